Context: an optimization exercise on an open-source flow, tuned for small area. The choices shown serve that exercise and are no tape-out recipe.
Function was checked by simulation only, so behaviour that the tests miss may differ from the original.
Runs are listed by start time; runs that overlapped did not see each other's results, and the first one shown may already differ from the original design.
Not every run is shown, and edits may drop behaviour that the tests do not exercise.

`flow/run.sh`:
```
#!/bin/bash
# synth_recipe.tcl (not shown) runs the flow's synth.tcl, then flattens the netlist and writes it again
# the make line also repeats each setting of config.mk as NAME=value (left out here)
make -C /OpenROAD-flow-scripts/flow DESIGN_CONFIG=/design/flow/config.mk WORK_HOME=/design/flow/orfs CLKGATE_MAP_FILE= SYNTH_SCRIPT=/design/flow/synth_recipe.tcl finish
```
`flow/config.mk`:
```
export PLATFORM = sky130hd
export DESIGN_NAME = top
export DESIGN_NICKNAME = top
export VERILOG_FILES = /design/flow/design.v
export SDC_FILE = /design/flow/constraint.sdc
export NUM_CORES = 4
export LEC_CHECK = 0
export CAP_MARGIN = 20
export CORE_MARGIN = 2
export CORE_UTILIZATION = 40
export SLEW_MARGIN = 20
```
`flow/constraint.sdc`:
```
create_clock -name core_clock -period 10.0 [get_ports {clk}]
set_input_delay 2.0000 -clock core_clock [delete_from_list [all_inputs] [get_ports {clk}]]
set_output_delay 2.0000 -clock core_clock [all_outputs]
set_load 0.01 [all_outputs]
```
`flow/design.v`:
```
module debouncer(
    input clk,
    input rst_n,
    input btn_in, 
    output reg btn_out 
);
    parameter [19:0] DEBOUNCE_LIMIT = 4999;
    reg [19:0] counter;
    reg btn_state; 
    always @(posedge clk or negedge rst_n) begin
        if (!rst_n) begin
            counter <= 0;
            btn_state <= 0;
            btn_out <= 0;
        end else begin
            if (btn_in == btn_state) begin
                counter <= 0;
            end else begin
                if (counter == DEBOUNCE_LIMIT) begin
                    btn_state <= btn_in;
                    btn_out <= btn_in;
                    counter <= 0;
                end else begin
                    counter <= counter + 1;
                end
            end
        end
    end
endmodule
module morse_buffer(
    input           clk,
    input           rst_n,
    input           new_dot,
    input           new_dash,
    input           clear,
    output reg [11:0] symbol_data,
    output reg [2:0]  symbol_count
);
    always @(posedge clk or negedge rst_n) begin
        if (!rst_n) begin
            symbol_data <= 0;
            symbol_count <= 0;
        end else if (clear) begin
            symbol_data <= 0;
            symbol_count <= 0;
        end else if (new_dot && symbol_count < 6) begin
            symbol_data <= {symbol_data[9:0], 2'b01};
            symbol_count <= symbol_count + 1;
        end else if (new_dash && symbol_count < 6) begin
            symbol_data <= {symbol_data[9:0], 2'b10};
            symbol_count <= symbol_count + 1;
        end
    end
endmodule
module morse_decoder(
    input [11:0] symbol_data, 
    input [2:0]  symbol_count, 
    output reg [7:0] ascii_out
);
    wire [14:0] lookup_key = {symbol_count, symbol_data};
    always @(*) begin
        case (lookup_key)
            {3'd2, 12'b000000000110}: ascii_out = "A";  
            {3'd4, 12'b000010010101}: ascii_out = "B";  
            {3'd4, 12'b000010011001}: ascii_out = "C";  
            {3'd3, 12'b000000100101}: ascii_out = "D";  
            {3'd1, 12'b000000000001}: ascii_out = "E";  
            {3'd4, 12'b000001011001}: ascii_out = "F";  
            {3'd3, 12'b000000101001}: ascii_out = "G";  
            {3'd4, 12'b000001010101}: ascii_out = "H";  
            {3'd2, 12'b000000000101}: ascii_out = "I";  
            {3'd4, 12'b000001101010}: ascii_out = "J";  
            {3'd3, 12'b000000100110}: ascii_out = "K";  
            {3'd4, 12'b000001100101}: ascii_out = "L";  
            {3'd2, 12'b000000001010}: ascii_out = "M";  
            {3'd2, 12'b000000001001}: ascii_out = "N";  
            {3'd3, 12'b000000101010}: ascii_out = "O";  
            {3'd4, 12'b000001101001}: ascii_out = "P";  
            {3'd4, 12'b000010100110}: ascii_out = "Q";  
            {3'd3, 12'b000000011001}: ascii_out = "R";  
            {3'd3, 12'b000000010101}: ascii_out = "S";  
            {3'd1, 12'b000000000010}: ascii_out = "T";  
            {3'd3, 12'b000000010110}: ascii_out = "U";  
            {3'd4, 12'b000001010110}: ascii_out = "V";  
            {3'd3, 12'b000000011010}: ascii_out = "W";  
            {3'd4, 12'b000010010110}: ascii_out = "X";  
            {3'd4, 12'b000010011010}: ascii_out = "Y";  
            {3'd4, 12'b000010100101}: ascii_out = "Z";  
            {3'd5, 12'b001010101010}: ascii_out = "0";  
            {3'd5, 12'b000110101010}: ascii_out = "1";  
            {3'd5, 12'b000101101010}: ascii_out = "2";  
            {3'd5, 12'b000101011010}: ascii_out = "3";  
            {3'd5, 12'b000101010110}: ascii_out = "4";  
            {3'd5, 12'b000101010101}: ascii_out = "5";  
            {3'd5, 12'b001001010101}: ascii_out = "6";  
            {3'd5, 12'b001010010101}: ascii_out = "7";  
            {3'd5, 12'b001010100101}: ascii_out = "8";  
            {3'd5, 12'b001010101001}: ascii_out = "9";  
            default: ascii_out = "?"; 
        endcase
    end
endmodule
module morse_logic(
    input           clk,
    input           rst_n,
    input           ms_tick,    
    input           key_state,    
    output  reg     new_dot,    
    output  reg     new_dash,  
    output  reg     gap_letter,   
    output  reg     gap_word,  
    output  reg     gap_line,    
    output  reg     long_press_clear 
);
    parameter MIN_PRESS = 50;
    parameter DOT_MAX = 200;
    parameter LETTER_GAP_MIN = 400;
    parameter WORD_GAP_MIN = 700;
    parameter LINE_GAP_MIN = 1200;
    parameter LONG_PRESS = 2000;   
    localparam S_IDLE = 2'b00;
    localparam S_PRESSED = 2'b01;
    localparam S_GAP = 2'b10;
    reg [1:0] state;
    reg [11:0] pulse_timer;  
    reg [11:0] gap_timer;  
    reg key_state_prev;
    wire key_pressed = key_state & ~key_state_prev;
    wire key_released = ~key_state & key_state_prev;
    always @(posedge clk or negedge rst_n) begin
        if (!rst_n) begin
            state <= S_IDLE;
            pulse_timer <= 0;
            gap_timer <= 0;
            key_state_prev <= 0;
            new_dot <= 0;
            new_dash <= 0;
            gap_letter <= 0;
            gap_word <= 0;
            gap_line <= 0;
            long_press_clear <= 0;  
        end else begin
            new_dot <= 0;
            new_dash <= 0;
            gap_letter <= 0;
            gap_word <= 0;
            gap_line <= 0;
            long_press_clear <= 0;  
            key_state_prev <= key_state;
            if (ms_tick) begin
                if (state == S_PRESSED) pulse_timer <= pulse_timer + 1;
                if (state == S_GAP)     gap_timer <= gap_timer + 1;
            end
            case (state)
                S_IDLE: begin
                    if (key_pressed) begin
                        state <= S_PRESSED;
                        pulse_timer <= 0;
                    end
                end
                S_PRESSED: begin
                    if (ms_tick && pulse_timer == LONG_PRESS) begin
                        long_press_clear <= 1;
                        state <= S_IDLE; 
                    end
                    else if (key_released) begin
                        state <= S_GAP;
                        gap_timer <= 0;
                        if (pulse_timer > MIN_PRESS) begin
                            if (pulse_timer < DOT_MAX) new_dot <= 1;
                            else new_dash <= 1;
                        end
                    end
                end
                S_GAP: begin
                    if (key_pressed) begin
                        state <= S_PRESSED;
                        pulse_timer <= 0;
                    end
                    if (ms_tick) begin
                        if (gap_timer == LINE_GAP_MIN) begin
                            gap_line <= 1;
                            state <= S_IDLE;
                        end
                        else if (gap_timer == WORD_GAP_MIN) begin
                            gap_word <= 1;
                        end
                        else if (gap_timer == LETTER_GAP_MIN) begin
                            gap_letter <= 1;
                        end
                    end
                end
            endcase
        end
    end
endmodule
module output_controller(
    input           clk,
    input           rst_n,
    input           trigger_letter,
    input           trigger_word,
    input           trigger_line,
    input           manual_space_press,
    input           manual_newline_press,
    input           manual_backspace_press,  
    input           long_press_clear,
    input [7:0]     decoded_char_in,
    input           uart_busy_in,
    output reg [7:0] char_to_send_out,
    output reg      send_trigger_out
);
    localparam S_IDLE = 4'b0000;
    localparam S_SEND_LF = 4'b0011;
    localparam S_WAIT = 4'b0100;
    localparam S_SEND_CLR1 = 4'b0101;  
    localparam S_SEND_CLR2 = 4'b0110;  
    localparam S_SEND_CLR3 = 4'b0111;  
    localparam S_SEND_CLR4 = 4'b1000;  
    localparam S_SEND_HOME1 = 4'b1001;  
    localparam S_SEND_HOME2 = 4'b1010;  
    localparam S_SEND_HOME3 = 4'b1011;  
    localparam S_SEND_BS1 = 4'b1100;  
    localparam S_SEND_BS2 = 4'b1101;  
    localparam S_SEND_BS3 = 4'b1110;  
    reg [3:0] state;
    reg [3:0] next_state;
    always @(posedge clk or negedge rst_n) begin
        if (!rst_n) begin
            state <= S_IDLE;
            next_state <= S_IDLE;
            send_trigger_out <= 0;
        end else begin
            send_trigger_out <= 0;  
            if (state != S_WAIT && state != S_IDLE && uart_busy_in) begin
                state <= state;  
            end
            else begin
                case (state)
                    S_IDLE: begin
                        if (manual_backspace_press && !uart_busy_in) begin
                            state <= S_SEND_BS1;  
                        end
                        else if (long_press_clear && !uart_busy_in) begin
                            state <= S_SEND_CLR1;  
                        end
                        else if (manual_space_press && !uart_busy_in) begin
                            char_to_send_out <= 8'h20;  
                            send_trigger_out <= 1;
                            state <= S_WAIT;
                            next_state <= S_IDLE;
                        end 
                        else if (manual_newline_press && !uart_busy_in) begin
                            char_to_send_out <= 8'h0D;  
                            send_trigger_out <= 1;
                            state <= S_WAIT;
                            next_state <= S_SEND_LF;
                        end
                        else if (trigger_letter && !uart_busy_in) begin
                            char_to_send_out <= decoded_char_in;
                            send_trigger_out <= 1;
                            state <= S_WAIT;
                            next_state <= S_IDLE;
                        end 
                        else if (trigger_word && !uart_busy_in) begin
                            char_to_send_out <= 8'h20;  
                            send_trigger_out <= 1;
                            state <= S_WAIT;
                            next_state <= S_IDLE;
                        end
                        else if (trigger_line && !uart_busy_in) begin
                            char_to_send_out <= 8'h0D;  
                            send_trigger_out <= 1;
                            state <= S_WAIT;
                            next_state <= S_SEND_LF;
                        end
                    end
                    S_SEND_LF: begin
                        char_to_send_out <= 8'h0A;  
                        send_trigger_out <= 1;
                        state <= S_WAIT;
                        next_state <= S_IDLE;
                    end
                    S_SEND_CLR1: begin
                        char_to_send_out <= 8'h1B;  
                        send_trigger_out <= 1;
                        state <= S_WAIT;
                        next_state <= S_SEND_CLR2;
                    end
                    S_SEND_CLR2: begin
                        char_to_send_out <= 8'h5B;  
                        send_trigger_out <= 1;
                        state <= S_WAIT;
                        next_state <= S_SEND_CLR3;
                    end
                    S_SEND_CLR3: begin
                        char_to_send_out <= 8'h32;  
                        send_trigger_out <= 1;
                        state <= S_WAIT;
                        next_state <= S_SEND_CLR4;
                    end
                    S_SEND_CLR4: begin
                        char_to_send_out <= 8'h4A;  
                        send_trigger_out <= 1;
                        state <= S_WAIT;
                        next_state <= S_SEND_HOME1;
                    end
                    S_SEND_HOME1: begin
                        char_to_send_out <= 8'h1B;  
                        send_trigger_out <= 1;
                        state <= S_WAIT;
                        next_state <= S_SEND_HOME2;
                    end
                    S_SEND_HOME2: begin
                        char_to_send_out <= 8'h5B;  
                        send_trigger_out <= 1;
                        state <= S_WAIT;
                        next_state <= S_SEND_HOME3;
                    end
                    S_SEND_HOME3: begin
                        char_to_send_out <= 8'h48;  
                        send_trigger_out <= 1;
                        state <= S_WAIT;
                        next_state <= S_IDLE;  
                    end
                    S_SEND_BS1: begin
                        char_to_send_out <= 8'h08;  
                        send_trigger_out <= 1;
                        state <= S_WAIT;
                        next_state <= S_SEND_BS2;
                    end
                    S_SEND_BS2: begin
                        char_to_send_out <= 8'h20;  
                        send_trigger_out <= 1;
                        state <= S_WAIT;
                        next_state <= S_SEND_BS3;
                    end
                    S_SEND_BS3: begin
                        char_to_send_out <= 8'h08;  
                        send_trigger_out <= 1;
                        state <= S_WAIT;
                        next_state <= S_IDLE;
                    end
                    S_WAIT: begin
                        if (!uart_busy_in) begin
                            state <= next_state;  
                        end
                    end
                endcase
            end
        end
    end
endmodule
module uart_tx(
    input           clk,       
    input           rst_n,      
    input [7:0]     data_in,    
    input           send,       
    output  reg     tx_pin,     
    output  reg     busy        
);
    parameter CLKS_PER_BIT = 26;
    localparam STATE_IDLE = 3'b001;
    localparam STATE_START = 3'b010;
    localparam STATE_DATA = 3'b011;
    localparam STATE_STOP = 3'b100;
    reg [2:0] state;
    reg [11:0] clk_counter;
    reg [3:0] bit_index;  
    reg [7:0] data_reg;   
    always @(posedge clk or negedge rst_n) begin
        if (!rst_n) begin
            state <= STATE_IDLE;
            tx_pin <= 1;  
            busy <= 0;
            clk_counter <= 0;
            bit_index <= 0;
        end else begin
            case (state)
                STATE_IDLE: begin
                    tx_pin <= 1;
                    busy <= 0;
                    clk_counter <= 0;
                    bit_index <= 0;
                    if (send) begin
                        data_reg <= data_in;
                        busy <= 1;
                        state <= STATE_START;
                    end
                end
                STATE_START: begin
                    tx_pin <= 0;  
                    if (clk_counter == CLKS_PER_BIT - 1) begin
                        clk_counter <= 0;
                        state <= STATE_DATA;
                    end else begin
                        clk_counter <= clk_counter + 1;
                    end
                end
                STATE_DATA: begin
                    tx_pin <= data_reg[bit_index];  
                    if (clk_counter == CLKS_PER_BIT - 1) begin
                        clk_counter <= 0;
                        if (bit_index == 7) begin
                            bit_index <= 0;
                            state <= STATE_STOP;
                        end else begin
                            bit_index <= bit_index + 1;
                        end
                    end else begin
                        clk_counter <= clk_counter + 1;
                    end
                end
                STATE_STOP: begin
                    tx_pin <= 1;  
                    if (clk_counter == CLKS_PER_BIT - 1) begin
                        clk_counter <= 0;
                        state <= STATE_IDLE;
                    end else begin
                        clk_counter <= clk_counter + 1;
                    end
                end
            endcase
        end
    end
endmodule
module top(
    input clk,       
    input morse_in,   
    input btn_space,  
    input btn_newline,
    input rst_n,
    output tx_pin    
);
    reg [14:0] ms_counter;
    wire ms_tick;
    assign ms_tick = (ms_counter == 249);
    always @(posedge clk or negedge rst_n) begin
        if (!rst_n) begin
            ms_counter <= 0;
        end else if (ms_tick) begin
            ms_counter <= 0;
        end else begin
            ms_counter <= ms_counter + 1;
        end
    end
    reg morse_sync_r1, morse_sync_r2;
    wire morse_in_sync;
    always @(posedge clk or negedge rst_n) begin
        if (!rst_n) begin
            morse_sync_r1 <= 0;
            morse_sync_r2 <= 0;
        end else begin
            morse_sync_r1 <= morse_in;
            morse_sync_r2 <= morse_sync_r1;
        end
    end
    assign morse_in_sync = morse_sync_r2;
    wire btn_space_clean;
    wire btn_newline_clean;
    debouncer space_debouncer (
        .clk(clk),
        .rst_n(rst_n),
        .btn_in(btn_space),
        .btn_out(btn_space_clean)
    );
    debouncer newline_debouncer (
        .clk(clk),
        .rst_n(rst_n),
        .btn_in(btn_newline),
        .btn_out(btn_newline_clean)
    );
    wire btn3_pressed = !btn_space_clean;
    wire btn4_pressed = !btn_newline_clean;
    reg btn3_prev;
    reg btn4_prev;
    wire btn3_just_pressed = btn3_pressed & !btn3_prev;
    wire btn4_just_pressed = btn4_pressed & !btn4_prev;
    always @(posedge clk) begin
        btn3_prev <= btn3_pressed;
        btn4_prev <= btn4_pressed;
    end
    wire manual_backspace_press;
    wire manual_space_press;
    wire manual_newline_press;
    assign manual_backspace_press = btn4_just_pressed & btn3_pressed;
    assign manual_space_press     = btn3_just_pressed & !btn4_pressed;
    assign manual_newline_press   = btn4_just_pressed & !btn3_pressed;
    wire        new_dot;
    wire        new_dash;
    wire        gap_letter;
    wire        gap_word;
    wire        gap_line;
    wire        long_press_clear;
    wire [11:0] symbol_data;
    wire [2:0]  symbol_count;
    wire [7:0]  decoded_char;
    wire [7:0]  char_to_send;
    wire        send_trigger;
    wire        uart_busy;
    morse_logic logic_fsm (
        .clk(clk),
        .rst_n(rst_n),
        .ms_tick(ms_tick),
        .key_state(morse_in_sync),
        .new_dot(new_dot),
        .new_dash(new_dash),
        .gap_letter(gap_letter),
        .gap_word(gap_word),
        .gap_line(gap_line),
        .long_press_clear(long_press_clear)
    );
    morse_buffer buffer (
        .clk(clk),
        .rst_n(rst_n),
        .new_dot(new_dot),
        .new_dash(new_dash),
        .clear(gap_letter | gap_word | gap_line | manual_backspace_press),  
        .symbol_data(symbol_data),
        .symbol_count(symbol_count)
    );
    morse_decoder decoder (
        .symbol_data(symbol_data),
        .symbol_count(symbol_count),
        .ascii_out(decoded_char)
    );
    output_controller out_ctrl (
        .clk(clk),
        .rst_n(rst_n),
        .trigger_letter(gap_letter),
        .trigger_word(gap_word),
        .trigger_line(gap_line),
        .manual_space_press(manual_space_press),
        .manual_newline_press(manual_newline_press),
        .manual_backspace_press(manual_backspace_press),  
        .long_press_clear(long_press_clear),
        .decoded_char_in(decoded_char),
        .uart_busy_in(uart_busy),
        .char_to_send_out(char_to_send),
        .send_trigger_out(send_trigger)
    );
    uart_tx my_uart (
        .clk(clk),
        .rst_n(rst_n),
        .data_in(char_to_send),
        .send(send_trigger),
        .tx_pin(tx_pin),
        .busy(uart_busy)
    );
endmodule
```
==> run_results.csv, run 1 <==
group,metric,value,unit
run_status,outcome,"timing/DRC/antenna clean",
finish,syn_to_final_growth,10.5,%
timing,skew,0.0108,ns
clocking,clkSinkCount,153,
clocking,hold_buffers,0,
clocking,cts_resized,0,
worst_setup_path,end_kind,"output pin",
yosys,syn_nets,961,
worst_setup_path,rr_worst_depth,10,
global_route,overflow,0,
global_route,track_usage,15.8,%
drt,vias,6387,
timing,setup_violations,0,
drt,dr.pass1.iters,5,
yosys,ys_warn_count,7,
timing,finalCritPeriodShare,34.9,%
min_path,min_from,"morse_sync_r1$_DFF_PN0_",
global_route,grt_pass1_wl,28800,um
finish,antennaDiodeCount,0,
place,globalplace.congestion,0.873,
finish,design_area,9250,um2
finish,nets,953,
timing,tightest_slew,0.943,ns
drt,routedWlPerCell,13.4,um
finish,largestRegisters,"newline_debouncer.counter: 20 flops, space_debouncer.counter: 20 flops, ms_counter: 15 flops",
worst_setup_path,cp_slowest_cell,"dfstp_2",
global_route,first_global_vias,6054,
min_path,hold_path_class,"reg -> reg",
global_route,grt_max_degree,78,
yosys,synth_area,8370,um2
finish,fin_cells,1211,
clocking,cts_setup_buffers,0,
drt,first_iter_violations,451,
yosys,synth_seq_cells,153,
run,cap_violations,0,
floorplan,io_pins,6,
yosys,synth_flop_cell,"dfrtp_1",
worst_setup_path,crit_type,"reg -> out",
yosys,synth-seq-area-share,46.5,%
yosys,async_flop_share,89.5,%
drt,routed_wl,16300,um
worst_setup_path,ff2ff_setup_slack,6.86,ns
place,placement.cell_area,8650,um2
finish,final_common_cell,"dfrtp_1",
timing,fin_crit,3.49,ns
worst_setup_path,rr_endpoint,"logic_fsm.pulse_timer[11]$_DFF_PN0_",
finish,drive_gt1_share,6.16,%
timing,slew_headroom,37.1,%
min_path,min_to,"morse_sync_r2$_DFF_PN0_",
clocking,clkTransAtPathRegs,0.06,ns
worst_setup_path,arrival,1.49,ns
clocking,cts_made_buffers,17,
yosys,avgSynthCellArea,8.94,um2
drt,drt.antenna.violating_nets,0,
timing,tns,0,ns
worst_setup_path,path_max_fanout,3,
timing,drv_slew,0,
floorplan,dieArea,22100,um2
worst_setup_path,worstPathCellList,"clkdlybuf4s50_1",
clocking,cts_tree,"built",
worst_setup_path,cp-start-kind,"register",
min_path,hold_depth,0,
timing,finalHoldViolations,0,
clocking,htree_num_levels,4,
finish,n_fill_cell,1964,
timing,rsz0062_at_grt,"false",
floorplan,rows,52,
clocking,clock_latency,0.43,ns
place,io_buffer_count,5,
floorplan,die_w,149,um
worst_setup_path,slowest_delay,0.54,ns
finish,final_core_util,45.4,%
floorplan,core_area,20400,um2
clocking,clockBufferDepth,2,
global_route,antenna_found_initial,0,
worst_setup_path,path_buf_inv,1,
yosys,synth_cells,936,
yosys,synth_edf_count,14,
drt,post-route-drc-count,0,
yosys,ys_types,71,
worst_setup_path,cpLargestDelayFamily,"flip-flops",
drt,viasPerCell,5.27,
place,dpl.hpwl,11400,um
floorplan,initial_core_util,41.1,%
worst_setup_path,r2r-start,"ms_counter[1]$_DFF_PN0_",
timing,fmax,286,MHz
clocking,cts_root_buffer,"clkbuf_16",
place,placed_cells,1179,
floorplan,dieHeight,149,um
worst_setup_path,required,8.00,ns
finish,final_cell_mix,"dfrtp_1 (135), nor2_1 (129), nand2_1 (119), nand3_1 (59), o21ai_0 (56)",
cells by family after synthesis:
family / after synthesis / share of synthesized area, %
DFF: 153 / 46.5
adders and majority gates: 20 / 2.99
xor gates and xnor gates: 79 / 8.27
buffers and inverters: 68 / 3.23
AOI/OAI and AO/OA: 146 / 10.4
muxes: 7 / 1.03
and+or+nand+nor: 463 / 27.6
through the flow:
stage          setup slack (ns)  hold WS, ns
2_1_floorplan              7.14        0.331
3_3_place_gp               6.39        0.347
3_5_place_dp               6.32        0.336
4_1_cts                    6.48        0.364
5_1_grt                    6.47        0.392
6_report                   6.51        0.364
Yosys cell counts (all sizes together), types with 15 or more instances:
master,number,area [um2]
xor2,46,403
clkbuf,24,90.1
nor2b,17,106
inv,34,128
a21oi,43,219
and3,19,119
nor3,22,110
ha,20,250
o21ai,56,280
dfrtp,135,3380
xnor2,33,289
nand2,120,453
nor2,129,484
nor4,15,109
nand3,59,295
area by class of cell:
class,instances,area [um2],area share [%]
timing repair buffer,7,66.3,0.717
clock buffer,20,457,4.94
inverter,34,128,1.38
sequential,153,3890,42.1
clock inverter,12,139,1.50
tap,270,338,3.65
multi-input combinational,715,4230,45.7
metal layers:
metal / up-vias / routed length (um) / part of all wire (%) / track usage (%)
li1: 3251 / - / - / -
met2: 101 / 7240 / 45 / 24.0
met5: - / 0 / 0 / 0
met4: 0 / 388 / 2.4 / 6.90
met3: 29 / 490 / 3.0 / 2.98
met1: 3006 / 8130 / 50 / 22.1
worst max-delay path by stage:
stage                                from                                     end  slack (ns)  cells after the start
2_1_floorplan                       rst_n  out_ctrl.char_to_send_out[0]$_DFFE_PP_        7.14                      2
5_1_grt        my_uart.tx_pin$_DFFE_PN1P_                                  tx_pin        6.47                      1
3_5_place_dp                        rst_n  out_ctrl.char_to_send_out[0]$_DFFE_PP_        6.32                      3
3_3_place_gp                        rst_n  out_ctrl.char_to_send_out[0]$_DFFE_PP_        6.39                      3
4_1_cts        my_uart.tx_pin$_DFFE_PN1P_                                  tx_pin        6.48                      1
6_report       my_uart.tx_pin$_DFFE_PN1P_                                  tx_pin        6.51                      1
Power of run 1 is not shown: the default activity estimate is doubtful for this run.
==> inputs of run 2 (changes only) <==
==> flow/design.v (replaced) <==
module top(
    input clk,
    input morse_in,
    input btn_space,
    input btn_newline,
    input rst_n,
    output tx_pin
);
    reg [7:0] ms_counter;
    wire ms_tick = (ms_counter == 8'd249);
    always @(posedge clk or negedge rst_n) begin
        if (!rst_n) ms_counter <= 8'd0;
        else if (ms_tick) ms_counter <= 8'd0;
        else ms_counter <= ms_counter + 8'd1;
    end
    reg morse_sync_r1, morse_sync_r2, key_prev;
    always @(posedge clk or negedge rst_n) begin
        if (!rst_n) begin
            morse_sync_r1 <= 1'b0;
            morse_sync_r2 <= 1'b0;
            key_prev <= 1'b0;
        end else begin
            morse_sync_r1 <= morse_in;
            morse_sync_r2 <= morse_sync_r1;
            key_prev <= morse_sync_r2;
        end
    end
    wire key_pressed  =  morse_sync_r2 & ~key_prev;
    wire key_released = ~morse_sync_r2 &  key_prev;
    reg [12:0] db3_cnt, db4_cnt;
    reg db3_state, db4_state;
    always @(posedge clk or negedge rst_n) begin
        if (!rst_n) begin
            db3_cnt <= 13'd0;
            db3_state <= 1'b0;
        end else if (btn_space == db3_state) begin
            db3_cnt <= 13'd0;
        end else if (db3_cnt == 13'd4999) begin
            db3_state <= btn_space;
            db3_cnt <= 13'd0;
        end else begin
            db3_cnt <= db3_cnt + 13'd1;
        end
    end
    always @(posedge clk or negedge rst_n) begin
        if (!rst_n) begin
            db4_cnt <= 13'd0;
            db4_state <= 1'b0;
        end else if (btn_newline == db4_state) begin
            db4_cnt <= 13'd0;
        end else if (db4_cnt == 13'd4999) begin
            db4_state <= btn_newline;
            db4_cnt <= 13'd0;
        end else begin
            db4_cnt <= db4_cnt + 13'd1;
        end
    end
    wire btn3_pressed = ~db3_state;
    wire btn4_pressed = ~db4_state;
    reg btn3_prev, btn4_prev;
    always @(posedge clk) begin
        btn3_prev <= btn3_pressed;
        btn4_prev <= btn4_pressed;
    end
    wire btn3_just_pressed = btn3_pressed & ~btn3_prev;
    wire btn4_just_pressed = btn4_pressed & ~btn4_prev;
    wire manual_backspace_press = btn4_just_pressed &  btn3_pressed;
    wire manual_space_press     = btn3_just_pressed & ~btn4_pressed;
    wire manual_newline_press   = btn4_just_pressed & ~btn3_pressed;
    localparam S_IDLE = 2'd0, S_PRESSED = 2'd1, S_GAP = 2'd2;
    reg [1:0] state;
    reg [10:0] timer;
    reg gap_letter, gap_word;
    wire t_inc_tick = ms_tick;
    wire [10:0] timer_inc = timer + 11'd1;
    wire is_idle    = (state == S_IDLE);
    wire is_pressed = (state == S_PRESSED);
    wire is_gap     = (state == S_GAP);
    wire long_press = is_pressed & ms_tick & (timer == 11'd2000);
    wire line_fire  = is_gap & ms_tick & (timer == 11'd1200);
    wire gap_line         = is_idle & timer[10] & ~timer[9];
    wire long_press_clear = is_idle & timer[9];
    wire sym_valid = timer > 11'd50;
    wire sym_dash  = timer >= 11'd200;
    wire new_sym   = is_pressed & ~long_press & key_released & sym_valid;
    always @(posedge clk or negedge rst_n) begin
        if (!rst_n) begin
            state <= S_IDLE;
            timer <= 11'd0;
            gap_letter <= 1'b0;
            gap_word <= 1'b0;
        end else begin
            gap_letter <= is_gap & ms_tick & (timer == 11'd400);
            gap_word   <= is_gap & ms_tick & (timer == 11'd700);
            case (state)
                S_IDLE: begin
                    timer <= 11'd0;
                    if (key_pressed) state <= S_PRESSED;
                end
                S_PRESSED: begin
                    if (long_press) begin
                        state <= S_IDLE;
                        timer <= timer_inc;
                    end else if (key_released) begin
                        state <= S_GAP;
                        timer <= 11'd0;
                    end else if (ms_tick) begin
                        timer <= timer_inc;
                    end
                end
                default: begin
                    if (line_fire) begin
                        state <= S_IDLE;
                        timer <= timer_inc;
                    end else if (key_pressed) begin
                        state <= S_PRESSED;
                        timer <= 11'd0;
                    end else if (ms_tick) begin
                        timer <= timer_inc;
                    end
                end
            endcase
        end
    end
    reg [6:0] symbols;
    wire buf_clear = gap_letter | gap_word | gap_line | manual_backspace_press;
    wire [6:0] sym_base = buf_clear ? 7'd1 : symbols;
    always @(posedge clk or negedge rst_n) begin
        if (!rst_n) symbols <= 7'd1;
        else if (new_sym & ~sym_base[6]) symbols <= {sym_base[5:0], sym_dash};
        else if (buf_clear) symbols <= 7'd1;
    end
    reg [7:0] dec;
    always @(*) begin
        case (symbols)
            7'd5: dec = 8'h41;  
            7'd24: dec = 8'h42;  
            7'd26: dec = 8'h43;  
            7'd12: dec = 8'h44;  
            7'd2: dec = 8'h45;  
            7'd18: dec = 8'h46;  
            7'd14: dec = 8'h47;  
            7'd16: dec = 8'h48;  
            7'd4: dec = 8'h49;  
            7'd23: dec = 8'h4A;  
            7'd13: dec = 8'h4B;  
            7'd20: dec = 8'h4C;  
            7'd7: dec = 8'h4D;  
            7'd6: dec = 8'h4E;  
            7'd15: dec = 8'h4F;  
            7'd22: dec = 8'h50;  
            7'd29: dec = 8'h51;  
            7'd10: dec = 8'h52;  
            7'd8: dec = 8'h53;  
            7'd3: dec = 8'h54;  
            7'd9: dec = 8'h55;  
            7'd17: dec = 8'h56;  
            7'd11: dec = 8'h57;  
            7'd25: dec = 8'h58;  
            7'd27: dec = 8'h59;  
            7'd28: dec = 8'h5A;  
            7'd63: dec = 8'h30;  
            7'd47: dec = 8'h31;  
            7'd39: dec = 8'h32;  
            7'd35: dec = 8'h33;  
            7'd33: dec = 8'h34;  
            7'd32: dec = 8'h35;  
            7'd48: dec = 8'h36;  
            7'd56: dec = 8'h37;  
            7'd60: dec = 8'h38;  
            7'd62: dec = 8'h39;  
            default: dec = 8'h3F;
        endcase
    end
    localparam Q_IDLE = 4'd0, Q_LF = 4'd1, Q_BS1 = 4'd2, Q_BS2 = 4'd3, Q_BS3 = 4'd4,
               Q_CLR1 = 4'd5, Q_CLR2 = 4'd6, Q_CLR3 = 4'd7, Q_CLR4 = 4'd8,
               Q_HOME1 = 4'd9, Q_HOME2 = 4'd10, Q_HOME3 = 4'd11;
    reg [3:0] q;
    reg [3:0] bitpos;
    reg [4:0] bitclk;
    reg [7:0] data;
    wire uart_free = (bitpos == 4'd1);
    reg [3:0] q_next;
    reg [7:0] seq_char;
    always @(*) begin
        case (q)
            Q_LF:    begin seq_char = 8'h0A; q_next = Q_IDLE;  end
            Q_BS1:   begin seq_char = 8'h08; q_next = Q_BS2;   end
            Q_BS2:   begin seq_char = 8'h20; q_next = Q_BS3;   end
            Q_BS3:   begin seq_char = 8'h08; q_next = Q_IDLE;  end
            Q_CLR1:  begin seq_char = 8'h1B; q_next = Q_CLR2;  end
            Q_CLR2:  begin seq_char = 8'h5B; q_next = Q_CLR3;  end
            Q_CLR3:  begin seq_char = 8'h32; q_next = Q_CLR4;  end
            Q_CLR4:  begin seq_char = 8'h4A; q_next = Q_HOME1; end
            Q_HOME1: begin seq_char = 8'h1B; q_next = Q_HOME2; end
            Q_HOME2: begin seq_char = 8'h5B; q_next = Q_HOME3; end
            Q_HOME3: begin seq_char = 8'h48; q_next = Q_IDLE;  end
            default: begin seq_char = 8'h0A; q_next = Q_IDLE;  end
        endcase
    end
    reg send;
    reg [7:0] send_char;
    reg [3:0] q_upd;
    always @(*) begin
        send = 1'b0;
        send_char = seq_char;
        q_upd = q;
        if (uart_free) begin
            if (q == Q_IDLE) begin
                if (manual_backspace_press) q_upd = Q_BS1;
                else if (long_press_clear) q_upd = Q_CLR1;
                else if (manual_space_press) begin
                    send = 1'b1; send_char = 8'h20;
                end else if (manual_newline_press) begin
                    send = 1'b1; send_char = 8'h0D; q_upd = Q_LF;
                end else if (gap_letter) begin
                    send = 1'b1; send_char = dec;
                end else if (gap_word) begin
                    send = 1'b1; send_char = 8'h20;
                end else if (gap_line) begin
                    send = 1'b1; send_char = 8'h0D; q_upd = Q_LF;
                end
            end else begin
                send = 1'b1;
                q_upd = q_next;
            end
        end
    end
    always @(posedge clk or negedge rst_n) begin
        if (!rst_n) q <= Q_IDLE;
        else q <= q_upd;
    end
    always @(posedge clk) begin
        if (send) data <= send_char;
    end
    always @(posedge clk or negedge rst_n) begin
        if (!rst_n) begin
            bitpos <= 4'd1;
            bitclk <= 5'd0;
        end else if (send) begin
            bitpos <= 4'd6;
            bitclk <= 5'd24;
        end else begin
            bitclk <= (bitclk == 5'd25) ? 5'd0 : bitclk + 5'd1;
            if (bitclk == 5'd25 && !uart_free) bitpos <= bitpos + 4'd1;
        end
    end
    assign tx_pin = bitpos[3] ? data[bitpos[2:0]] : (bitpos != 4'd7);
endmodule
==> run_results.csv, run 2 <==
group,metric,value,unit
timing,tightest_slew,0.935,ns
global_route,gr-usage-met3,3.68,%
timing,slew_headroom,37.7,%
min_path,hold_path_class,"reg -> reg",
yosys,syn_nets,561,
worst_setup_path,cp-start-kind,"register",
timing,drv_slew,0,
clocking,clkTransAtPathRegs,0.06,ns
finish,syn_to_final_growth,9.79,%
yosys,synth_flop_cell,"dfrtp_1",
clocking,cts_resized,0,
finish,largestRegisters,"db3_cnt: 13 flops, db4_cnt: 13 flops, timer: 11 flops",
global_route,grt_max_degree,75,
yosys,ys_warn_count,1,
yosys,synthTopCellsByCount,"dfrtp_1 (72), nor2_1 (64), nand2_1 (38)",
yosys,synth-seq-area-share,41.7,%
timing,finalCritPeriodShare,42.1,%
timing,final.setup.worst_slack,5.79,ns
yosys,yosys.area.top_type,"dfrtp_1",
floorplan,core_area,12500,um2
floorplan,rows,41,
clocking,htree_num_levels,3,
yosys,synth_cells,533,
timing,rsz0062_at_grt,"false",
place,io_buffer_count,5,
place,place_ws,6.14,ns
drt,vias,3838,
timing,finalHoldViolations,0,
worst_setup_path,path_buf_inv,1,
global_route,grt_busiest_layer,"met2",
timing,tns,0,ns
global_route,use_met2,24.7,%
run_status,outcome,"timing/DRC/antenna clean",
finish,final_core_util,44.4,%
clocking,cts_root_buffer,"clkbuf_16",
global_route,first_global_vias,3621,
worst_setup_path,slowest_delay,0.62,ns
global_route,antenna_found_initial,0,
worst_setup_path,crit_type,"reg -> out",
timing,fin_crit,4.21,ns
worst_setup_path,path_max_fanout,8,
yosys,ys_types,71,
worst_setup_path,crit_end,"tx_pin",
finish,antennaDiodeCount,0,
yosys,synth_area,5050,um2
drt,post-route-drc-count,0,
finish,nets,554,
timing,fmax,238,MHz
global_route,grt_pass1_wl,17000,um
finish,final_cell_mix,"dfrtp_1 (72), nor2_1 (64), nand2_1 (38), o21ai_0 (29), nand3_1 (26)",
finish,drive_gt1_share,6.78,%
worst_setup_path,r2r-start,"db3_state$_DFFE_PN0P_",
worst_setup_path,ff2ff_setup_slack,7.47,ns
floorplan,dieHeight,116,um
timing,skew,0.00638,ns
yosys,avgSynthCellArea,9.47,um2
worst_setup_path,rr_endpoint,"data[2]$_SDFFCE_PP0P_",
place,globalplace.congestion,0.880,
drt,viasPerCell,5.46,
drt,drt.antenna.violating_nets,0,
run,cap_violations,0,
yosys,synth_edf_count,7,
worst_setup_path,rr_worst_depth,4,
clocking,clkSinkCount,83,
worst_setup_path,cp_slowest_cell,"dfstp_2",
worst_setup_path,end_kind,"output pin",
yosys,async_flop_share,89.2,%
clocking,cts_setup_buffers,0,
clocking,clockBufferDepth,2,
drt,routedWlPerCell,14.2,um
worst_setup_path,cpLargestDelayFamily,"flip-flops",
clocking,cts_made_buffers,9,
worst_setup_path,cp.depth,4,
floorplan,initial_core_util,40.5,%
global_route,overflow,0,
floorplan,die_w,116,um
yosys,synthTopCellsByArea,"dfrtp_1 (36%), ha_1 (5.7%), nor2_1 (4.8%)",
drt,first_iter_violations,135,
worst_setup_path,required,8.00,ns
worst_setup_path,arrival,2.21,ns
floorplan,dieArea,13500,um2
timing,setup_violations,0,
yosys,synth_top_cell_area_share,35.7,%
clocking,hold_buffers,0,
place,dpl.hpwl,6990,um
global_route,track_usage,15.7,%
floorplan,io_pins,6,
yosys,synth_most_common_cell,"dfrtp_1",
drt,dr.pass1.iters,4,
clocking,clock_latency,0.34,ns
worst_setup_path,crit_start,"bitpos[0]$_DFFE_PN1P_",
yosys,synth_seq_cells,83,
drt,routed_wl,9950,um
clocking,cts_tree,"built",
finish,final_common_cell,"dfrtp_1",
global_route,grt_util_met1,21.0,%
worst_setup_path,worstPathCellList,"mux4_2 -> o21ai_0 -> a21oi_1 -> clkdlybuf4s50_1",
## run 2: cell count changes in the layout (fill, tap and decap cells not counted), sizes merged, moves of 26 or more
cell,before,now
dfrtp,135,72
o21ai,56,30
nor2,129,65
nand2,120,38
a21oi,43,17
nand3,59,26
## run 2: worst min path at each step
stage | startpoint | end | slack (ns) | depth (start not counted)
after detailed placement | morse_sync_r1$_DFF_PN0_ | morse_sync_r2$_DFF_PN0_ | 0.33 | 0
after global placement | morse_sync_r1$_DFF_PN0_ | morse_sync_r2$_DFF_PN0_ | 0.34 | 0
after CTS | morse_sync_r1$_DFF_PN0_ | morse_sync_r2$_DFF_PN0_ | 0.35 | 0
after global routing | morse_sync_r1$_DFF_PN0_ | morse_sync_r2$_DFF_PN0_ | 0.37 | 0
after floorplan | morse_sync_r1$_DFF_PN0_ | morse_sync_r2$_DFF_PN0_ | 0.33 | 0
final | morse_sync_r1$_DFF_PN0_ | morse_sync_r2$_DFF_PN0_ | 0.35 | 0
## run 2: cells by family (layout without fill, tap and decap cells)
group,Yosys count,after routing,synth area share (%)
simple gates,225,225,24.2
compound gates,100,100,13.4
flops,83,83,41.7
xor+xnor,42,42,7.29
buf+inv,41,39,3.30
fa+ha+maj,23,23,5.70
mux,19,19,4.34
## run 2: final cells by class
| cell class | count | area [um2] |
|---|---|---|
| flip-flops and latches | 83 | 2100 |
| repair buffers | 5 | 47.5 |
| fillers | 1154 | 6930 |
| clock buffers | 9 | 225 |
| multi-input cells | 409 | 2780 |
| well taps | 172 | 215 |
| inverters | 18 | 67.6 |
| clock inverters | 7 | 105 |
## run 2: worst register-to-register path: cells and delay by family, from the launching register on
kind	cells	cell delay, ns
simple gates	3	1.40
compound gates	1	0.26
flops	1	0.50
## run 2: metal layers
| metal | up-vias | share of wire (%) |
|---|---|---|
| li1 | 1907 | - |
| met1 | 1836 | 48 |
| met2 | 80 | 47 |
| met3 | 15 | 3.5 |
| met4 | 0 | 1.7 |
| met5 | - | 0 |
## run 2: stage by stage
stage                     cell area, um2  hold WS, ns  std cells
after floorplan                     5050        0.331        533
after global placement              5210        0.335        687
after CTS                           5540        0.350        703
after global routing                5540        0.370        703
final                               5540        0.347        703
after detailed placement            5210        0.335        687
Power of run 2 is not shown: the default activity estimate is doubtful for this run.
==> inputs of run 3 (changes only) <==
--- a/flow/design.v
+++ b/flow/design.v
@@ -8,9 +8,9 @@
 );
     reg [7:0] ms_counter;
-    wire ms_tick = (ms_counter == 8'd249);
+    wire ms_tick = (ms_counter == 8'd72);
     always @(posedge clk or negedge rst_n) begin
         if (!rst_n) ms_counter <= 8'd0;
         else if (ms_tick) ms_counter <= 8'd0;
-        else ms_counter <= ms_counter + 8'd1;
+        else ms_counter <= {ms_counter[6:0], ~(ms_counter[7] ^ ms_counter[6] ^ ms_counter[5])};
     end
     reg morse_sync_r1, morse_sync_r2, key_prev;
@@ -36,9 +36,9 @@
         end else if (btn_space == db3_state) begin
             db3_cnt <= 13'd0;
-        end else if (db3_cnt == 13'd4999) begin
+        end else if (db3_cnt == 13'd311) begin
             db3_state <= btn_space;
             db3_cnt <= 13'd0;
         end else begin
-            db3_cnt <= db3_cnt + 13'd1;
+            db3_cnt <= {db3_cnt[11:0], ~(db3_cnt[12] ^ db3_cnt[0])};
         end
     end
@@ -49,9 +49,9 @@
         end else if (btn_newline == db4_state) begin
             db4_cnt <= 13'd0;
-        end else if (db4_cnt == 13'd4999) begin
+        end else if (db4_cnt == 13'd311) begin
             db4_state <= btn_newline;
             db4_cnt <= 13'd0;
         end else begin
-            db4_cnt <= db4_cnt + 13'd1;
+            db4_cnt <= {db4_cnt[11:0], ~(db4_cnt[12] ^ db4_cnt[0])};
         end
     end
@@ -72,54 +72,47 @@
     reg [10:0] timer;
     reg gap_letter, gap_word;
-    wire t_inc_tick = ms_tick;
-    wire [10:0] timer_inc = timer + 11'd1;
+    reg over50, over199;    
+    wire [10:0] timer_inc = {timer[9:0], ~(timer[10] ^ timer[8])};
     wire is_idle    = (state == S_IDLE);
     wire is_pressed = (state == S_PRESSED);
     wire is_gap     = (state == S_GAP);
-    wire long_press = is_pressed & ms_tick & (timer == 11'd2000);
-    wire line_fire  = is_gap & ms_tick & (timer == 11'd1200);
-    wire gap_line         = is_idle & timer[10] & ~timer[9];
-    wire long_press_clear = is_idle & timer[9];
-    wire sym_valid = timer > 11'd50;
-    wire sym_dash  = timer >= 11'd200;
-    wire new_sym   = is_pressed & ~long_press & key_released & sym_valid;
+    wire long_press = is_pressed & ms_tick & (timer == 11'd935);
+    wire line_fire  = is_gap & ms_tick & (timer == 11'd158);
+    wire gap_line         = is_idle & timer[0];
+    wire long_press_clear = is_idle & timer[10];
+    wire new_sym   = is_pressed & ~long_press & key_released & over50;
+    wire sym_dash  = over199;
+    wire enter_pressed = key_pressed & ~is_pressed;
     always @(posedge clk or negedge rst_n) begin
         if (!rst_n) begin
             state <= S_IDLE;
-            timer <= 11'd0;
-            gap_letter <= 1'b0;
-            gap_word <= 1'b0;
-        end else begin
-            gap_letter <= is_gap & ms_tick & (timer == 11'd400);
-            gap_word   <= is_gap & ms_tick & (timer == 11'd700);
+        end else begin
             case (state)
-                S_IDLE: begin
-                    timer <= 11'd0;
-                    if (key_pressed) state <= S_PRESSED;
-                end
-                S_PRESSED: begin
-                    if (long_press) begin
-                        state <= S_IDLE;
-                        timer <= timer_inc;
-                    end else if (key_released) begin
-                        state <= S_GAP;
-                        timer <= 11'd0;
-                    end else if (ms_tick) begin
-                        timer <= timer_inc;
-                    end
-                end
-                default: begin
-                    if (line_fire) begin
-                        state <= S_IDLE;
-                        timer <= timer_inc;
-                    end else if (key_pressed) begin
-                        state <= S_PRESSED;
-                        timer <= 11'd0;
-                    end else if (ms_tick) begin
-                        timer <= timer_inc;
-                    end
-                end
+                S_IDLE:    if (key_pressed) state <= S_PRESSED;
+                S_PRESSED: if (long_press) state <= S_IDLE;
+                           else if (key_released) state <= S_GAP;
+                default:   if (line_fire) state <= S_IDLE;
+                           else if (key_pressed) state <= S_PRESSED;
             endcase
         end
+    end
+    always @(posedge clk) begin
+        gap_letter <= is_gap & ms_tick & (timer == 11'd442);
+        gap_word   <= is_gap & ms_tick & (timer == 11'd1912);
+        over50  <= ~enter_pressed & (over50  | (ms_tick & (timer == 11'd39)));
+        over199 <= ~enter_pressed & (over199 | (ms_tick & (timer == 11'd1251)));
+        case (state)
+            S_IDLE: timer <= 11'd0;
+            S_PRESSED: begin
+                if (long_press) timer <= timer_inc;
+                else if (key_released) timer <= 11'd0;
+                else if (ms_tick) timer <= timer_inc;
+            end
+            default: begin
+                if (line_fire) timer <= timer_inc;
+                else if (key_pressed) timer <= 11'd0;
+                else if (ms_tick) timer <= timer_inc;
+            end
+        endcase
     end
     reg [6:0] symbols;
@@ -179,5 +172,5 @@
     reg [3:0] bitpos;
     reg [4:0] bitclk;
-    reg [7:0] data;
+    reg [6:0] data;    
     wire uart_free = (bitpos == 4'd1);
     reg [3:0] q_next;
@@ -232,18 +225,15 @@
     end
     always @(posedge clk) begin
-        if (send) data <= send_char;
-    end
-    always @(posedge clk or negedge rst_n) begin
-        if (!rst_n) begin
-            bitpos <= 4'd1;
-            bitclk <= 5'd0;
-        end else if (send) begin
-            bitpos <= 4'd6;
-            bitclk <= 5'd24;
-        end else begin
-            bitclk <= (bitclk == 5'd25) ? 5'd0 : bitclk + 5'd1;
-            if (bitclk == 5'd25 && !uart_free) bitpos <= bitpos + 4'd1;
-        end
-    end
-    assign tx_pin = bitpos[3] ? data[bitpos[2:0]] : (bitpos != 4'd7);
+        if (send) data <= send_char[6:0];
+    end
+    always @(posedge clk or negedge rst_n) begin
+        if (!rst_n) bitpos <= 4'd1;
+        else if (send) bitpos <= 4'd6;
+        else if (bitclk == 5'd9 && !uart_free) bitpos <= bitpos + 4'd1;
+    end
+    always @(posedge clk) begin
+        if (send) bitclk <= 5'd20;
+        else bitclk <= (bitclk == 5'd9) ? 5'd0 : {bitclk[3:0], ~(bitclk[4] ^ bitclk[2])};
+    end
+    assign tx_pin = bitpos[3] ? (bitpos[2:0] != 3'd7 && data[bitpos[2:0]]) : (bitpos != 4'd7);
 endmodule
==> run_results.csv, run 3 <==
group,metric,value,unit
run_status,outcome,"timing/DRC/antenna clean",
timing,fin_crit,4.33,ns
timing,slew_headroom,40.3,%
yosys,synthTopCellsByArea,"dfrtp_1 (31%), dfxtp_1 (10%), edfxtp_1 (4.8%)",
worst_setup_path,path_max_fanout,8,
finish,n_fill_cell,1057,
finish,final_common_cell,"dfrtp_1",
drt,routedWlPerCell,14.6,um
timing,rsz0062_at_grt,"false",
clocking,cts_tree,"built",
yosys,async_flop_share,65.9,%
clocking,cts_setup_buffers,0,
timing,fmax,231,MHz
clocking,clkSinkCount,85,
finish,largestRegisters,"db3_cnt: 13 flops, db4_cnt: 13 flops, timer: 11 flops",
clocking,hold_buffers,0,
clocking,cts_resized,0,
yosys,synth_seq_cells,85,
worst_setup_path,cp-start-kind,"register",
place,io_buffer_count,5,
floorplan,initial_core_util,40.6,%
worst_setup_path,arrival,2.33,ns
worst_setup_path,required,8.00,ns
yosys,ys_types,74,
yosys,synth_area,4370,um2
clocking,htree_num_levels,3,
yosys,synth-seq-area-share,47.0,%
finish,final_cell_mix,"dfrtp_1 (54), nor2_1 (36), nand2_1 (34), and2_1 (27), dfxtp_1 (22)",
global_route,grt_pass1_wl,14700,um
run,cap_violations,0,
floorplan,dieArea,11800,um2
place,dpl.hpwl,5910,um
drt,first_iter_violations,159,
clocking,clock_latency,0.35,ns
timing,skew,0.00788,ns
yosys,synth_top_cell_area_share,30.9,%
clocking,clkTransAtPathRegs,0.08,ns
floorplan,rows,38,
drt,drt.antenna.violating_nets,0,
worst_setup_path,crit_type,"reg -> out",
finish,antennaDiodeCount,0,
floorplan,dieHeight,108,um
drt,vias,3169,
min_path,hold_path_class,"reg -> reg",
finish,drive_gt1_share,9.45,%
place,globalplace.congestion,0.817,
timing,tns,0,ns
floorplan,io_pins,6,
yosys,synthTopCellsByCount,"dfrtp_1 (54), nor2_1 (36), nand2_1 (34)",
yosys,yosys.area.top_type,"dfrtp_1",
global_route,overflow,0,
drt,dr.pass1.iters,4,
drt,post-route-drc-count,0,
yosys,synth_most_common_cell,"dfrtp_1",
timing,tightest_slew,0.895,ns
yosys,synth_flop_cell,"dfrtp_1",
worst_setup_path,end_kind,"output pin",
floorplan,core_area,10700,um2
yosys,syn_nets,453,
timing,setup_violations,0,
drt,routed_wl,8400,um
timing,drv_slew,0,
global_route,antenna_found_initial,0,
yosys,ys_warn_count,1,
finish,syn_to_final_growth,6.88,%
drt,viasPerCell,5.52,
worst_setup_path,ff2ff_setup_slack,7.44,ns
clocking,clockBufferDepth,2,
yosys,synth_edf_count,7,
global_route,grt_max_degree,57,
clocking,cts_made_buffers,9,
global_route,first_global_vias,3157,
global_route,track_usage,15.8,%
yosys,synth_cells,432,
finish,nets,450,
yosys,avgSynthCellArea,10.1,um2
timing,finalCritPeriodShare,43.3,%
clocking,cts_root_buffer,"clkbuf_8",
timing,finalHoldViolations,0,
floorplan,die_w,108,um
==> run 3: cell types whose count changed after synthesis, moves of 12 or more <==
cell     previous run  this run
dfrtp_1            72        54
and2_1              1        27
dfxtp_1             2        22
xor2_1             25         6
xnor2_1            17         5
o21ai_0            29        17
nand3_1            26         7
nor2_1             64        36
==> run 3: cells by family (layout without fill, tap and decap cells) <==
kind of cell / Yosys count / count (layout) / synth area share [%]
DFF: 85 / 85 / 47.0
AOI/OAI and AO/OA: 94 / 94 / 16.0
muxes: 16 / 16 / 4.27
and+or+nand+nor: 171 / 171 / 21.7
xor gates and xnor gates: 11 / 11 / 2.21
buffers and inverters: 39 / 41 / 4.18
adders and majority gates: 16 / 16 / 4.58
==> run 3: critical path: stages (launching register included) <==
cell and delay [ns]:
dfstp_2 0.63, mux4_2 0.51, o21ai_0 0.15, nor2_1 0.06, a21o_1 0.17, clkdlybuf4s50_1 0.46
==> run 3: final timing paths <==
check | start | end | cells after the start
hold reg to reg | morse_sync_r1$_DFF_PN0_ | morse_sync_r2$_DFF_PN0_ | 0
setup / recovery | bitpos[0]$_DFFE_PN1P_ | tx_pin | 5
min in group asynchronous | rst_n | bitpos[1]$_DFFE_PN0P_ | 2
max in group asynchronous | rst_n | db3_cnt[3]$_DFF_PN0_ | 2
setup reg to reg | bitpos[0]$_DFFE_PN1P_ | bitpos[0]$_DFFE_PN1P_ | 6
hold / removal | morse_sync_r1$_DFF_PN0_ | morse_sync_r2$_DFF_PN0_ | 0
==> run 3: per-layer routing <==
layer / share of wire (%) / vias up / track usage, %
met1: 49 / 1549 / 20.6
met3: 2.9 / 10 / 3.80
met2: 47 / 47 / 25.4
met5: 0 / - / 0
li1: - / 1563 / -
met4: 1.3 / 0 / 5.95
==> run 3: cell type report <==
cell class	instances	area, um2	area share (%)
clock buffers	11	131	2.82
clock inverters	5	52.6	1.13
inverters	19	71.3	1.53
multi-input cells	308	2130	45.6
flip-flops and latches	85	2050	44.0
well taps	140	175	3.75
repair buffers	6	52.6	1.13
==> run 3: per-stage QoR <==
step           setup slack [ns]  hold WS [ns]  cells  cell area [um2]  util (%)
6_report                   5.67         0.352    574             4670      43.4
5_1_grt                    5.55         0.363    574             4670      43.4
4_1_cts                    5.64         0.355    574             4670      43.4
3_5_place_dp               6.04         0.337    558             4480      41.7
3_3_place_gp               6.05         0.334    558             4480      41.7
2_1_floorplan              6.54         0.331    432             4370         -
Power of run 3 is not shown: the default activity estimate is doubtful for this run.
==> inputs of run 4 (changes only) <==
--- a/flow/config.mk
+++ b/flow/config.mk
@@ -8,4 +8,4 @@
 export CAP_MARGIN = 20
 export CORE_MARGIN = 2
-export CORE_UTILIZATION = 40
+export CORE_UTILIZATION = 70
 export SLEW_MARGIN = 20
==> run_results.csv, run 4 <==
group,metric,value,unit
global_route,grt_pass1_wl,14100,um
timing,tns,0,ns
place,globalplace.congestion,0.887,
drt,drt.antenna.violating_nets,0,
yosys,synthSimpleGateAreaFrac,21.7,%
finish,n_fill_cell,411,
worst_setup_path,slowest_delay,0.63,ns
timing,finalHoldViolations,0,
worst_setup_path,cpLargestDelayFamily,"flip-flops",
yosys,synth_top_cell_area_share,30.9,%
place,io_buffer_count,5,
timing,slew_headroom,42.8,%
run,cap_violations,0,
finish,final_common_cell,"dfrtp_1",
floorplan,dieHeight,83.0,um
drt,routed_wl,8080,um
global_route,overflow,0,
yosys,async_flop_share,65.9,%
timing,setup_violations,0,
finish,largestRegisters,"db3_cnt: 13 flops, db4_cnt: 13 flops, timer: 11 flops",
timing,tightest_slew,0.858,ns
finish,drive_gt1_share,9.68,%
timing,final.setup.worst_slack,5.65,ns
finish,antennaDiodeCount,0,
floorplan,dieArea,6890,um2
yosys,avgSynthCellArea,10.1,um2
clocking,clkSinkCount,85,
clocking,cts_setup_buffers,0,
timing,fmax,230,MHz
clocking,htree_num_levels,3,
drt,post-route-drc-count,0,
min_path,min_from,"morse_sync_r1$_DFF_PN0_",
yosys,yosys.area.top_type,"dfrtp_1",
yosys,synth-seq-area-share,47.0,%
min_path,hold_path_class,"reg -> reg",
floorplan,core_area,5990,um2
timing,fin_crit,4.35,ns
finish,nets,450,
worst_setup_path,required,8.00,ns
yosys,syn_nets,453,
clocking,cts_resized,0,
worst_setup_path,cp-start-kind,"register",
global_route,first_global_vias,3003,
run_status,outcome,"timing/DRC/antenna clean",
yosys,synth_seq_cells,85,
floorplan,die_w,83.0,um
worst_setup_path,worstPathCellList,"mux4_2 -> o21ai_0 -> nor2_1 -> a21o_1 -> clkdlybuf4s50_1",
place,dpl.hpwl,5620,um
global_route,antenna_found_initial,0,
global_route,grt_max_degree,57,
clocking,cts_root_buffer,"clkbuf_8",
clocking,clkTransAtPathRegs,0.07,ns
global_route,track_usage,25.3,%
drt,vias,3164,
timing,rsz0062_at_grt,"false",
yosys,synth_flop_cell,"dfrtp_1",
clocking,clockBufferDepth,2,
yosys,synthTopCellsByArea,"dfrtp_1 (31%), dfxtp_1 (10%), edfxtp_1 (4.8%)",
yosys,synth_xor_area_share,2.21,%
yosys,synthTopCellsByCount,"dfrtp_1 (54), nor2_1 (36), nand2_1 (34)",
clocking,cts_made_buffers,9,
timing,skew,0.0161,ns
worst_setup_path,cp_slowest_cell,"dfstp_2",
yosys,synth_mux_area_share,4.27,%
place,place_ws,6.01,ns
timing,finalCritPeriodShare,43.5,%
clocking,hold_buffers,0,
drt,routedWlPerCell,15.9,um
yosys,synth_area,4370,um2
yosys,synth_edf_count,7,
floorplan,rows,28,
yosys,synth_top_family_by_area,"simple AND/OR/NAND/NOR gates",
floorplan,io_pins,6,
yosys,synth_most_common_cell,"dfrtp_1",
timing,drv_slew,0,
drt,dr.pass1.iters,4,
worst_setup_path,r2r-start,"bitpos[0]$_DFFE_PN1P_",
yosys,synth_compound_area_share,16.0,%
finish,final_cell_mix,"dfrtp_1 (54), nor2_1 (36), nand2_1 (34), and2_1 (27), dfxtp_1 (22)",
floorplan,initial_core_util,72.9,%
worst_setup_path,ff2ff_setup_slack,7.42,ns
clocking,cts_tree,"built",
drt,first_iter_violations,180,
yosys,ys_types,74,
worst_setup_path,crit_type,"reg -> out",
yosys,ys_warn_count,1,
worst_setup_path,path_buf_inv,1,
drt,viasPerCell,6.22,
yosys,synth_cells,432,
worst_setup_path,arrival,2.35,ns
yosys,synth_fa_ha_area_share,4.58,%
worst_setup_path,path_max_fanout,8,
worst_setup_path,end_kind,"output pin",
worst_setup_path,crit_start,"bitpos[0]$_DFFE_PN1P_",
clocking,clock_latency,0.37,ns
finish,syn_to_final_growth,5.73,%
run 4: area by class of cell:
cell class / count / area [um2] / share of cell area, %
tap: 75 / 93.8 / 2.03
inverter: 19 / 71.3 / 1.54
clock inverter: 5 / 83.8 / 1.82
clock buffer: 11 / 131 / 2.85
timing repair buffer: 6 / 52.6 / 1.14
multi-input combinational: 308 / 2130 / 46.1
sequential: 85 / 2050 / 44.5
run 4: stage by stage:
stage / instances / hold WS, ns / area (um2) / util (%)
global placement: 493 / 0.341 / 4400 / 73.5
finish: 509 / 0.361 / 4620 / 77.1
detailed placement: 493 / 0.340 / 4400 / 73.5
CTS: 509 / 0.363 / 4620 / 77.1
floorplan: 432 / 0.331 / 4370 / -
global route: 509 / 0.380 / 4620 / 77.1
run 4: layer usage:
layer	wire, um	part of all wire (%)	track usage (%)	vias to the layer above
met3	274	3.4	5.57	17
li1	-	-	-	1563
met4	218	2.7	11.5	0
met2	3780	47	38.1	65
met5	0	0	0	-
met1	3810	47	35.2	1519
run 4: final timing paths:
path / endpoint / depth (start not counted)
worst min-delay path: morse_sync_r2$_DFF_PN0_ / 0
worst max-delay path: tx_pin / 5
worst min register to register: morse_sync_r2$_DFF_PN0_ / 0
min in group asynchronous: bitpos[3]$_DFFE_PN0P_ / 2
worst max register to register: bitpos[0]$_DFFE_PN1P_ / 6
max in group asynchronous: morse_sync_r1$_DFF_PN0_ / 2
run 4: logic make-up after synthesis:
group | count (synthesis)
AOI/OAI and AO/OA | 94
DFF | 85
and+or+nand+nor | 171
xor gates and xnor gates | 11
muxes | 16
buffers and inverters | 39
adders and majority gates | 16
Power of run 4 is not shown: the default activity estimate is doubtful for this run.
==> inputs of run 5 (changes only) <==
--- a/flow/design.v
+++ b/flow/design.v
@@ -29,30 +29,26 @@
     wire key_released = ~morse_sync_r2 &  key_prev;
     reg [12:0] db3_cnt, db4_cnt;
+    reg db3_run, db4_run;
     reg db3_state, db4_state;
+    wire db3_diff = btn_space ^ db3_state;
+    wire db4_diff = btn_newline ^ db4_state;
+    wire db3_flip = db3_diff & db3_run & (db3_cnt == 13'd311);
+    wire db4_flip = db4_diff & db4_run & (db4_cnt == 13'd311);
     always @(posedge clk or negedge rst_n) begin
         if (!rst_n) begin
-            db3_cnt <= 13'd0;
+            db3_run <= 1'b0;
             db3_state <= 1'b0;
-        end else if (btn_space == db3_state) begin
-            db3_cnt <= 13'd0;
-        end else if (db3_cnt == 13'd311) begin
-            db3_state <= btn_space;
-            db3_cnt <= 13'd0;
+            db4_run <= 1'b0;
+            db4_state <= 1'b0;
         end else begin
-            db3_cnt <= {db3_cnt[11:0], ~(db3_cnt[12] ^ db3_cnt[0])};
-        end
-    end
-    always @(posedge clk or negedge rst_n) begin
-        if (!rst_n) begin
-            db4_cnt <= 13'd0;
-            db4_state <= 1'b0;
-        end else if (btn_newline == db4_state) begin
-            db4_cnt <= 13'd0;
-        end else if (db4_cnt == 13'd311) begin
-            db4_state <= btn_newline;
-            db4_cnt <= 13'd0;
-        end else begin
-            db4_cnt <= {db4_cnt[11:0], ~(db4_cnt[12] ^ db4_cnt[0])};
-        end
+            db3_run <= db3_diff & ~db3_flip;
+            db3_state <= db3_state ^ db3_flip;
+            db4_run <= db4_diff & ~db4_flip;
+            db4_state <= db4_state ^ db4_flip;
+        end
+    end
+    always @(posedge clk) begin
+        db3_cnt <= db3_run ? {db3_cnt[11:0], ~(db3_cnt[12] ^ db3_cnt[0])} : 13'd1;
+        db4_cnt <= db4_run ? {db4_cnt[11:0], ~(db4_cnt[12] ^ db4_cnt[0])} : 13'd1;
     end
     wire btn3_pressed = ~db3_state;
--- a/flow/config.mk
+++ b/flow/config.mk
@@ -8,4 +8,4 @@
 export CAP_MARGIN = 20
 export CORE_MARGIN = 2
-export CORE_UTILIZATION = 70
+export CORE_UTILIZATION = 40
 export SLEW_MARGIN = 20
==> run_results.csv, run 5 <==
group,metric,value,unit
run_status,outcome,"timing/DRC/antenna clean",
yosys,avgSynthCellArea,9.94,um2
global_route,grt_max_degree,33,
floorplan,core_area,10400,um2
yosys,ys_warn_count,1,
drt,dr.pass1.iters,4,
finish,final_common_cell,"dfxtp_1",
clocking,clockBufferDepth,2,
global_route,overflow,0,
yosys,synth_area,4300,um2
worst_setup_path,crit_type,"reg -> out",
yosys,syn_nets,454,
global_route,first_global_vias,2925,
worst_setup_path,end_kind,"output pin",
finish,final_cell_mix,"dfxtp_1 (48), nor2_1 (32), nand2_1 (30), dfrtp_1 (30), and2_1 (26)",
yosys,synth_top_cell_area_share,22.3,%
timing,rsz0062_at_grt,"false",
worst_setup_path,cp-start-kind,"register",
drt,routed_wl,8070,um
floorplan,dieHeight,108,um
min_path,hold_path_class,"reg -> reg",
floorplan,initial_core_util,41.5,%
floorplan,rows,37,
clocking,clkTransAtPathRegs,0.10,ns
timing,slew_headroom,29.1,%
clocking,htree_num_levels,3,
timing,drv_slew,0,
floorplan,die_w,108,um
finish,nets,447,
timing,finalCritPeriodShare,43.6,%
clocking,hold_buffers,0,
finish,antennaDiodeCount,0,
clocking,cts_made_buffers,9,
run,cap_violations,0,
drt,viasPerCell,5.47,
yosys,yosys.area.top_type,"dfxtp_1",
clocking,cts_root_buffer,"clkbuf_8",
clocking,cts_tree,"built",
worst_setup_path,path_max_fanout,7,
timing,fin_crit,4.36,ns
place,io_buffer_count,5,
yosys,synth_edf_count,7,
floorplan,io_pins,6,
worst_setup_path,required,8.00,ns
finish,drive_gt1_share,9.74,%
clocking,clkSinkCount,87,
clocking,clock_latency,0.37,ns
drt,drt.antenna.violating_nets,0,
finish,syn_to_final_growth,7.91,%
place,dpl.hpwl,5750,um
timing,tightest_slew,1.06,ns
global_route,track_usage,15.3,%
yosys,async_flop_share,36.8,%
timing,skew,0.0109,ns
yosys,synth_cells,433,
drt,routedWlPerCell,14.2,um
yosys,synth_flop_cell,"dfxtp_1",
drt,first_iter_violations,153,
yosys,synth-seq-area-share,45.9,%
yosys,synth_most_common_cell,"dfxtp_1",
place,globalplace.congestion,0.837,
yosys,synthTopCellsByArea,"dfxtp_1 (22%), dfrtp_1 (17%), edfxtp_1 (4.9%)",
global_route,antenna_found_initial,0,
timing,setup_violations,0,
finish,largestRegisters,"db3_cnt: 13 flops, db4_cnt: 13 flops, timer: 11 flops",
yosys,synth_seq_cells,87,
global_route,grt_pass1_wl,14200,um
drt,vias,3100,
floorplan,dieArea,11600,um2
timing,tns,0,ns
yosys,ys_types,77,
clocking,cts_setup_buffers,0,
clocking,cts_resized,0,
worst_setup_path,arrival,2.36,ns
drt,post-route-drc-count,0,
timing,finalHoldViolations,0,
timing,fmax,229,MHz
yosys,synthTopCellsByCount,"dfxtp_1 (48), nor2_1 (32), dfrtp_1 (30), nand2_1 (30), and2_1 (26)",
[run 5: stage by stage]
step,instance area (um2),cells,hold slack (ns),utilization [%],setup slack [ns]
floorplan,4300,433,0.331,-,6.54
global placement,4430,551,0.338,42.7,6.05
detailed placement,4430,551,0.337,42.7,6.01
CTS,4640,567,0.362,44.8,5.60
global route,4640,567,0.370,44.8,5.50
finish,4640,567,0.358,44.8,5.64
[run 5: worst paths after layout]
check,startpoint,cells past startpoint,slack (ns),endpoint
worst min register to register,morse_sync_r1$_DFF_PN0_,0,0.36,morse_sync_r2$_DFF_PN0_
worst max-delay path,bitpos[0]$_DFFE_PN1P_,5,5.64,tx_pin
worst min-delay path,morse_sync_r1$_DFF_PN0_,0,0.36,morse_sync_r2$_DFF_PN0_
worst max register to register,bitpos[0]$_DFFE_PN1P_,3,7.48,data[0]$_DFFE_PP_
max in group asynchronous,rst_n,2,7.62,bitpos[0]$_DFFE_PN1P_
min in group asynchronous,rst_n,2,2.03,symbols[2]$_DFF_PN0_
[run 5: per-layer routing]
metal / share of wire (%) / GRT usage, % / vias up / routed length (um)
met5: 0 / 0 / - / 0
met4: 1.3 / 5.04 / 0 / 104
met3: 3.1 / 3.45 / 9 / 247
met2: 46 / 23.3 / 40 / 3700
met1: 50 / 21.6 / 1493 / 4010
li1: - / - / 1558 / -
[run 5: final cells by class]
cell class                 instances  area, um2
sequential                        87       1970
clock inverter                     7       86.3
timing repair buffer               6       57.6
tap                              136        170
fill                            1005       5730
multi-input combinational        309       2180
inverter                          13       48.8
clock buffer                       9        124
[run 5: logic make-up after synthesis]
group / after synthesis / synth area share, %
XOR/XNOR: 10 / 2.04
AO/OA/AOI/OAI: 98 / 16.5
buffers and inverters: 37 / 3.40
multiplexers: 24 / 6.22
AND/OR/NAND/NOR: 161 / 21.3
adder cells (fa/ha/maj): 16 / 4.65
flip-flops: 87 / 45.9
[run 5: critical path, cell delays in order (launching register included)]
cell	delay (ns)
dfstp_2	0.62
mux4_2	0.50
o21ai_0	0.18
nor2_1	0.06
a21o_1	0.17
clkdlybuf4s50_1	0.47
Power of run 5 is not shown: the default activity estimate is doubtful for this run.
==> inputs of run 6 (changes only) <==
--- a/flow/design.v
+++ b/flow/design.v
@@ -113,5 +113,8 @@
     end
     reg [6:0] symbols;
-    wire buf_clear = gap_letter | gap_word | gap_line | manual_backspace_press;
+    wire buf_clear_req = gap_letter | gap_word | gap_line | manual_backspace_press;
+    wire buf_hold;
+    wire letter_done;
+    wire buf_clear = (buf_clear_req & ~buf_hold) | letter_done;
     wire [6:0] sym_base = buf_clear ? 7'd1 : symbols;
     always @(posedge clk or negedge rst_n) begin
@@ -120,93 +123,112 @@
         else if (buf_clear) symbols <= 7'd1;
     end
-    reg [7:0] dec;
+    reg [6:0] dec;
     always @(*) begin
         case (symbols)
-            7'd5: dec = 8'h41;  
-            7'd24: dec = 8'h42;  
-            7'd26: dec = 8'h43;  
-            7'd12: dec = 8'h44;  
-            7'd2: dec = 8'h45;  
-            7'd18: dec = 8'h46;  
-            7'd14: dec = 8'h47;  
-            7'd16: dec = 8'h48;  
-            7'd4: dec = 8'h49;  
-            7'd23: dec = 8'h4A;  
-            7'd13: dec = 8'h4B;  
-            7'd20: dec = 8'h4C;  
-            7'd7: dec = 8'h4D;  
-            7'd6: dec = 8'h4E;  
-            7'd15: dec = 8'h4F;  
-            7'd22: dec = 8'h50;  
-            7'd29: dec = 8'h51;  
-            7'd10: dec = 8'h52;  
-            7'd8: dec = 8'h53;  
-            7'd3: dec = 8'h54;  
-            7'd9: dec = 8'h55;  
-            7'd17: dec = 8'h56;  
-            7'd11: dec = 8'h57;  
-            7'd25: dec = 8'h58;  
-            7'd27: dec = 8'h59;  
-            7'd28: dec = 8'h5A;  
-            7'd63: dec = 8'h30;  
-            7'd47: dec = 8'h31;  
-            7'd39: dec = 8'h32;  
-            7'd35: dec = 8'h33;  
-            7'd33: dec = 8'h34;  
-            7'd32: dec = 8'h35;  
-            7'd48: dec = 8'h36;  
-            7'd56: dec = 8'h37;  
-            7'd60: dec = 8'h38;  
-            7'd62: dec = 8'h39;  
-            default: dec = 8'h3F;
+            7'd5: dec = 7'h41;  
+            7'd24: dec = 7'h42;  
+            7'd26: dec = 7'h43;  
+            7'd12: dec = 7'h44;  
+            7'd2: dec = 7'h45;  
+            7'd18: dec = 7'h46;  
+            7'd14: dec = 7'h47;  
+            7'd16: dec = 7'h48;  
+            7'd4: dec = 7'h49;  
+            7'd23: dec = 7'h4A;  
+            7'd13: dec = 7'h4B;  
+            7'd20: dec = 7'h4C;  
+            7'd7: dec = 7'h4D;  
+            7'd6: dec = 7'h4E;  
+            7'd15: dec = 7'h4F;  
+            7'd22: dec = 7'h50;  
+            7'd29: dec = 7'h51;  
+            7'd10: dec = 7'h52;  
+            7'd8: dec = 7'h53;  
+            7'd3: dec = 7'h54;  
+            7'd9: dec = 7'h55;  
+            7'd17: dec = 7'h56;  
+            7'd11: dec = 7'h57;  
+            7'd25: dec = 7'h58;  
+            7'd27: dec = 7'h59;  
+            7'd28: dec = 7'h5A;  
+            7'd63: dec = 7'h30;  
+            7'd47: dec = 7'h31;  
+            7'd39: dec = 7'h32;  
+            7'd35: dec = 7'h33;  
+            7'd33: dec = 7'h34;  
+            7'd32: dec = 7'h35;  
+            7'd48: dec = 7'h36;  
+            7'd56: dec = 7'h37;  
+            7'd60: dec = 7'h38;  
+            7'd62: dec = 7'h39;  
+            default: dec = 7'h3F;
         endcase
     end
-    localparam Q_IDLE = 4'd0, Q_LF = 4'd1, Q_BS1 = 4'd2, Q_BS2 = 4'd3, Q_BS3 = 4'd4,
-               Q_CLR1 = 4'd5, Q_CLR2 = 4'd6, Q_CLR3 = 4'd7, Q_CLR4 = 4'd8,
-               Q_HOME1 = 4'd9, Q_HOME2 = 4'd10, Q_HOME3 = 4'd11;
+    localparam Q_SP   = 4'd0,   
+               Q_LET  = 4'd1,   
+               Q_LF   = 4'd2,   
+               Q_BS3  = 4'd3,   
+               Q_H    = 4'd4,   
+               Q_CR   = 4'd5,   
+               Q_BS0  = 4'd6,   
+               Q_BS1  = 4'd7,   
+               Q_SP2  = 4'd8,   
+               Q_CLR0 = 4'd9,   
+               Q_ESC1 = 4'd10,  
+               Q_LB1  = 4'd11,  
+               Q_TWO  = 4'd12,  
+               Q_J    = 4'd13,  
+               Q_ESC2 = 4'd14,  
+               Q_LB2  = 4'd15;  
     reg [3:0] q;
     reg [3:0] bitpos;
     reg [4:0] bitclk;
-    reg [6:0] data;    
     wire uart_free = (bitpos == 4'd1);
+    wire bit_end = (bitclk == 5'd9);
     reg [3:0] q_next;
-    reg [7:0] seq_char;
+    reg q_last;
+    reg [6:0] q_char;
     always @(*) begin
+        q_last = 1'b0;
         case (q)
-            Q_LF:    begin seq_char = 8'h0A; q_next = Q_IDLE;  end
-            Q_BS1:   begin seq_char = 8'h08; q_next = Q_BS2;   end
-            Q_BS2:   begin seq_char = 8'h20; q_next = Q_BS3;   end
-            Q_BS3:   begin seq_char = 8'h08; q_next = Q_IDLE;  end
-            Q_CLR1:  begin seq_char = 8'h1B; q_next = Q_CLR2;  end
-            Q_CLR2:  begin seq_char = 8'h5B; q_next = Q_CLR3;  end
-            Q_CLR3:  begin seq_char = 8'h32; q_next = Q_CLR4;  end
-            Q_CLR4:  begin seq_char = 8'h4A; q_next = Q_HOME1; end
-            Q_HOME1: begin seq_char = 8'h1B; q_next = Q_HOME2; end
-            Q_HOME2: begin seq_char = 8'h5B; q_next = Q_HOME3; end
-            Q_HOME3: begin seq_char = 8'h48; q_next = Q_IDLE;  end
-            default: begin seq_char = 8'h0A; q_next = Q_IDLE;  end
+            Q_SP:    begin q_char = 7'h20; q_next = Q_SP;   q_last = 1'b1; end
+            Q_LET:   begin q_char = dec;   q_next = Q_SP;   q_last = 1'b1; end
+            Q_LF:    begin q_char = 7'h0A; q_next = Q_SP;   q_last = 1'b1; end
+            Q_BS3:   begin q_char = 7'h08; q_next = Q_SP;   q_last = 1'b1; end
+            Q_H:     begin q_char = 7'h48; q_next = Q_SP;   q_last = 1'b1; end
+            Q_CR:    begin q_char = 7'h0D; q_next = Q_LF;   end
+            Q_BS0:   begin q_char = 7'h08; q_next = Q_BS1;  end
+            Q_BS1:   begin q_char = 7'h08; q_next = Q_SP2;  end
+            Q_SP2:   begin q_char = 7'h20; q_next = Q_BS3;  end
+            Q_CLR0:  begin q_char = 7'h1B; q_next = Q_ESC1; end
+            Q_ESC1:  begin q_char = 7'h1B; q_next = Q_LB1;  end
+            Q_LB1:   begin q_char = 7'h5B; q_next = Q_TWO;  end
+            Q_TWO:   begin q_char = 7'h32; q_next = Q_J;    end
+            Q_J:     begin q_char = 7'h4A; q_next = Q_ESC2; end
+            Q_ESC2:  begin q_char = 7'h1B; q_next = Q_LB2;  end
+            default: begin q_char = 7'h5B; q_next = Q_H;    end
         endcase
     end
     reg send;
-    reg [7:0] send_char;
+    reg send_letter;
     reg [3:0] q_upd;
     always @(*) begin
         send = 1'b0;
-        send_char = seq_char;
+        send_letter = 1'b0;
         q_upd = q;
         if (uart_free) begin
-            if (q == Q_IDLE) begin
-                if (manual_backspace_press) q_upd = Q_BS1;
-                else if (long_press_clear) q_upd = Q_CLR1;
+            if (q_last) begin
+                if (manual_backspace_press) q_upd = Q_BS0;
+                else if (long_press_clear) q_upd = Q_CLR0;
                 else if (manual_space_press) begin
-                    send = 1'b1; send_char = 8'h20;
+                    send = 1'b1; q_upd = Q_SP;
                 end else if (manual_newline_press) begin
-                    send = 1'b1; send_char = 8'h0D; q_upd = Q_LF;
+                    send = 1'b1; q_upd = Q_CR;
                 end else if (gap_letter) begin
-                    send = 1'b1; send_char = dec;
+                    send = 1'b1; send_letter = 1'b1; q_upd = Q_LET;
                 end else if (gap_word) begin
-                    send = 1'b1; send_char = 8'h20;
+                    send = 1'b1; q_upd = Q_SP;
                 end else if (gap_line) begin
-                    send = 1'b1; send_char = 8'h0D; q_upd = Q_LF;
+                    send = 1'b1; q_upd = Q_CR;
                 end
             end else begin
@@ -216,20 +238,19 @@
         end
     end
-    always @(posedge clk or negedge rst_n) begin
-        if (!rst_n) q <= Q_IDLE;
+    assign buf_hold = send_letter | ((q == Q_LET) & ~uart_free);
+    assign letter_done = (q == Q_LET) & (bitpos == 4'd0) & bit_end;
+    always @(posedge clk or negedge rst_n) begin
+        if (!rst_n) q <= Q_SP;
         else q <= q_upd;
-    end
-    always @(posedge clk) begin
-        if (send) data <= send_char[6:0];
     end
     always @(posedge clk or negedge rst_n) begin
         if (!rst_n) bitpos <= 4'd1;
         else if (send) bitpos <= 4'd6;
-        else if (bitclk == 5'd9 && !uart_free) bitpos <= bitpos + 4'd1;
+        else if (bit_end && !uart_free) bitpos <= bitpos + 4'd1;
     end
     always @(posedge clk) begin
         if (send) bitclk <= 5'd20;
-        else bitclk <= (bitclk == 5'd9) ? 5'd0 : {bitclk[3:0], ~(bitclk[4] ^ bitclk[2])};
-    end
-    assign tx_pin = bitpos[3] ? (bitpos[2:0] != 3'd7 && data[bitpos[2:0]]) : (bitpos != 4'd7);
+        else bitclk <= bit_end ? 5'd0 : {bitclk[3:0], ~(bitclk[4] ^ bitclk[2])};
+    end
+    assign tx_pin = bitpos[3] ? (bitpos[2:0] != 3'd7 && q_char[bitpos[2:0]]) : (bitpos != 4'd7);
 endmodule
==> run_results.csv, run 6 <==
group,metric,value,unit
worst_setup_path,crit_type,"reg -> out",
timing,fmax,190,MHz
timing,tns,0,ns
worst_setup_path,path_max_fanout,8,
finish,final_cell_mix,"dfxtp_1 (48), nor2_1 (40), nand2_1 (32), and2_1 (31), dfrtp_1 (30)",
place,dpl.hpwl,5520,um
worst_setup_path,end_kind,"output pin",
yosys,synthTopCellsByArea,"dfxtp_1 (23%), dfrtp_1 (18%), and2_1 (4.7%)",
yosys,yosys.area.top_type,"dfxtp_1",
drt,post-route-drc-count,0,
finish,nets,456,
clocking,htree_num_levels,3,
clocking,cts_resized,0,
finish,multiInputGateArea,2190,um2
floorplan,die_w,106,um
worst_setup_path,arrival,3.25,ns
place,placement.cell_area,4230,um2
finish,final_core_util,43.7,%
floorplan,dieArea,11200,um2
global_route,track_usage,14.9,%
timing,rsz0062_at_grt,"false",
yosys,synth_seq_cells,80,
yosys,synth_top_cell_area_share,23.2,%
run,cap_violations,0,
clocking,clockBufferDepth,2,
clocking,clkTransAtPathRegs,0.08,ns
clocking,cts_made_buffers,9,
timing,drv_slew,0,
timing,skew,0.0153,ns
floorplan,core_area,10200,um2
global_route,first_global_vias,2943,
clocking,clock_latency,0.35,ns
finish,final_common_cell,"dfxtp_1",
drt,first_iter_violations,136,
drt,routed_wl,7720,um
clocking,cts_root_buffer,"clkbuf_8",
worst_setup_path,r2r-start,"q[3]$_DFFE_PN0P_",
worst_setup_path,crit_start,"symbols[0]$_DFF_PN1_",
yosys,ys_warn_count,1,
clocking,cts_setup_buffers,0,
drt,drt.antenna.violating_nets,0,
yosys,syn_nets,467,
min_path,hold_path_class,"reg -> reg",
floorplan,initial_core_util,40.7,%
place,globalplace.congestion,0.845,
yosys,synthTopCellsByCount,"dfxtp_1 (48), nor2_1 (40), nand2_1 (32)",
clocking,cts_tree,"built",
yosys,synth_edf_count,0,
finish,regArea,1760,um2
floorplan,dieHeight,106,um
finish,antennaDiodeCount,0,
global_route,grt_pass1_wl,13700,um
yosys,ys_types,71,
finish,drive_gt1_share,8.33,%
drt,viasPerCell,5.33,
global_route,grt_max_degree,33,
drt,dr.pass1.iters,4,
finish,n_fill_cell,1009,
clocking,clkSinkCount,80,
timing,fin_crit,5.25,ns
timing,setup_violations,0,
floorplan,rows,37,
yosys,synth_area,4140,um2
timing,finalCritPeriodShare,52.5,%
finish,syn_to_final_growth,7.55,%
global_route,overflow,0,
clocking,hold_buffers,0,
timing,slew_headroom,48.2,%
drt,vias,3094,
timing,finalHoldViolations,0,
yosys,synth_cells,450,
worst_setup_path,required,8.00,ns
place,io_buffer_count,5,
finish,largestRegisters,"db3_cnt: 13 flops, db4_cnt: 13 flops, timer: 11 flops",
timing,tightest_slew,0.767,ns
worst_setup_path,cp-start-kind,"register",
yosys,synth_flop_cell,"dfxtp_1",
yosys,synth_most_common_cell,"dfxtp_1",
run_status,outcome,"timing/DRC/antenna clean",
floorplan,io_pins,6,
yosys,synth-seq-area-share,42.6,%
yosys,avgSynthCellArea,9.20,um2
yosys,async_flop_share,40.0,%
global_route,antenna_found_initial,0,
min_path,min_from,"morse_sync_r1$_DFF_PN0_",
drt,routedWlPerCell,13.3,um
finish,design_area,4450,um2
[run 6: critical path, stage by stage (launching register included)]
cell and delay, ns:
dfstp_2 0.61, inv_1 0.16, ha_1 0.35, mux4_2 0.47, a21oi_1 0.14, o21ai_0 0.10
a221o_1 0.37, a32oi_1 0.15, clkdlybuf4s50_1 0.56
[run 6: worst paths after layout]
kind,endpoint,slack (ns),cells after the start
max in group asynchronous,symbols[0]$_DFF_PN1_,7.61,2
setup reg to reg,symbols[1]$_DFF_PN0_,7.47,5
min in group asynchronous,ms_counter[0]$_DFF_PN0_,2.04,2
setup / recovery,tx_pin,4.75,8
hold reg to reg,morse_sync_r2$_DFF_PN0_,0.35,0
hold / removal,morse_sync_r2$_DFF_PN0_,0.35,0
[run 6: per-stage QoR]
step	setup WS, ns	cells	hold slack, ns
2_1_floorplan	5.71	450	0.331
3_3_place_gp	5.13	564	0.334
3_5_place_dp	5.11	564	0.337
4_1_cts	4.71	580	0.358
5_1_grt	4.54	580	0.368
6_report	4.75	580	0.355
[run 6: logic make-up after synthesis]
group | after synthesis | share of synthesized area (%)
and+or+nand+nor | 183 | 24.6
AOI/OAI and AO/OA | 101 | 16.8
DFF | 80 | 42.6
buffers and inverters | 43 | 4.62
muxes | 19 | 5.23
xor gates and xnor gates | 12 | 2.54
adders and majority gates | 12 | 3.63
[run 6: layout make-up]
| class | count | area share [%] |
|---|---|---|
| Multi-Input combinational cell | 327 | 49.1 |
| Sequential cell | 80 | 39.6 |
| Clock buffer | 11 | 3.90 |
| Tap cell | 136 | 3.82 |
| Timing Repair Buffer | 6 | 1.29 |
| Inverter | 15 | 1.26 |
| Clock inverter | 5 | 1.04 |
[run 6: metal layers]
metal,GRT usage [%],wire length [um],up-vias
met5,0,0,-
met4,5.73,112,0
met3,2.84,225,11
met2,22.9,3460,43
met1,20.6,3920,1454
li1,-,-,1586
Power of run 6 is not shown: the default activity estimate is doubtful for this run.
==> inputs of run 7 (changes only) <==
==> flow/flow/run.sh (new file) <==
#!/bin/bash
set -euo pipefail
bash standard.sh ADDER_MAP_FILE= finish > flow_make.log 2>&1
==> flow/standard.sh (new file) <==
#!/bin/bash
# synth_recipe.tcl (not shown) runs the flow's synth.tcl, then flattens the netlist and writes it again
# the make line also repeats each setting of config.mk as NAME=value (left out here)
make -C /OpenROAD-flow-scripts/flow DESIGN_CONFIG=/design/flow/config.mk WORK_HOME=/design/flow/orfs CLKGATE_MAP_FILE= SYNTH_SCRIPT=/design/flow/synth_recipe.tcl "${@:-finish}"
removed: flow/run.sh
==> run_results.csv, run 7 <==
group,metric,value,unit
clocking,clock_latency,0.34,ns
yosys,synth_flop_cell,"dfxtp_1",
yosys,synthTopCellsByArea,"dfxtp_1 (23%), dfrtp_1 (18%), and2_1 (4.6%)",
clocking,cts_root_buffer,"clkbuf_8",
clocking,clkSinkCount,80,
global_route,grt_max_degree,33,
finish,syn_to_final_growth,6.54,%
floorplan,rows,36,
worst_setup_path,path_max_fanout,27,
global_route,overflow,0,
finish,antennaDiodeCount,0,
timing,tightest_slew,0.933,ns
drt,routed_wl,8320,um
drt,vias,3297,
timing,fin_crit,5.41,ns
drt,dr.pass1.iters,5,
floorplan,dieArea,11100,um2
timing,skew,0.0175,ns
place,io_buffer_count,5,
yosys,ys_types,68,
clocking,cts_setup_buffers,0,
clocking,cts_tree,"built",
finish,multiInputGateArea,2110,um2
yosys,synth_area,4090,um2
place,place_ws,5.01,ns
finish,largestRegisters,"db3_cnt: 13 flops, db4_cnt: 13 flops, timer: 11 flops",
timing,finalHoldViolations,0,
worst_setup_path,cp-start-kind,"register",
global_route,grt_pass1_wl,14400,um
place,globalplace.congestion,0.835,
timing,whs,0.357,ns
worst_setup_path,crit_type,"reg -> out",
run_status,outcome,"timing/DRC/antenna clean",
timing,slew_headroom,37.4,%
clocking,htree_num_levels,3,
yosys,synth_edf_count,0,
yosys,async_flop_share,40.0,%
place,dpl.hpwl,5630,um
finish,n_fill_cell,954,
yosys,syn_nets,472,
drt,first_iter_violations,197,
floorplan,dieHeight,105,um
yosys,synth_cells,467,
min_path,hold_path_class,"reg -> reg",
floorplan,core_area,9860,um2
finish,regArea,1760,um2
yosys,avgSynthCellArea,8.76,um2
worst_setup_path,end_kind,"output pin",
floorplan,initial_core_util,41.5,%
yosys,ys_warn_count,1,
finish,final_common_cell,"dfxtp_1",
timing,rsz0062_at_grt,"false",
timing,tns,0,ns
finish,nets,448,
worst_setup_path,required,8.00,ns
timing,finalCritPeriodShare,54.1,%
worst_setup_path,arrival,3.41,ns
clocking,clockBufferDepth,2,
clocking,cts_resized,0,
global_route,track_usage,15.6,%
timing,fmax,185,MHz
clocking,cts_made_buffers,9,
yosys,synth_top_cell_area_share,23.5,%
drt,viasPerCell,5.67,
floorplan,die_w,105,um
drt,routedWlPerCell,14.3,um
drt,drt.antenna.violating_nets,0,
timing,setup_violations,0,
drt,post-route-drc-count,0,
timing,final.setup.worst_slack,4.59,ns
yosys,synth_seq_cells,80,
floorplan,io_pins,6,
clocking,hold_buffers,0,
clocking,clkTransAtPathRegs,0.08,ns
finish,drive_gt1_share,7.14,%
yosys,synthTopCellsByCount,"dfxtp_1 (48), nor2_1 (40), clkbuf_1 (33)",
finish,final_cell_mix,"dfxtp_1 (48), nor2_1 (40), and2_1 (30), dfrtp_1 (30), o21ai_0 (26)",
timing,drv_slew,0,
yosys,yosys.area.top_type,"dfxtp_1",
global_route,first_global_vias,2962,
yosys,synth-seq-area-share,43.1,%
global_route,antenna_found_initial,0,
run,cap_violations,0,
yosys,synth_most_common_cell,"dfxtp_1",
-- run 7: cell families (layout without fill, tap and decap cells) --
| kind of cell | Yosys count | after routing | share of synthesized area (%) |
|---|---|---|---|
| flops | 80 | 80 | 43.1 |
| simple gates | 190 | 190 | 25.7 |
| buf+inv | 55 | 36 | 5.41 |
| mux | 12 | 12 | 3.00 |
| compound gates | 116 | 116 | 19.8 |
| xor+xnor | 14 | 14 | 3.00 |
-- run 7: routing by layer --
metal / vias to the layer above / part of all wire [%] / track usage [%]
met5: - / 0 / 0
met4: 0 / 1.1 / 4.48
met3: 10 / 4.6 / 3.24
met2: 82 / 46 / 23.3
met1: 1566 / 49 / 22.6
li1: 1639 / - / -
-- run 7: worst paths after layout --
check | slack [ns] | to | start | cells after the start
max | 4.59 | tx_pin | symbols[1]$_DFF_PN0_ | 7
min | 0.36 | morse_sync_r2$_DFF_PN0_ | morse_sync_r1$_DFF_PN0_ | 0
max reg2reg | 7.47 | timer[6]$_DFF_P_ | ms_counter[5]$_DFF_PN0_ | 6
min reg2reg | 0.36 | morse_sync_r2$_DFF_PN0_ | morse_sync_r1$_DFF_PN0_ | 0
max in group asynchronous | 7.60 | symbols[0]$_DFF_PN1_ | rst_n | 2
min in group asynchronous | 2.04 | ms_counter[6]$_DFF_PN0_ | rst_n | 2
-- run 7: area by class of cell --
| type | count | share of cell area [%] |
|---|---|---|
| clock buffers | 11 | 3.47 |
| multi-input cells | 332 | 48.3 |
| inverters | 14 | 1.21 |
| clock inverters | 5 | 1.41 |
| flip-flops and latches | 80 | 40.5 |
| well taps | 133 | 3.82 |
| repair buffers | 6 | 1.32 |
-- run 7: critical path, cell delays in order (launching register included) --
cell and delay, ns:
dfrtp_1 0.64, or4b_1 0.61, a21oi_1 0.14, a2111oi_0 0.09, or4_1 0.57, a2111oi_1 0.45, a311oi_1 0.08, clkdlybuf4s50_1 0.49
-- run 7: through the flow --
| step | cells | utilization [%] | instance area [um2] |
|---|---|---|---|
| after global routing | 581 | 44.2 | 4360 |
| after floorplan | 467 | - | 4090 |
| final | 581 | 44.2 | 4360 |
| after CTS | 581 | 44.2 | 4360 |
| after global placement | 565 | 42.0 | 4150 |
| after detailed placement | 565 | 42.0 | 4150 |
Power of run 7 is not shown: the default activity estimate is doubtful for this run.
==> inputs of run 8 (changes only) <==
==> flow/flow/run.sh (replaced) <==
#!/bin/bash
# Own layout flow: the standard flow (standard.sh), with two changes to
# synthesis only:
#  1. ADDER_MAP_FILE is empty, so Yosys does not turn XOR/AND pairs into
#     half-adder cells (extract_fa); ABC maps that logic instead.
#  2. After the standard synthesis, the combinational cells are re-mapped by
#     ABC with an area-oriented script (post_synth.sh). Every flip-flop cell
#     of the standard synthesis is kept as it is: same instance names, cell
#     types and Q net names. The re-mapped netlist is proven equivalent to the
#     standard one with Yosys (equiv_make/equiv_induct); if the proof fails the
#     standard netlist is used unchanged.
# Floorplan, placement, CTS, routing and finishing are standard.sh unchanged.
set -euo pipefail
WORK=$(pwd)
R=$WORK/orfs/results/$FLOW_PLATFORM/top/base
bash standard.sh ADDER_MAP_FILE= synth > log_1_synth.log 2>&1
cp $R/1_2_yosys.v $WORK/std_1_2_yosys.v
if bash flow/post_synth.sh $WORK/std_1_2_yosys.v $WORK/post_1_2_yosys.v > log_2_post_synth.log 2>&1; then
  cp $WORK/post_1_2_yosys.v $R/1_2_yosys.v
  rm -f $R/1_synth.odb $R/1_synth.sdc
  echo "post-synthesis netlist used" >> log_2_post_synth.log
else
  echo "post-synthesis failed or not proven; standard netlist kept" >> log_2_post_synth.log
fi
bash standard.sh ADDER_MAP_FILE= finish > log_3_finish.log 2>&1
==> flow/flow/area.abc (new file) <==
&get -n
&st
&deepsyn -T 120
&dch -f
&nf -R 1000
&put
==> flow/flow/post_synth.sh (new file) <==
#!/bin/bash
# post_synth.sh IN OUT: re-map the combinational cells of netlist IN with ABC,
# keeping its flip-flops, write OUT, and prove OUT equivalent to IN.
set -euo pipefail
IN=$1; OUT=$2
HERE=$(cd "$(dirname "$0")" && pwd)
YOSYS=$(command -v yosys || echo "$FLOW_HOME/../tools/install/yosys/bin/yosys")
PDIR=$FLOW_HOME/platforms/$FLOW_PLATFORM
LIB=$PDIR/lib/sky130_fd_sc_hd__tt_025C_1v80.lib
DU=""
for c in $(sed -n '/DONT_USE_CELLS += /,/^$/p' $PDIR/config.mk | tr -d '\\' | grep -o 'sky130_fd_sc_hd__[a-z0-9_]*'); do DU="$DU -dont_use $c"; done
$YOSYS -l log_post_synth_yosys.log -p "
read_liberty -ignore_miss_func $LIB
blackbox sky130_fd_sc_hd__df* sky130_fd_sc_hd__edf* sky130_fd_sc_hd__conb_1
read_verilog $IN
hierarchy -top $FLOW_TOP
flatten
rename -hide w:*.*
opt_clean
abc -liberty $LIB $DU -script $HERE/area.abc
setundef -zero
hilomap -singleton -hicell sky130_fd_sc_hd__conb_1 HI -locell sky130_fd_sc_hd__conb_1 LO
splitnets
opt_clean -purge
insbuf -buf sky130_fd_sc_hd__buf_4 A X
write_verilog -noattr -nohex -nodec $OUT
stat -liberty $LIB
"
$YOSYS -l log_post_synth_equiv.log -p "
read_liberty -ignore_miss_func $LIB
read_verilog $IN
rename $FLOW_TOP gold
read_verilog $OUT
rename $FLOW_TOP gate
flatten
rename -hide w:*.* w:_*_
opt_clean -purge
async2sync
equiv_make gold gate equiv
hierarchy -top equiv
equiv_simple -seq 2
equiv_induct
equiv_status -assert
"
==> run_results.csv, run 8 <==
group,metric,value,unit
run_status,outcome,"timing/DRC/antenna clean",
finish,antennaDiodeCount,0,
global_route,grt_util_met1,23.4,%
worst_setup_path,required,8.00,ns
min_path,hold_path_class,"reg -> reg",
finish,multiInputGateArea,1580,um2
floorplan,rows,33,
timing,finalHoldViolations,0,
timing,final.setup.worst_slack,4.90,ns
floorplan,core_area,8220,um2
timing,tightest_slew,0.689,ns
worst_setup_path,cp-start-kind,"register",
worst_setup_path,slowest_delay,0.62,ns
yosys,synth_area,3380,um2
drt,routedWlPerCell,13.6,um
drt,routed_wl,6560,um
place,io_buffer_count,5,
timing,tns,0,ns
worst_setup_path,path_buf_inv,1,
clocking,clkSinkCount,80,
global_route,grt_pass1_wl,11700,um
clocking,cts_made_buffers,9,
clocking,clockBufferDepth,2,
floorplan,initial_core_util,41.1,%
floorplan,dieArea,9200,um2
floorplan,dieHeight,95.9,um
finish,nets,376,
timing,setup_violations,0,
timing,slew_headroom,53.9,%
place,globalplace.congestion,0.895,
finish,drive_gt1_share,5.32,%
clocking,cts_tree,"built",
worst_setup_path,cp_slowest_cell,"dfrtp_1",
global_route,use_met2,23.5,%
drt,post-route-drc-count,0,
worst_setup_path,cpLargestDelayFamily,"compound AO/OA/AOI/OAI gates",
finish,largestRegisters,"db3_cnt: 13 flops, db4_cnt: 13 flops, timer: 11 flops",
drt,first_iter_violations,138,
drt,drt.antenna.violating_nets,0,
yosys,avgSynthCellArea,9.57,um2
drt,viasPerCell,5.48,
clocking,clock_latency,0.35,ns
floorplan,die_w,95.9,um
worst_setup_path,end_kind,"output pin",
global_route,gr-usage-met3,4.23,%
global_route,track_usage,16.4,%
finish,final_common_cell,"dfxtp_1",
worst_setup_path,crit_type,"reg -> out",
timing,finalCritPeriodShare,51.0,%
global_route,first_global_vias,2499,
timing,fmax,196,MHz
clocking,cts_setup_buffers,0,
worst_setup_path,path_max_fanout,15,
drt,vias,2637,
global_route,grt_max_degree,33,
clocking,htree_num_levels,3,
clocking,clkTransAtPathRegs,0.08,ns
global_route,overflow,0,
finish,n_fill_cell,825,
timing,drv_slew,0,
global_route,antenna_found_initial,0,
clocking,cts_root_buffer,"clkbuf_8",
finish,syn_to_final_growth,11.6,%
run,cap_violations,0,
global_route,grt_busiest_layer,"met2",
yosys,synth_cells,353,
timing,rsz0062_at_grt,"false",
yosys,syn_nets,358,
clocking,hold_buffers,0,
yosys,ys_warn_count,1,
floorplan,io_pins,6,
place,dpl.hpwl,4550,um
worst_setup_path,worstPathCellList,"nand2b_1 -> nand2_1 -> a211o_1 -> o2111ai_1 -> nor2_1 -> o21ai_0 -> a21oi_1 -> o31ai_1 -> a22o_1 -> clkdlybuf4s50_1",
worst_setup_path,arrival,3.10,ns
finish,regArea,1760,um2
clocking,cts_resized,0,
timing,skew,0.0100,ns
place,place_ws,5.29,ns
finish,final_cell_mix,"dfxtp_1 (48), nand2_1 (35), dfrtp_1 (30), nor2_1 (29), and2_0 (25)",
timing,fin_crit,5.10,ns
drt,dr.pass1.iters,4,
-- run 8: final cells by class --
type                            instances  area share (%)
Sequential cell                        80            46.8
Multi-Input combinational cell        264            41.9
Clock buffer                           10            3.95
Tap cell                              105            3.48
Timing Repair Buffer                    7            1.73
Clock inverter                          6            1.26
Inverter                                9           0.896
-- run 8: through the flow --
step	instance area (um2)	hold WS, ns	util, %	cells
detailed placement	3570	0.335	43.5	465
global route	3770	0.374	45.9	481
floorplan	3380	0.331	-	353
finish	3770	0.351	45.9	481
CTS	3770	0.354	45.9	481
global placement	3570	0.335	43.5	465
-- run 8: worst reg2reg max path: cells and delay by family, from the launching register on --
family | cells | cell delay [ns]
simple gates | 2 | 0.20
compound gates | 8 | 1.93
buf+inv | 1 | 0.11
flops | 1 | 0.45
-- run 8: layer usage --
metal | vias to the layer above | share of wire [%] | wire [um]
met5 | - | 0 | 0
met4 | 0 | 2.3 | 150
met3 | 14 | 4.2 | 276
met2 | 52 | 43 | 2800
met1 | 1238 | 51 | 3330
li1 | 1333 | - | -
-- run 8: final timing paths --
path / startpoint / to / slack (ns) / cells past startpoint
max in group asynchronous: rst_n / symbols[0]$_DFF_PN1_ / 7.62 / 2
setup / recovery: symbols[3]$_DFF_PN0_ / tx_pin / 4.90 / 10
min in group asynchronous: rst_n / bitpos[2]$_DFFE_PN0P_ / 2.04 / 2
hold / removal: morse_sync_r1$_DFF_PN0_ / morse_sync_r2$_DFF_PN0_ / 0.35 / 0
setup reg to reg: q[0]$_DFFE_PN0P_ / symbols[2]$_DFF_PN0_ / 7.25 / 11
hold reg to reg: morse_sync_r1$_DFF_PN0_ / morse_sync_r2$_DFF_PN0_ / 0.35 / 0
Power of run 8 is not shown: the default activity estimate is doubtful for this run.
==> inputs of run 9 (changes only) <==
--- a/flow/design.v
+++ b/flow/design.v
@@ -16,13 +16,10 @@
     reg morse_sync_r1, morse_sync_r2, key_prev;
     always @(posedge clk or negedge rst_n) begin
-        if (!rst_n) begin
-            morse_sync_r1 <= 1'b0;
-            morse_sync_r2 <= 1'b0;
-            key_prev <= 1'b0;
-        end else begin
-            morse_sync_r1 <= morse_in;
-            morse_sync_r2 <= morse_sync_r1;
-            key_prev <= morse_sync_r2;
-        end
+        if (!rst_n) morse_sync_r1 <= 1'b0;
+        else morse_sync_r1 <= morse_in;
+    end
+    always @(posedge clk) begin
+        morse_sync_r2 <= morse_sync_r1;
+        key_prev <= morse_sync_r2;
     end
     wire key_pressed  =  morse_sync_r2 & ~key_prev;
@@ -68,16 +65,14 @@
     reg [10:0] timer;
     reg gap_letter, gap_word;
-    reg over50, over199;    
-    wire [10:0] timer_inc = {timer[9:0], ~(timer[10] ^ timer[8])};
+    wire [10:0] timer_inc = timer + 11'd1;
     wire is_idle    = (state == S_IDLE);
     wire is_pressed = (state == S_PRESSED);
     wire is_gap     = (state == S_GAP);
-    wire long_press = is_pressed & ms_tick & (timer == 11'd935);
-    wire line_fire  = is_gap & ms_tick & (timer == 11'd158);
-    wire gap_line         = is_idle & timer[0];
-    wire long_press_clear = is_idle & timer[10];
-    wire new_sym   = is_pressed & ~long_press & key_released & over50;
-    wire sym_dash  = over199;
-    wire enter_pressed = key_pressed & ~is_pressed;
+    wire long_press = is_pressed & ms_tick & (timer == 11'd2000);
+    wire line_fire  = is_gap & ms_tick & (timer == 11'd1200);
+    wire gap_line         = is_idle & timer[10] & ~timer[9];
+    wire long_press_clear = is_idle & timer[9];
+    wire new_sym   = is_pressed & ~long_press & key_released & (timer > 11'd50);
+    wire sym_dash  = (timer >= 11'd200);
     always @(posedge clk or negedge rst_n) begin
         if (!rst_n) begin
@@ -94,8 +89,6 @@
     end
     always @(posedge clk) begin
-        gap_letter <= is_gap & ms_tick & (timer == 11'd442);
-        gap_word   <= is_gap & ms_tick & (timer == 11'd1912);
-        over50  <= ~enter_pressed & (over50  | (ms_tick & (timer == 11'd39)));
-        over199 <= ~enter_pressed & (over199 | (ms_tick & (timer == 11'd1251)));
+        gap_letter <= is_gap & ms_tick & (timer == 11'd400);
+        gap_word   <= is_gap & ms_tick & (timer == 11'd700);
         case (state)
             S_IDLE: timer <= 11'd0;
--- a/flow/flow/run.sh
+++ b/flow/flow/run.sh
@@ -10,4 +10,6 @@
 #     standard one with Yosys (equiv_make/equiv_induct); if the proof fails the
 #     standard netlist is used unchanged.
+# Port buffers are sky130_fd_sc_hd__buf_1 (BUFFER_PORTS_ARGS) instead of the
+# default choice.
 # Floorplan, placement, CTS, routing and finishing are standard.sh unchanged.
 set -euo pipefail
@@ -23,3 +25,3 @@
   echo "post-synthesis failed or not proven; standard netlist kept" >> log_2_post_synth.log
 fi
-bash standard.sh ADDER_MAP_FILE= finish > log_3_finish.log 2>&1
+bash standard.sh ADDER_MAP_FILE= "BUFFER_PORTS_ARGS=-buffer_cell sky130_fd_sc_hd__buf_1" finish > log_3_finish.log 2>&1
==> run_results.csv, run 9 <==
group,metric,value,unit
floorplan,die_w,96.1,um
place,dpl.hpwl,4730,um
floorplan,rows,33,
run_status,outcome,"timing/DRC/antenna clean",
timing,rsz0062_at_grt,"false",
global_route,first_global_vias,2598,
yosys,synth_area,3390,um2
yosys,ys_warn_count,1,
worst_setup_path,path_buf_inv,2,
timing,finalHoldViolations,0,
timing,skew,0.0132,ns
worst_setup_path,crit_type,"reg -> out",
worst_setup_path,slowest_delay,0.74,ns
place,place_ws,4.99,ns
finish,largestRegisters,"db3_cnt: 13 flops, db4_cnt: 13 flops, timer: 11 flops",
timing,setup_violations,0,
timing,finalCritPeriodShare,54.3,%
worst_setup_path,arrival,3.43,ns
drt,routed_wl,6700,um
place,io_buffer_count,5,
drt,viasPerCell,5.41,
drt,first_iter_violations,90,
clocking,htree_num_levels,3,
floorplan,io_pins,6,
yosys,syn_nets,376,
clocking,cts_resized,0,
global_route,grt_max_degree,31,
yosys,synth_cells,371,
run,cap_violations,0,
floorplan,initial_core_util,41.3,%
worst_setup_path,cp-start-kind,"register",
timing,tns,0,ns
worst_setup_path,worstPathCellList,"clkinv_1 -> xnor2_1 -> nand3_1 -> nand2_1 -> a2111oi_0 -> nand3b_1 -> a41oi_1 -> o311ai_0 -> o22ai_1 -> o311ai_0 -> nand2_1 -> buf_1",
timing,slew_headroom,38.3,%
timing,final.setup.worst_slack,4.57,ns
worst_setup_path,rr_worst_depth,10,
min_path,hold_depth,0,
finish,syn_to_final_growth,10.0,%
clocking,clockBufferDepth,2,
floorplan,dieArea,9230,um2
timing,fin_crit,5.43,ns
global_route,grt_pass1_wl,12200,um
worst_setup_path,cp.depth,12,
finish,n_fill_cell,799,
floorplan,dieHeight,96.1,um
clocking,cts_tree,"built",
drt,post-route-drc-count,0,
timing,tightest_slew,0.925,ns
worst_setup_path,end_kind,"output pin",
timing,fmax,184,MHz
drt,routedWlPerCell,13.5,um
worst_setup_path,path_max_fanout,10,
worst_setup_path,cp_slowest_cell,"a2111oi_0",
place,globalplace.congestion,0.895,
floorplan,core_area,8220,um2
finish,nets,393,
clocking,clkTransAtPathRegs,0.09,ns
global_route,gr-usage-met3,4.39,%
finish,final_cell_mix,"dfxtp_1 (48), nand2_1 (41), dfrtp_1 (28), and2_0 (27), nor2_1 (27)",
worst_setup_path,ff2ff_setup_slack,6.94,ns
worst_setup_path,cpLargestDelayFamily,"compound AO/OA/AOI/OAI gates",
global_route,antenna_found_initial,0,
global_route,use_met2,26.2,%
global_route,grt_busiest_layer,"met2",
global_route,grt_util_met1,22.8,%
clocking,clkSinkCount,78,
finish,drive_gt1_share,5.09,%
clocking,cts_setup_buffers,0,
clocking,cts_made_buffers,9,
clocking,clock_latency,0.35,ns
finish,antennaDiodeCount,0,
worst_setup_path,required,8.00,ns
global_route,overflow,0,
clocking,cts_root_buffer,"clkbuf_8",
yosys,avgSynthCellArea,9.14,um2
finish,final_common_cell,"dfxtp_1",
drt,dr.pass1.iters,4,
global_route,track_usage,16.8,%
drt,drt.antenna.violating_nets,0,
timing,drv_slew,0,
clocking,hold_buffers,0,
min_path,hold_path_class,"reg -> reg",
drt,vias,2693,
-- run 9: stage by stage --
| step | instance area [um2] | util, % | std cells | hold WS [ns] |
|---|---|---|---|---|
| final | 3730 | 45.4 | 498 | 0.347 |
| after global routing | 3730 | 45.4 | 498 | 0.367 |
| after CTS | 3730 | 45.4 | 498 | 0.350 |
| after detailed placement | 3550 | 43.2 | 482 | 0.337 |
| after global placement | 3550 | 43.2 | 482 | 0.340 |
| after floorplan | 3390 | - | 371 | 0.324 |
-- run 9: path summary, 6_finish.rpt --
| path | to | from |
|---|---|---|
| hold / removal | morse_sync_r2$_DFF_P_ | morse_sync_r1$_DFF_PN0_ |
| setup reg to reg | timer[10]$_DFF_P_ | ms_counter[2]$_DFF_PN0_ |
| setup / recovery | tx_pin | symbols[0]$_DFF_PN1_ |
| hold reg to reg | morse_sync_r2$_DFF_P_ | morse_sync_r1$_DFF_PN0_ |
| min in group asynchronous | db4_state$_DFF_PN0_ | rst_n |
| max in group asynchronous | symbols[1]$_DFF_PN0_ | rst_n |
-- run 9: final cells by class --
cell class	instances	area [um2]	share of cell area (%)
Multi-Input combinational cell	281	1630	43.7
Inverter	12	45.0	1.21
Clock inverter	7	57.6	1.54
Tap cell	105	131	3.52
Timing Repair Buffer	6	27.5	0.738
Sequential cell	78	1710	45.9
Clock buffer	9	124	3.32
-- run 9: routing by layer --
metal  vias to the layer above  routed length, um
li1                       1378                  -
met1                      1265               3400
met2                        43               3010
met3                         7                207
met4                         0                 78
met5                         -                  0
-- run 9: worst register-to-register path, delay by kind of cell, from the launching register on --
kind,cells,cell delay [ns]
AOI/OAI and AO/OA,2,0.20
buffers and inverters,1,0.21
DFF,1,0.38
and+or+nand+nor,7,2.14
Power of run 9 is not shown: the default activity estimate is doubtful for this run.
==> inputs of run 10 (changes only) <==
--- a/flow/flow/run.sh
+++ b/flow/flow/run.sh
@@ -11,6 +11,7 @@
 #     standard netlist is used unchanged.
 # Port buffers are sky130_fd_sc_hd__buf_1 (BUFFER_PORTS_ARGS) instead of the
-# default choice.
-# Floorplan, placement, CTS, routing and finishing are standard.sh unchanged.
+# default choice, and clock tree synthesis inserts no dummy loads
+# (CTS_ARGS adds -dont_use_dummy_load to the standard arguments).
+# Otherwise floorplan, placement, CTS, routing and finishing are standard.sh.
 set -euo pipefail
 WORK=$(pwd)
@@ -25,3 +26,4 @@
   echo "post-synthesis failed or not proven; standard netlist kept" >> log_2_post_synth.log
 fi
-bash standard.sh ADDER_MAP_FILE= "BUFFER_PORTS_ARGS=-buffer_cell sky130_fd_sc_hd__buf_1" finish > log_3_finish.log 2>&1
+bash standard.sh ADDER_MAP_FILE= "BUFFER_PORTS_ARGS=-buffer_cell sky130_fd_sc_hd__buf_1" \
+  "CTS_ARGS=-sink_clustering_enable -repair_clock_nets -dont_use_dummy_load" finish > log_3_finish.log 2>&1
==> run_results.csv, run 10 <==
group,metric,value,unit
worst_setup_path,cpLargestDelayFamily,"compound AO/OA/AOI/OAI gates",
timing,finalCritPeriodShare,50.8,%
finish,largestRegisters,"db3_cnt: 13 flops, db4_cnt: 13 flops, timer: 11 flops",
clocking,cts_made_buffers,9,
yosys,syn_nets,369,
global_route,overflow,0,
worst_setup_path,rr_worst_depth,14,
finish,syn_to_final_growth,8.43,%
timing,finalHoldViolations,0,
clocking,clock_latency,0.35,ns
clocking,cts_resized,0,
place,globalplace.congestion,0.916,
floorplan,core_area,8180,um2
timing,slew_headroom,44.1,%
clocking,cts_setup_buffers,0,
drt,routed_wl,6690,um
global_route,first_global_vias,2510,
drt,routedWlPerCell,13.8,um
timing,fmax,197,MHz
floorplan,die_w,95.6,um
clocking,cts_root_buffer,"clkbuf_8",
finish,final_common_cell,"dfxtp_1",
floorplan,dieArea,9140,um2
place,io_buffer_count,5,
place,dpl.hpwl,4680,um
clocking,htree_num_levels,3,
min_path,hold_path_class,"reg -> reg",
worst_setup_path,rr_endpoint,"bitpos[1]$_DFFE_PN0P_",
global_route,grt_max_degree,31,
worst_setup_path,ff2ff_setup_slack,7.06,ns
run,cap_violations,0,
timing,fin_crit,5.08,ns
worst_setup_path,cp.depth,12,
worst_setup_path,crit_end,"tx_pin",
worst_setup_path,crit_start,"symbols[4]$_DFF_PN0_",
floorplan,dieHeight,95.6,um
run_status,outcome,"timing/DRC/antenna clean",
timing,setup_violations,0,
drt,first_iter_violations,122,
drt,dr.pass1.iters,4,
finish,nets,386,
worst_setup_path,path_max_fanout,12,
global_route,antenna_found_initial,0,
drt,post-route-drc-count,0,
drt,vias,2733,
timing,drv_slew,0,
yosys,ys_warn_count,1,
finish,final_cell_mix,"dfxtp_1 (48), nor2_1 (39), nand2_1 (38), and2_0 (35), dfrtp_1 (28)",
global_route,track_usage,16.3,%
yosys,synth_area,3360,um2
worst_setup_path,end_kind,"output pin",
drt,viasPerCell,5.65,
finish,drive_gt1_share,3.43,%
clocking,clockBufferDepth,2,
worst_setup_path,cp_slowest_cell,"dfrtp_1",
timing,rsz0062_at_grt,"false",
worst_setup_path,path_buf_inv,1,
worst_setup_path,crit_type,"reg -> out",
worst_setup_path,r2r-start,"q[0]$_DFFE_PN0P_",
yosys,avgSynthCellArea,9.22,um2
clocking,hold_buffers,0,
worst_setup_path,slowest_delay,0.51,ns
floorplan,initial_core_util,41.0,%
worst_setup_path,cp_common_cell,"nor2_1",
floorplan,rows,33,
worst_setup_path,worstPathCellList,"nor2_1 -> a21oi_1 -> nor3_1 -> nor2_1 -> a2111oi_0 -> o21ai_0 -> nand3_1 -> a21boi_0 -> a311oi_1 -> nor2_1 -> a21oi_1 -> buf_1",
finish,antennaDiodeCount,0,
timing,skew,0.0193,ns
timing,tns,0,ns
yosys,synth_cells,364,
drt,drt.antenna.violating_nets,0,
timing,tightest_slew,0.831,ns
worst_setup_path,cp-start-kind,"register",
floorplan,io_pins,6,
clocking,cts_tree,"built",
finish,final_core_util,44.5,%
clocking,clkSinkCount,78,
global_route,grt_pass1_wl,11700,um
clocking,clkTransAtPathRegs,0.06,ns
worst_setup_path,arrival,3.08,ns
worst_setup_path,required,8.00,ns
-- run 10: metal layers --
layer	wire length [um]	vias to the layer above	global-route usage, %
met3	244	13	3.79
met5	0	-	0
met1	3290	1302	22.1
li1	-	1357	-
met4	140	0	7.02
met2	3010	61	24.8
-- run 10: worst min path at each step --
stage                                 end               startpoint  cells past startpoint  slack, ns
floorplan           morse_sync_r2$_DFF_P_  morse_sync_r1$_DFF_PN0_                      0       0.32
detailed placement  morse_sync_r2$_DFF_P_  morse_sync_r1$_DFF_PN0_                      0       0.33
global placement    morse_sync_r2$_DFF_P_  morse_sync_r1$_DFF_PN0_                      0       0.33
global route        morse_sync_r2$_DFF_P_  morse_sync_r1$_DFF_PN0_                      0       0.36
CTS                 morse_sync_r2$_DFF_P_  morse_sync_r1$_DFF_PN0_                      0       0.35
finish              morse_sync_r2$_DFF_P_  morse_sync_r1$_DFF_PN0_                      0       0.34
-- run 10: cell type report --
cell class,count,area (um2)
Inverter,8,30.0
Tap cell,105,131
Sequential cell,78,1710
Multi-Input combinational cell,278,1610
Fill cell,804,4540
Clock buffer,9,124
Timing Repair Buffer,6,27.5
-- run 10: per-stage QoR --
step	setup WS [ns]	instance area [um2]	hold slack [ns]	cells
6_report	4.92	3640	0.343	484
3_3_place_gp	5.41	3510	0.327	475
5_1_grt	4.66	3640	0.363	484
4_1_cts	4.97	3640	0.346	484
2_1_floorplan	5.71	3360	0.324	364
3_5_place_dp	5.36	3510	0.331	475
Power of run 10 is not shown: the default activity estimate is doubtful for this run.
==> inputs of run 11 (changes only) <==
==> flow/flow/area.abc (replaced) <==
&get -n
&st
&deepsyn -T 60
&dch -f
&nf -R 1000
&st
&deepsyn -T 60
&dch -f
&nf -R 1000
&st
&deepsyn -T 60
&dch -f
&nf -R 1000
&put
==> run_results.csv, run 11 <==
group,metric,value,unit
global_route,first_global_vias,2563,
timing,finalCritPeriodShare,60.4,%
timing,drv_slew,0,
yosys,synth_cells,363,
floorplan,initial_core_util,41.2,%
worst_setup_path,required,8.00,ns
clocking,cts_made_buffers,9,
timing,setup_violations,0,
timing,fmax,166,MHz
finish,final_cell_mix,"dfxtp_1 (48), nor2_1 (35), nand2_1 (33), and2_0 (32), dfrtp_1 (28)",
global_route,track_usage,16.8,%
clocking,htree_num_levels,3,
finish,largestRegisters,"db3_cnt: 13 flops, db4_cnt: 13 flops, timer: 11 flops",
worst_setup_path,path_max_fanout,14,
floorplan,core_area,8180,um2
clocking,clkTransAtPathRegs,0.08,ns
drt,first_iter_violations,185,
finish,regArea,1710,um2
floorplan,io_pins,6,
floorplan,dieHeight,95.8,um
finish,drive_gt1_share,3.18,%
clocking,clkSinkCount,78,
global_route,grt_pass1_wl,12000,um
place,place_ws,4.34,ns
place,globalplace.congestion,0.889,
finish,multiInputGateArea,1630,um2
worst_setup_path,crit_type,"reg -> out",
yosys,syn_nets,368,
timing,skew,0.0205,ns
worst_setup_path,cp-start-kind,"register",
worst_setup_path,end_kind,"output pin",
timing,slew_headroom,40.5,%
yosys,ys_warn_count,1,
timing,final.setup.worst_slack,3.96,ns
clocking,cts_resized,0,
clocking,clockBufferDepth,2,
global_route,grt_max_degree,31,
clocking,clock_latency,0.35,ns
finish,n_fill_cell,805,
global_route,antenna_found_initial,0,
drt,dr.pass1.iters,5,
finish,nets,384,
drt,vias,2657,
timing,tightest_slew,0.893,ns
yosys,synth_area,3370,um2
floorplan,dieArea,9180,um2
timing,rsz0062_at_grt,"false",
finish,syn_to_final_growth,8.17,%
finish,antennaDiodeCount,0,
run_status,outcome,"timing/DRC/antenna clean",
clocking,cts_tree,"built",
timing,fin_crit,6.04,ns
yosys,avgSynthCellArea,9.29,um2
worst_setup_path,arrival,4.04,ns
drt,routedWlPerCell,13.8,um
floorplan,rows,33,
drt,drt.antenna.violating_nets,0,
run,cap_violations,0,
drt,post-route-drc-count,0,
finish,final_common_cell,"dfxtp_1",
min_path,hold_path_class,"reg -> reg",
place,io_buffer_count,5,
timing,tns,0,ns
drt,routed_wl,6650,um
place,dpl.hpwl,4630,um
floorplan,die_w,95.8,um
global_route,overflow,0,
timing,finalHoldViolations,0,
clocking,hold_buffers,0,
drt,viasPerCell,5.51,
clocking,cts_root_buffer,"clkbuf_8",
clocking,cts_setup_buffers,0,
-- run 11: worst max-delay path, stage by stage, from the launching register on --
cell and delay (ns):
dfstp_2 0.65, clkinv_1 0.17, nand2_1 0.19, or2_0 0.17, nor2_1 0.08, o221a_1 0.28
nor4_1 0.39, a211o_1 0.19, nand2_1 0.07, o21a_1 0.21, o32ai_1 0.27, nor4_1 0.09
or4_1 0.52, a22o_1 0.20, o21ai_0 0.06, buf_1 0.17
-- run 11: per-stage QoR --
step | cells | util, % | instance area (um2) | hold WS, ns
floorplan | 363 | - | 3370 | 0.324
detailed placement | 473 | 43.1 | 3520 | 0.329
global placement | 473 | 43.1 | 3520 | 0.332
finish | 482 | 44.6 | 3650 | 0.350
global route | 482 | 44.6 | 3650 | 0.373
CTS | 482 | 44.6 | 3650 | 0.350
-- run 11: layer usage --
layer	global-route usage (%)	wire [um]
met3	4.62	282
met4	5.71	107
met2	25.1	2920
met5	0	0
met1	23.4	3330
-- run 11: area by class of cell --
| type | count | area share (%) |
|---|---|---|
| clock buffers | 9 | 3.40 |
| inverters | 8 | 0.824 |
| multi-input cells | 277 | 44.6 |
| flip-flops and latches | 78 | 47.0 |
| well taps | 105 | 3.60 |
| repair buffers | 5 | 0.549 |
-- run 11: path summary, 6_finish.rpt --
kind	startpoint	endpoint	slack (ns)	cells after the start
setup reg to reg	q[3]$_DFFE_PN0P_	bitpos[2]$_DFFE_PN0P_	6.70	10
max in group asynchronous	rst_n	db4_state$_DFF_PN0_	7.76	1
setup / recovery	symbols[0]$_DFF_PN1_	tx_pin	3.96	15
hold / removal	morse_sync_r1$_DFF_PN0_	morse_sync_r2$_DFF_P_	0.35	0
hold reg to reg	morse_sync_r1$_DFF_PN0_	morse_sync_r2$_DFF_P_	0.35	0
min in group asynchronous	rst_n	state[1]$_DFFE_PN0P_	1.73	1
Power of run 11 is not shown: the default activity estimate is doubtful for this run.
==> inputs of run 12 (changes only) <==
--- a/flow/flow/run.sh
+++ b/flow/flow/run.sh
@@ -27,3 +27,3 @@
 fi
 bash standard.sh ADDER_MAP_FILE= "BUFFER_PORTS_ARGS=-buffer_cell sky130_fd_sc_hd__buf_1" \
-  "CTS_ARGS=-sink_clustering_enable -repair_clock_nets -dont_use_dummy_load" finish > log_3_finish.log 2>&1
+  "CTS_ARGS=-sink_clustering_enable -repair_clock_nets -dont_use_dummy_load -sink_clustering_size 20 -sink_clustering_max_diameter 120" finish > log_3_finish.log 2>&1
==> flow/flow/area.abc (replaced) <==
&get -n
&st
&deepsyn -T 120
&dch -f
&nf -R 1000
&put
==> run_results.csv, run 12 <==
group,metric,value,unit
worst_setup_path,cp-start-kind,"register",
floorplan,rows,33,
finish,antennaDiodeCount,0,
clocking,hold_buffers,0,
timing,skew,0.0193,ns
worst_setup_path,required,8.00,ns
global_route,grt_max_degree,31,
place,io_buffer_count,5,
drt,post-route-drc-count,0,
global_route,track_usage,16.3,%
worst_setup_path,cp_common_cell,"nor2_1",
timing,setup_violations,0,
finish,nets,386,
timing,fmax,197,MHz
worst_setup_path,crit_type,"reg -> out",
finish,final_common_cell,"dfxtp_1",
timing,drv_slew,0,
clocking,clock_latency,0.35,ns
worst_setup_path,end_kind,"output pin",
clocking,htree_num_levels,3,
drt,first_iter_violations,122,
worst_setup_path,path_max_fanout,12,
clocking,cts_tree,"built",
worst_setup_path,ff2ff_setup_slack,7.06,ns
place,dpl.hpwl,4680,um
finish,n_fill_cell,804,
yosys,ys_warn_count,1,
yosys,synth_area,3360,um2
timing,rsz0062_at_grt,"false",
floorplan,core_area,8180,um2
floorplan,die_w,95.6,um
timing,slew_headroom,44.1,%
worst_setup_path,slowest_delay,0.51,ns
timing,finalHoldViolations,0,
finish,final_cell_mix,"dfxtp_1 (48), nor2_1 (39), nand2_1 (38), and2_0 (35), dfrtp_1 (28)",
yosys,avgSynthCellArea,9.22,um2
drt,viasPerCell,5.65,
clocking,clkSinkCount,78,
global_route,first_global_vias,2510,
worst_setup_path,cp_slowest_cell,"dfrtp_1",
timing,fin_crit,5.08,ns
drt,vias,2733,
yosys,synth_cells,364,
finish,drive_gt1_share,3.43,%
floorplan,dieArea,9140,um2
floorplan,dieHeight,95.6,um
drt,routed_wl,6690,um
timing,finalCritPeriodShare,50.8,%
min_path,hold_path_class,"reg -> reg",
clocking,cts_root_buffer,"clkbuf_8",
place,globalplace.congestion,0.916,
floorplan,io_pins,6,
run,cap_violations,0,
clocking,cts_made_buffers,9,
global_route,overflow,0,
clocking,cts_setup_buffers,0,
timing,tns,0,ns
drt,dr.pass1.iters,4,
floorplan,initial_core_util,41.0,%
finish,syn_to_final_growth,8.43,%
run_status,outcome,"timing/DRC/antenna clean",
yosys,syn_nets,369,
clocking,clockBufferDepth,2,
clocking,clkTransAtPathRegs,0.06,ns
global_route,grt_pass1_wl,11700,um
global_route,antenna_found_initial,0,
clocking,cts_resized,0,
finish,largestRegisters,"db3_cnt: 13 flops, db4_cnt: 13 flops, timer: 11 flops",
worst_setup_path,cpLargestDelayFamily,"compound AO/OA/AOI/OAI gates",
timing,tightest_slew,0.831,ns
drt,drt.antenna.violating_nets,0,
worst_setup_path,arrival,3.08,ns
worst_setup_path,path_buf_inv,1,
worst_setup_path,worstPathCellList,"nor2_1 -> a21oi_1 -> nor3_1 -> nor2_1 -> a2111oi_0 -> o21ai_0 -> nand3_1 -> a21boi_0 -> a311oi_1 -> nor2_1 -> a21oi_1 -> buf_1",
drt,routedWlPerCell,13.8,um
run 12: changes by cell type in the layout (fill, tap and decap cells not counted), moves of 3 or more:
cell and change:
nor2_1 +4, a21o_1 -3, nand2_1 +5, or3_1 -3, a21oi_1 -5, nand2b_1 -6, nor2b_1 +3, and2_0 +3
a211oi_1 +3
run 12: path summary, 6_finish.rpt:
| check | end | depth (start not counted) | start |
|---|---|---|---|
| setup / recovery | tx_pin | 12 | symbols[4]$_DFF_PN0_ |
| hold / removal | morse_sync_r2$_DFF_P_ | 0 | morse_sync_r1$_DFF_PN0_ |
| setup reg to reg | bitpos[1]$_DFFE_PN0P_ | 14 | q[0]$_DFFE_PN0P_ |
| hold reg to reg | morse_sync_r2$_DFF_P_ | 0 | morse_sync_r1$_DFF_PN0_ |
| max in group asynchronous | symbols[4]$_DFF_PN0_ | 1 | rst_n |
| min in group asynchronous | bitpos[3]$_DFFE_PN0P_ | 1 | rst_n |
run 12: final cells by class:
| type | count | area, um2 | share of cell area (%) |
|---|---|---|---|
| Multi-Input combinational cell | 278 | 1610 | 44.3 |
| Timing Repair Buffer | 6 | 27.5 | 0.757 |
| Clock buffer | 9 | 124 | 3.40 |
| Sequential cell | 78 | 1710 | 47.1 |
| Tap cell | 105 | 131 | 3.61 |
| Inverter | 8 | 30.0 | 0.825 |
run 12: per-stage QoR:
step                instances  util [%]  hold slack [ns]  area (um2)  setup WS, ns
global route              484      44.5            0.363        3640          4.66
finish                    484      44.5            0.343        3640          4.92
global placement          475      43.0            0.327        3510          5.41
detailed placement        475      43.0            0.331        3510          5.36
CTS                       484      44.5            0.346        3640          4.97
floorplan                 364         -            0.324        3360          5.71
run 12: worst reg2reg max path: stages (launching register included):
cell      delay (ns)
dfrtp_1         0.50
nor2_1          0.21
nand2_1         0.07
o211ai_1        0.17
o21ai_0         0.23
nor2_1          0.18
nand2_1         0.09
nor3_1          0.32
nand2_1         0.09
nand2_1         0.15
a21oi_1         0.09
o31ai_1         0.24
o21ai_0         0.18
o21ai_0         0.18
xnor2_1         0.16
run 12: layer usage:
layer / global-route usage [%] / vias to the layer above / wire (um)
met3: 3.79 / 13 / 244
met2: 24.8 / 61 / 3010
met4: 7.02 / 0 / 140
li1: - / 1357 / -
met1: 22.1 / 1302 / 3290
met5: 0 / - / 0
Power of run 12 is not shown: the default activity estimate is doubtful for this run.
==> inputs of run 13 (changes only) <==
--- a/flow/flow/run.sh
+++ b/flow/flow/run.sh
@@ -27,3 +27,3 @@
 fi
 bash standard.sh ADDER_MAP_FILE= "BUFFER_PORTS_ARGS=-buffer_cell sky130_fd_sc_hd__buf_1" \
-  "CTS_ARGS=-sink_clustering_enable -repair_clock_nets -dont_use_dummy_load -sink_clustering_size 20 -sink_clustering_max_diameter 120" finish > log_3_finish.log 2>&1
+  "CTS_ARGS=-sink_clustering_enable -repair_clock_nets -dont_use_dummy_load -buf_list sky130_fd_sc_hd__clkbuf_16 -root_buf sky130_fd_sc_hd__clkbuf_16 -sink_clustering_size 40 -sink_clustering_max_diameter 200" finish > log_3_finish.log 2>&1
==> run_results.csv, run 13 <==
group,metric,value,unit
clocking,cts_made_buffers,9,
worst_setup_path,required,8.00,ns
drt,routedWlPerCell,14.0,um
drt,drt.antenna.violating_nets,0,
worst_setup_path,cpLargestDelayFamily,"compound AO/OA/AOI/OAI gates",
timing,fmax,197,MHz
worst_setup_path,arrival,3.07,ns
min_path,hold_path_class,"reg -> reg",
worst_setup_path,cp_slowest_cell,"dfrtp_1",
drt,routed_wl,6750,um
clocking,htree_num_levels,3,
finish,design_area,3740,um2
finish,nets,386,
yosys,ys_warn_count,1,
floorplan,rows,33,
clocking,clkSinkCount,78,
global_route,grt_pass1_wl,11800,um
yosys,synth_cells,364,
timing,tns,0,ns
worst_setup_path,worstPathCellList,"nor2_1 -> a21oi_1 -> nor3_1 -> nor2_1 -> a2111oi_0 -> o21ai_0 -> nand3_1 -> a21boi_0 -> a311oi_1 -> nor2_1 -> a21oi_1 -> buf_1",
yosys,synth_area,3360,um2
finish,antennaDiodeCount,0,
timing,slew_headroom,45.9,%
finish,fin_cells,484,
timing,finalHoldViolations,0,
floorplan,io_pins,6,
clocking,clkTransAtPathRegs,0.05,ns
timing,rsz0062_at_grt,"false",
worst_setup_path,cp-start-kind,"register",
clocking,cts_resized,0,
global_route,antenna_found_initial,0,
worst_setup_path,end_kind,"output pin",
clocking,clockBufferDepth,2,
place,dpl.hpwl,4680,um
worst_setup_path,cp_common_cell,"nor2_1",
clocking,cts_tree,"built",
finish,final_common_cell,"dfxtp_1",
yosys,syn_nets,369,
worst_setup_path,path_max_fanout,12,
clocking,hold_buffers,0,
timing,drv_slew,0,
drt,wl_met1,3270,um
yosys,avgSynthCellArea,9.22,um2
drt,first_iter_violations,131,
floorplan,die_w,95.6,um
global_route,grt_max_degree,31,
worst_setup_path,slowest_delay,0.50,ns
floorplan,dieArea,9140,um2
worst_setup_path,crit_type,"reg -> out",
global_route,track_usage,16.4,%
timing,skew,0.0139,ns
place,globalplace.congestion,0.916,
finish,drive_gt1_share,3.43,%
drt,dr.pass1.iters,4,
run_status,outcome,"timing/DRC/antenna clean",
drt,post-route-drc-count,0,
drt,viasPerCell,5.67,
place,io_buffer_count,5,
global_route,first_global_vias,2550,
finish,final_cell_mix,"dfxtp_1 (48), nor2_1 (39), nand2_1 (38), and2_0 (35), dfrtp_1 (28)",
finish,syn_to_final_growth,11.4,%
place,placed_cells,475,
timing,setup_violations,0,
worst_setup_path,path_buf_inv,1,
timing,finalCritPeriodShare,50.7,%
clocking,cts_root_buffer,"clkbuf_16",
drt,met2_length,3060,um
drt,top_layer,"met4",
run,cap_violations,0,
finish,largestRegisters,"db3_cnt: 13 flops, db4_cnt: 13 flops, timer: 11 flops",
drt,dr_wl_met3,305,um
timing,tightest_slew,0.804,ns
place,placement.cell_area,3510,um2
clocking,clock_latency,0.33,ns
global_route,overflow,0,
floorplan,initial_core_util,41.0,%
timing,fin_crit,5.07,ns
floorplan,core_area,8180,um2
drt,vias,2743,
clocking,cts_setup_buffers,0,
floorplan,dieHeight,95.6,um
-- run 13: cell type report --
| type | count | area [um2] |
|---|---|---|
| Fill cell | 788 | 4440 |
| Sequential cell | 78 | 1710 |
| Multi-Input combinational cell | 278 | 1610 |
| Clock buffer | 9 | 225 |
| Tap cell | 105 | 131 |
| Inverter | 8 | 30.0 |
| Timing Repair Buffer | 6 | 27.5 |
-- run 13: per-stage QoR --
stage	setup slack [ns]	hold WS (ns)	utilization [%]
floorplan	5.71	0.324	-
global placement	5.41	0.327	43.0
detailed placement	5.36	0.331	43.0
CTS	4.99	0.343	45.7
global route	4.69	0.359	45.7
finish	4.93	0.340	45.7
-- run 13: path summary, 6_finish.rpt --
kind	endpoint	slack, ns	cells after the start	from
worst max-delay path	tx_pin	4.93	12	symbols[4]$_DFF_PN0_
worst min-delay path	morse_sync_r2$_DFF_P_	0.34	0	morse_sync_r1$_DFF_PN0_
worst max register to register	bitpos[1]$_DFFE_PN0P_	7.07	14	q[0]$_DFFE_PN0P_
worst min register to register	morse_sync_r2$_DFF_P_	0.34	0	morse_sync_r1$_DFF_PN0_
max in group asynchronous	symbols[4]$_DFF_PN0_	7.77	1	rst_n
min in group asynchronous	bitpos[2]$_DFFE_PN0P_	1.73	1	rst_n
-- run 13: worst register-to-register path, stage by stage (launching register included) --
cell and delay [ns]:
dfrtp_1 0.49, nor2_1 0.22, nand2_1 0.07, o211ai_1 0.17, o21ai_0 0.23, nor2_1 0.18
nand2_1 0.09, nor3_1 0.31, nand2_1 0.10, nand2_1 0.15, a21oi_1 0.09, o31ai_1 0.24
o21ai_0 0.18, o21ai_0 0.18, xnor2_1 0.16
-- run 13: layer usage --
metal / up-vias / global-route usage [%]
li1: 1357 / -
met1: 1296 / 22.2
met2: 79 / 25.3
met3: 11 / 4.27
met4: 0 / 5.95
met5: - / 0
Power of run 13 is not shown: the default activity estimate is doubtful for this run.
==> inputs of run 14 (changes only) <==
--- a/flow/flow/run.sh
+++ b/flow/flow/run.sh
@@ -27,3 +27,3 @@
 fi
 bash standard.sh ADDER_MAP_FILE= "BUFFER_PORTS_ARGS=-buffer_cell sky130_fd_sc_hd__buf_1" \
-  "CTS_ARGS=-sink_clustering_enable -repair_clock_nets -dont_use_dummy_load -buf_list sky130_fd_sc_hd__clkbuf_16 -root_buf sky130_fd_sc_hd__clkbuf_16 -sink_clustering_size 40 -sink_clustering_max_diameter 200" finish > log_3_finish.log 2>&1
+  "CTS_ARGS=-repair_clock_nets -dont_use_dummy_load -buf_list sky130_fd_sc_hd__clkbuf_8 -root_buf sky130_fd_sc_hd__clkbuf_8" finish > log_3_finish.log 2>&1
==> run_results.csv, run 14 <==
group,metric,value,unit
run_status,outcome,"timing/DRC/antenna clean",
timing,fmax,197,MHz
drt,viasPerCell,5.65,
floorplan,dieArea,9140,um2
timing,finalHoldViolations,0,
floorplan,core_area,8180,um2
finish,syn_to_final_growth,8.43,%
place,dpl.hpwl,4680,um
worst_setup_path,cpLargestDelayFamily,"compound AO/OA/AOI/OAI gates",
global_route,grt_pass1_wl,11700,um
timing,drv_slew,0,
floorplan,rows,33,
floorplan,io_pins,6,
clocking,clkTransAtPathRegs,0.06,ns
floorplan,initial_core_util,41.0,%
worst_setup_path,cp_common_cell,"nor2_1",
finish,nets,386,
global_route,first_global_vias,2510,
worst_setup_path,slowest_delay,0.51,ns
place,globalplace.congestion,0.916,
floorplan,die_w,95.6,um
timing,finalCritPeriodShare,50.8,%
drt,routed_wl,6690,um
worst_setup_path,crit_type,"reg -> out",
timing,skew,0.0193,ns
finish,drive_gt1_share,3.43,%
yosys,syn_nets,369,
clocking,clkSinkCount,78,
clocking,cts_root_buffer,"clkbuf_8",
timing,tns,0,ns
clocking,cts_resized,0,
clocking,cts_tree,"built",
global_route,track_usage,16.3,%
finish,largestRegisters,"db3_cnt: 13 flops, db4_cnt: 13 flops, timer: 11 flops",
worst_setup_path,path_buf_inv,1,
worst_setup_path,required,8.00,ns
global_route,grt_max_degree,31,
worst_setup_path,ff2ff_setup_slack,7.06,ns
drt,vias,2733,
worst_setup_path,cp-start-kind,"register",
worst_setup_path,cp_slowest_cell,"dfrtp_1",
yosys,ys_warn_count,1,
timing,setup_violations,0,
drt,dr.pass1.iters,4,
clocking,clockBufferDepth,2,
timing,rsz0062_at_grt,"false",
global_route,overflow,0,
clocking,htree_num_levels,3,
drt,first_iter_violations,122,
timing,tightest_slew,0.831,ns
timing,slew_headroom,44.1,%
yosys,synth_cells,364,
drt,drt.antenna.violating_nets,0,
timing,fin_crit,5.08,ns
drt,routedWlPerCell,13.8,um
clocking,cts_setup_buffers,0,
yosys,avgSynthCellArea,9.22,um2
yosys,synth_area,3360,um2
clocking,hold_buffers,0,
place,io_buffer_count,5,
worst_setup_path,end_kind,"output pin",
finish,final_cell_mix,"dfxtp_1 (48), nor2_1 (39), nand2_1 (38), and2_0 (35), dfrtp_1 (28)",
worst_setup_path,arrival,3.08,ns
min_path,hold_path_class,"reg -> reg",
finish,final_common_cell,"dfxtp_1",
clocking,clock_latency,0.35,ns
run,cap_violations,0,
clocking,cts_made_buffers,9,
worst_setup_path,worstPathCellList,"nor2_1 -> a21oi_1 -> nor3_1 -> nor2_1 -> a2111oi_0 -> o21ai_0 -> nand3_1 -> a21boi_0 -> a311oi_1 -> nor2_1 -> a21oi_1 -> buf_1",
drt,post-route-drc-count,0,
worst_setup_path,path_max_fanout,12,
finish,antennaDiodeCount,0,
floorplan,dieHeight,95.6,um
global_route,antenna_found_initial,0,
run 14: metal layers:
layer | global-route usage [%] | up-vias | routed length (um)
met5 | 0 | - | 0
met3 | 3.79 | 13 | 244
li1 | - | 1357 | -
met1 | 22.1 | 1302 | 3290
met4 | 7.02 | 0 | 140
met2 | 24.8 | 61 | 3010
run 14: final cells by class:
cell class / count / area [um2]
fill: 804 / 4540
sequential: 78 / 1710
multi-input combinational: 278 / 1610
tap: 105 / 131
clock buffer: 9 / 124
inverter: 8 / 30.0
timing repair buffer: 6 / 27.5
run 14: final timing paths:
kind / cells past startpoint / startpoint / end
setup / recovery: 12 / symbols[4]$_DFF_PN0_ / tx_pin
hold reg to reg: 0 / morse_sync_r1$_DFF_PN0_ / morse_sync_r2$_DFF_P_
hold / removal: 0 / morse_sync_r1$_DFF_PN0_ / morse_sync_r2$_DFF_P_
max in group asynchronous: 1 / rst_n / symbols[4]$_DFF_PN0_
setup reg to reg: 14 / q[0]$_DFFE_PN0P_ / bitpos[1]$_DFFE_PN0P_
min in group asynchronous: 1 / rst_n / bitpos[3]$_DFFE_PN0P_
run 14: through the flow:
stage | hold slack (ns) | setup WS, ns | std cells | instance area (um2) | util [%]
floorplan | 0.324 | 5.71 | 364 | 3360 | -
global placement | 0.327 | 5.41 | 475 | 3510 | 43.0
detailed placement | 0.331 | 5.36 | 475 | 3510 | 43.0
CTS | 0.346 | 4.97 | 484 | 3640 | 44.5
global route | 0.363 | 4.66 | 484 | 3640 | 44.5
finish | 0.343 | 4.92 | 484 | 3640 | 44.5
Power of run 14 is not shown: the default activity estimate is doubtful for this run.

==> what the ideal ports hide <==
In the flow no input, the clock included, has a driving cell. The finished layouts below were timed again as built, in two steps. Step 1 (the two cells are an assumption about what drives the block):
set clk [get_ports {clk}]
set_driving_cell -lib_cell sky130_fd_sc_hd__clkbuf_16 $clk
set_driving_cell -lib_cell sky130_fd_sc_hd__buf_2 [delete_from_list [all_inputs] $clk]
Step 2 moves the port delays by t, midway between the first and last clock arrival at a register: inputs arrive t later, outputs are due t later. That takes back most of the time a late clock gives input paths. Three values: ideal, step 1, step 2; two values: the first two.
| run | t, ns | slack for setup (ns) | hold slack, ns | cell pins on the clock port's net |
|---|---|---|---|---|
| run 1 | 0.470 | 6.506 / 6.457 / 6.335 | 0.364 / 0.364 / 0.364 | 1 |
| run 2 | 0.379 | 5.794 / 5.753 / 6.131 | 0.347 / 0.347 / 0.347 | 1 |
| run 3 | 0.379 | 5.673 / 5.641 / 6.020 | 0.352 / 0.352 / 0.352 | 1 |
| run 4 | 0.392 | 5.650 / 5.620 / 6.011 | 0.361 / 0.361 / 0.361 | 1 |
| run 5 | 0.392 | 5.639 / 5.609 / 6.000 | 0.358 / 0.358 / 0.358 | 1 |
| run 6 | 0.370 | 4.749 / 4.719 / 5.090 | 0.355 / 0.355 / 0.355 | 1 |
| run 7 | 0.366 | 4.594 / 4.560 / 4.926 | 0.357 / 0.357 / 0.357 | 1 |
| run 8 | 0.374 | 4.898 / 4.870 / 5.244 | 0.351 / 0.351 / 0.351 | 1 |
| run 9 | 0.372 | 4.570 / 4.541 / 4.913 | 0.347 / 0.347 / 0.347 | 1 |
| run 10 | 0.368 | 4.922 / 4.894 / 5.262 | 0.343 / 0.343 / 0.343 | 1 |
| run 11 | 0.366 | 3.960 / 3.931 / 4.297 | 0.350 / 0.350 / 0.350 | 1 |
| run 12 | 0.368 | 4.922 / 4.894 / 5.262 | 0.343 / 0.343 / 0.343 | 1 |
| run 13 | 0.351 | 4.933 / 4.902 / 5.254 | 0.340 / 0.340 / 0.340 | 1 |
| run 14 | 0.368 | 4.922 / 4.894 / 5.262 | 0.343 / 0.343 / 0.343 | 1 |
After both steps setup and hold are still met in every run listed. For run 1, which loses most, drivers alone change the setup slack by -0.049 ns; drivers and shift together by -0.171 ns.
